Context: an optimization exercise on an open-source flow, tuned for small area and a short achievable clock period. The choices shown serve that exercise and are no tape-out recipe. The RTL was checked by simulation tests, not by an equivalence proof against the original design. Order is by start time. A run may have started before the one above it ended, and the first run may already hold edits. Not every run is shown, and edits may drop behaviour that the tests do not exercise.

**config.mk**
```make
export PLATFORM = sky130hd
export DESIGN_NAME = single_cycle_alu_memory
export DESIGN_NICKNAME = single_cycle_alu_memory
export VERILOG_FILES = /design/flow/design.v
export SDC_FILE = /design/flow/constraint.sdc
export NUM_CORES = 4
export LEC_CHECK = 0
export CAP_MARGIN = 30
export CORE_MARGIN = 2
export CORE_UTILIZATION = 30
export SLEW_MARGIN = 30
```
**constraint.sdc**
```tcl
create_clock -name core_clock -period 35.0 [get_ports {clk}]
set_input_delay 7.0000 -clock core_clock [delete_from_list [all_inputs] [get_ports {clk}]]
set_output_delay 7.0000 -clock core_clock [all_outputs]
set_load 0.01 [all_outputs]
```
**design.v**
```verilog
module single_cycle_alu_memory (
    input clk, rst, start,
    input [1:0] op,                 
    input [1:0] mem_op,             
    input [7:0] addr,               
    input [7:0] in_a, in_b,         
    input [7:0] write_data,         
    output reg [15:0] result,       
    output reg error,               
    output reg done                 
);
    reg [7:0] memory [0:255];       
    always @(posedge clk or posedge rst) begin
        if (rst) begin
            result <= 0;
            error <= 0;
            done <= 0;
        end else if (start) begin
            done <= 0;
            error <= 0;
            if (mem_op == 2'b01) begin
                memory[addr] <= write_data;
                done <= 1;
            end else if (mem_op == 2'b10) begin
                result <= memory[addr];
                done <= 1;
            end else begin
                case (op)
                    2'b00: result <= in_a + in_b;                      
                    2'b01: result <= in_a - in_b;                      
                    2'b10: result <= in_a * in_b;                      
                    2'b11: begin
                        if (in_b != 0)
                            result <= in_a / in_b;                     
                        else begin
                            result <= 16'hFFFF;                        
                            error <= 1;
                        end
                    end
                    default: result <= 16'h0;
                endcase
                done <= 1;
            end
        end
    end
endmodule
```
**run.sh**
```bash
#!/bin/bash
# synth_recipe.tcl (not shown) runs the flow's synth.tcl, then flattens the netlist and writes it again
# the make line also repeats each setting of config.mk as NAME=value (left out here)
make -C /OpenROAD-flow-scripts/flow DESIGN_CONFIG=/design/flow/config.mk WORK_HOME=/design/flow/orfs CLKGATE_MAP_FILE= SYNTH_SCRIPT=/design/flow/synth_recipe.tcl finish
```
==> flow_metrics.env, run 1 <==
export IMPL_synth_edf_count=2048
export IMPL_io_buffers=56
export IMPL_hold_viol=0
export IMPL_synthToLayoutAreaGrowth_pct=26.5
export IMPL_min_period_ps=33060
export IMPL_start_util_pct=30.1
export IMPL_slew_violations=0
export IMPL_grt_busiest_layer="met2"
export IMPL_drc=0
export IMPL_synthAdderAreaFrac_pct=3.23
export IMPL_die_w_um=533
export IMPL_ys_ff_latch=2066
export IMPL_post_place_ws_ps=246
export IMPL_utilization_pct=38.1
export IMPL_antenna_found_initial=100
export IMPL_grt_pass1_vias=63009
export IMPL_place_congestion=1.17
export IMPL_synth_lib_cells_used_distinct=98
export IMPL_synthTopCellsByCount="2048 x edfxtp_1, 403 x nor2_1, 377 x a221oi_1"
export IMPL_ys_warnings_count=2
export IMPL_first_pass_iters=12
export IMPL_final_antenna_net_count=0
export IMPL_cts_sinks=2066
export IMPL_grt_pass1_wl_um=707000
export IMPL_hold_worst_slack_ps=476
export IMPL_dieArea_um2=284000
export IMPL_postCtsSetupRepairBufs=0
export IMPL_grt_max_degree=120
export IMPL_synth_top_family_by_area="compound AO/OA/AOI/OAI gates"
export IMPL_core_area_um2=279000
export IMPL_nNetsFinal=6627
export IMPL_max_freq_ghz=0.0302
export IMPL_clk_pin_slew_ps=70
export IMPL_grt_use_met1_pct=42.2
export IMPL_vias=74236
export IMPL_synth_top_area_share_pct=73.2
export IMPL_grt_overflow_total=0
export IMPL_end_kind="flop"
export IMPL_ys_seq_area_share_pct=73.7
export IMPL_muxShareOfSynthArea_pct=0.496
export IMPL_maxCapViolations=0
export IMPL_gr_usage_met3_pct=28.0
export IMPL_clk_insertion_delay_late_ps=950
export IMPL_cts_made_buffers=210
export IMPL_critical_path_top_delay_family="compound AO/OA/AOI/OAI gates"
export IMPL_setup_violations=0
export IMPL_status="finished clean"
export IMPL_cp_max_fo=15
export IMPL_vias_per_cell=7.13
export IMPL_finalCritPeriodShare_pct=94.5
export IMPL_pin_count=57
export IMPL_clock_skew_ps=114
export IMPL_tritoncts="yes"
export IMPL_met2_usage_pct=49.7
export IMPL_path_class="in -> reg"
export IMPL_cp_num_buf_inv=13
export IMPL_crit_required_ps=35720
export IMPL_cts_root_buffer="clkbuf_16"
export IMPL_synth_xor_area_share_pct=0.626
export IMPL_synth_compound_area_share_pct=13.4
export IMPL_drive_gt1_share_pct=26.8
export IMPL_relSlewSlack_pct=8.80
export IMPL_synth_area_um2=84000
export IMPL_rows=194
export IMPL_avgRoutedWirePerCell_um=54.9
export IMPL_synth_area_per_cell_um2=15.9
export IMPL_cp_slowest_cell="clkdlybuf4s50_1"
export IMPL_tightest_slew_ps=1360
export IMPL_wl_um=572000
export IMPL_clock_path_buffers=3
export IMPL_synth_top_flop_cell="edfxtp_1"
export IMPL_cp_data_arrival_time_ps=33790
export IMPL_synthArstFlopShare_pct=0.871
export IMPL_synthSimpleGateAreaFrac_pct=7.26
export IMPL_synth_area_leaders="edfxtp_1 73%, a221oi_1 3.9%, a22o_1 3.9%"
export IMPL_worst_path_most_repeated_cell="o21a_1"
export IMPL_die_y_um=533
export IMPL_fin_ws_ps=1940
export IMPL_yosysMostFrequentCell="edfxtp_1"
export IMPL_cp_start_kind="input pin"
export IMPL_track_usage_pct=39.0
export IMPL_synth_largest_area_cell="edfxtp_1"
export IMPL_drt_iter0_drc=17256
export IMPL_cts_max_level=4
export IMPL_place_hpwl_um=403000
export IMPL_hp_class="reg -> reg"
export IMPL_max_stage_delay_ps=490
export IMPL_synthCells=5300
[worst paths after layout]
kind	cells after the start	from	to	slack [ps]
max	132	in_b[0]	result[0]	1940
min reg2reg	1	done	done	480
max in group asynchronous	2	rst	result[0]	27830
max reg2reg	9	memory[55][2]	result[2]	30300
min in group asynchronous	2	rst	done	6580
min	1	done	done	480
[metal layers]
metal | wire length (µm) | part of all wire, %
met1 | 183000 | 32
met3 | 110000 | 19
met4 | 61400 | 11
met2 | 214000 | 37
met5 | 3940 | 0.69
[registers in the layout, indices dropped and copies added (netlist names)]
| register | count |
|---|---|
| memory | 2048 |
| error | 1 |
| done | 1 |
| result | 16 |
[repair_timing]
action | 4_1_cts | 5_1_grt
resized for setup | 0 | 16
hold endpoints to repair | 0 | 0
endpoints found under the setup margin | 0 | 1
hold buffers | 0 | 0
[layout make-up]
| type | instances | area, µm² |
|---|---|---|
| fillers | 25772 | 173000 |
| flip-flops and latches | 2066 | 61900 |
| multi-input cells | 2960 | 23900 |
| repair buffers | 1048 | 8370 |
| clock buffers | 254 | 5460 |
| well taps | 3724 | 4660 |
| clock inverters | 128 | 1240 |
| inverters | 109 | 409 |
| diodes | 123 | 308 |
[cells in the final DEF, fill, tap and decap left out, drive strengths merged, types with 16 or more instances in the layout]
cell type / netlist / routed
a22oi: 265 / 265
nor2: 407 / 407
xor2: 20 / 20
clkbuf: 120 / 260
a22o: 376 / 376
clkinv: 1 / 100
ha: 155 / 155
nand3: 65 / 65
nand2b: 25 / 25
mux2: 25 / 25
diode: 0 / 123
nand4: 163 / 163
edfxtp: 2048 / 2048
fa: 38 / 38
o21a: 37 / 37
o31ai: 17 / 17
buf: 52 / 994
nor2b: 19 / 19
nand2: 132 / 132
nor4: 51 / 51
o21ai: 91 / 91
nor3: 320 / 320
bufinv: 0 / 16
dfrtp: 18 / 18
a221oi: 378 / 378
a211oi: 16 / 16
a21oi: 116 / 116
a21o: 23 / 23
clkdlybuf4s50: 0 / 48
xnor2: 40 / 40
inv: 108 / 117
or3: 18 / 18
[stage by stage]
stage | setup TNS (ps) | std cells | cell area, µm²
6_report | 0 | 10412 | 106000
5_1_grt | -70.0 | 10316 | 106000
4_1_cts | 0 | 10258 | 105000
3_5_place_dp | 0 | 9876 | 98700
3_3_place_gp | 0 | 9803 | 97700
2_1_floorplan | 0 | 5307 | 84000
[kinds of logic (layout without fill, tap and decap cells)]
family / Yosys count / count (layout)
AO/OA/AOI/OAI: 1413 / 1413
XOR/XNOR: 60 / 60
flip-flops: 2066 / 2066
adder cells (fa/ha/maj): 194 / 194
buffers and inverters: 281 / 1539
multiplexers: 37 / 37
AND/OR/NAND/NOR: 1248 / 1248
other: 1 / 131
Power of run 1 is not shown: the default activity estimate is doubtful for this run.
==> inputs of run 2 (changes only) <==
==> design.v (replaced) <==
module single_cycle_alu_memory (
    input clk, rst, start,
    input [1:0] op,                 
    input [1:0] mem_op,             
    input [7:0] addr,               
    input [7:0] in_a, in_b,         
    input [7:0] write_data,         
    output reg [15:0] result,       
    output reg error,               
    output reg done                 
);
    reg [7:0] memory [0:255];
    wire is_wr  = (mem_op == 2'b01);
    wire is_rd  = (mem_op == 2'b10);
    wire is_alu = ~is_wr & ~is_rd;
    always @(posedge clk)
        if (start && !rst && is_wr)
            memory[addr] <= write_data;
    wire [7:0] rd_data = memory[addr];
    wire [9:0] b1 = {2'b0, in_b};
    wire [9:0] b2 = {1'b0, in_b, 1'b0};
    wire [9:0] b3 = b1 + b2;
    reg  [7:0] rem;
    reg  [7:0] quo;
    reg  [9:0] t;
    reg        c1, c2, c3;
    integer k;
    always @* begin
        rem = in_a;
        for (k = 3; k >= 0; k = k - 1) begin
            t  = {2'b0, rem} >> (2*k);
            c1 = t >= b1;
            c2 = t >= b2;
            c3 = t >= b3;
            quo[2*k+1] = c2;
            quo[2*k]   = c3 | (c1 & ~c2);
            if (c3)      rem = rem - (b3 << (2*k));
            else if (c2) rem = rem - (b2 << (2*k));
            else if (c1) rem = rem - (b1 << (2*k));
        end
    end
    wire b_zero = (in_b == 8'd0);
    reg [15:0] alu;
    always @* begin
        case (op)
            2'b00: alu = {8'd0, in_a} + {8'd0, in_b};
            2'b01: alu = {8'd0, in_a} - {8'd0, in_b};
            2'b10: alu = in_a * in_b;
            default: alu = b_zero ? 16'hFFFF : {8'd0, quo};
        endcase
    end
    always @(posedge clk or posedge rst) begin
        if (rst) begin
            result <= 16'd0;
            error  <= 1'b0;
            done   <= 1'b0;
        end else if (start) begin
            done  <= 1'b1;
            error <= is_alu & (op == 2'b11) & b_zero;
            if (is_rd)
                result <= {8'd0, rd_data};
            else if (is_alu)
                result <= alu;
        end
    end
endmodule
==> flow/run.sh (new file) <==
#!/bin/bash
set -euo pipefail
sed 's/"\${@:-finish}"/ADDER_MAP_FILE= "${@:-finish}"/' standard.sh > standard_nofa.sh
grep -q 'ADDER_MAP_FILE= ' standard_nofa.sh
for step in synth floorplan place cts route finish; do
    bash standard_nofa.sh $step > flow_$step.log 2>&1
done
==> standard.sh (new file) <==
#!/bin/bash
# synth_recipe.tcl (not shown) runs the flow's synth.tcl, then flattens the netlist and writes it again
# the make line also repeats each setting of config.mk as NAME=value (left out here)
make -C /OpenROAD-flow-scripts/flow DESIGN_CONFIG=/design/flow/config.mk WORK_HOME=/design/flow/orfs CLKGATE_MAP_FILE= SYNTH_SCRIPT=/design/flow/synth_recipe.tcl "${@:-finish}"
--- a/config.mk
+++ b/config.mk
@@ -7,5 +7,5 @@
 export LEC_CHECK = 0
 export CAP_MARGIN = 30
 export CORE_MARGIN = 2
-export CORE_UTILIZATION = 30
+export CORE_UTILIZATION = 50
 export SLEW_MARGIN = 30
removed: run.sh
==> run 2 against run 1 <==
Cell area down 11%; highest routed layer unchanged; critical path type unchanged; die area down 39%; setup slack better by 20000 ps; area after synthesis up 0.99%; core utilization up 18 points; maximum frequency rose to 2.6 times the previous value; critical path depth down 117; non-clock buffer count down 904; count of clock-buffer cells in the layout up 5.
==> flow_metrics.env, run 2 <==
export IMPL_clock_path_buffers=3
export IMPL_top_register="memory"
export IMPL_setup_tns_ps=0
export IMPL_r2r_slack_ps=30770
export IMPL_relSlewSlack_pct=33.3
export IMPL_finalCritPeriodShare_pct=36.9
export IMPL_r2r_start="memory[87][0]"
export IMPL_clk_insertion_delay_late_ps=840
export IMPL_synthArstFlopShare_pct=0.871
export IMPL_hp_class="reg -> reg"
export IMPL_cp_start_kind="input pin"
export IMPL_grt_max_degree=142
export IMPL_cts_resized=0
export IMPL_cp_data_arrival_time_ps=13640
export IMPL_layout_top_registers="memory x2048, result x16"
export IMPL_holdPathEnd="done"
export IMPL_ys_ff_latch=2066
export IMPL_core_area_um2=169000
export IMPL_max_stage_delay_ps=860
export IMPL_wl_um=217000
export IMPL_yosysMostFrequentCell="edfxtp_1"
export IMPL_fin_ws_ps=22080
export IMPL_maxCapViolations=0
export IMPL_largest_reg_flops=2048
export IMPL_rows=151
export IMPL_drive_gt1_share_pct=24.9
export IMPL_clock_skew_ps=27.5
export IMPL_worstHoldStart="done"
export IMPL_drc=0
export IMPL_stdcell_area_um2=94700
export IMPL_post_place_ws_ps=21140
export IMPL_place_hpwl_um=133000
export IMPL_cts_root_buffer="clkbuf_16"
export IMPL_status="finished clean"
export IMPL_dieArea_um2=173000
export IMPL_synth_area_um2=84800
export IMPL_final_common_cell="edfxtp_1"
export IMPL_cp_slowest_cell="a2111oi_1"
export IMPL_pin_count=57
export IMPL_end_kind="flop"
export IMPL_synthCells=4188
export IMPL_ys_warnings_count=1
export IMPL_crit_required_ps=35720
export IMPL_worst_path_most_repeated_cell="buf_4"
export IMPL_crit_start="addr[0]"
export IMPL_place_congestion=0.853
export IMPL_slew_violations=0
export IMPL_grt_pass1_wl_um=313000
export IMPL_postCtsSetupRepairBufs=0
export IMPL_start_util_pct=50.2
export IMPL_cts_max_level=4
export IMPL_path_class="in -> reg"
export IMPL_first_pass_iters=6
export IMPL_track_usage_pct=25.3
export IMPL_setup_violations=0
export IMPL_utilization_pct=56.1
export IMPL_hold_buffers=0
export IMPL_synth_lib_cells_used_distinct=91
export IMPL_io_buffers=56
export IMPL_grt_pass1_vias=42474
export IMPL_final_cell_mix="2048 x edfxtp_1, 651 x mux4_2, 331 x nor2_1, 212 x clkbuf_16, 166 x nand2_1"
export IMPL_r2r_end="result[0]"
export IMPL_die_y_um=416
export IMPL_avgRoutedWirePerCell_um=32.4
export IMPL_vias=42255
export IMPL_synth_top_area_share_pct=72.5
export IMPL_grt_overflow_total=0
export IMPL_max_freq_ghz=0.0774
export IMPL_die_w_um=416
export IMPL_r2r_cells=11
export IMPL_min_period_ps=12920
export IMPL_synth_area_per_cell_um2=20.3
export IMPL_synth_top_flop_cell="edfxtp_1"
export IMPL_tightest_slew_ps=996
export IMPL_vias_per_cell=6.32
export IMPL_final_antenna_net_count=0
export IMPL_clk_pin_slew_ps=50
export IMPL_hold_viol=0
export IMPL_cts_made_buffers=209
export IMPL_crit_chain="buf_8, buf_4, buf_4, buf_4, buf_4, mux4_2, mux4_2, mux2i_1, o22ai_1, a2111oi_1, buf_4, a31oi_1, o2111ai_1, a21oi_1, a22o_1"
export IMPL_synthTopCellsByCount="2048 x edfxtp_1, 651 x mux4_2, 340 x nor2_1"
export IMPL_cp_max_fo=40
export IMPL_ys_seq_area_share_pct=73.0
export IMPL_synth_area_leaders="edfxtp_1 72%, mux4_2 17%, nor2_1 1.5%"
export IMPL_min_path_cells=1
export IMPL_synth_edf_count=2048
export IMPL_grt_setup_unrepaired="no"
export IMPL_nNetsFinal=4332
export IMPL_cts_sinks=2066
export IMPL_placed_cell_area_um2=88000
export IMPL_tritoncts="yes"
export IMPL_drt_iter0_drc=5021
export IMPL_synth_largest_area_cell="edfxtp_1"
export IMPL_synthToLayoutAreaGrowth_pct=11.7
export IMPL_antenna_found_initial=12
run 2: cell count changes after synthesis, sizes merged, moves of 44 or more:
cell and change:
a221oi -370, ha -155, nor3 -302, xnor2 +44, nor2 -67, mux4 +651
a22oi -256, clkbuf +52, a22o -367, nand4 -152, inv -75, nand2 +46
a21oi -61
run 2: metrics by stage:
step	std cells	hold slack, ps
CTS	6682	493
global placement	6298	453
floorplan	4188	509
detailed placement	6298	480
global route	6684	502
finish	6685	479
run 2: worst max path at each step:
stage                endpoint  slack [ps]  cells after the start
floorplan           result[6]       23480                     12
global placement    result[0]       20880                     15
detailed placement  result[0]       21140                     15
CTS                 result[0]       22030                     15
global route        result[0]       21630                     15
finish              result[0]       22080                     15
run 2: critical path: cells and delay by family:
kind | cells | cell delay, ps
buffers and inverters | 6 | 3300
AO/OA/AOI/OAI | 6 | 1820
multiplexers | 3 | 1390
run 2: final cells by class:
type	instances	area (µm²)
clock buffer	259	5480
multi-input combinational	1836	21900
clock inverter	125	1180
sequential	2066	61900
inverter	36	135
tap	2218	2780
antenna	1	2.50
timing repair buffer	144	1320
fill	12748	74200
run 2: metal layers:
layer  global-route usage, %  vias up  share of wire, %
li1                        -    17602                 -
met1                    36.7    22845                42
met2                    40.3     1513                49
met3                    4.33      291               7.1
met4                    6.68        4               2.5
met5                       0        -             0.012
run 2: cell families (layout without fill, tap and decap cells):
group | after synthesis | count (layout) | synth area share [%]
AO/OA/AOI/OAI | 322 | 322 | 2.76
other | 0 | 1 | 0
flip-flops | 2066 | 2066 | 73.0
AND/OR/NAND/NOR | 676 | 676 | 3.43
buffers and inverters | 286 | 564 | 1.30
XOR/XNOR | 114 | 114 | 1.31
adder cells (fa/ha/maj) | 43 | 43 | 0.513
multiplexers | 681 | 681 | 17.7
Power of run 2 is not shown: the default activity estimate is doubtful for this run.
==> inputs of run 3 (changes only) <==
--- a/design.v
+++ b/design.v
@@ -1,3 +1,17 @@
+module mem_hold (input we, input wen, input d, input q, output y);
+    assign y = (we & d) | (wen & q);
+endmodule
+module rd_aoi3 (input s0, d0, s1, d1, s2, d2, output y);
+    assign y = ~((s0 & d0) | (s1 & d1) | (s2 & d2));
+endmodule
+module row_ctl (input hn, ln, hw, hwn, l, output sel, we, wen);
+    assign sel = ~(hn | ln);
+    assign we  = ~(hwn | ln);
+    assign wen = ~(hw & l);
+endmodule
+module rd_or (input [85:0] xn, output y);
+    assign y = ~&xn;
+endmodule
 module single_cycle_alu_memory (
     input clk, rst, start,
     input [1:0] op,                 
@@ -9,14 +23,44 @@
     output reg error,               
     output reg done                 
 );
-    reg [7:0] memory [0:255];
     wire is_wr  = (mem_op == 2'b01);
     wire is_rd  = (mem_op == 2'b10);
     wire is_alu = ~is_wr & ~is_rd;
-    always @(posedge clk)
-        if (start && !rst && is_wr)
-            memory[addr] <= write_data;
-    wire [7:0] rd_data = memory[addr];
+    wire wr_go = start & ~rst & is_wr;
+    wire [15:0] hi = 16'd1 << addr[7:4];
+    wire [15:0] lo = 16'd1 << addr[3:0];
+    wire [15:0] hiw = hi & {16{wr_go}};
+    wire [255:0] sel;
+    wire [255:0] we;
+    wire [255:0] wen;
+    wire [2047:0] bits;             
+    genvar r, b, g;
+    generate
+        for (r = 0; r < 256; r = r + 1) begin : row
+            reg [7:0] word;
+            wire [7:0] nxt;
+            row_ctl ctl (.hn(~hi[r/16]), .ln(~lo[r%16]), .hw(hiw[r/16]), .hwn(~hiw[r/16]),
+                         .l(lo[r%16]), .sel(sel[r]), .we(we[r]), .wen(wen[r]));
+            for (b = 0; b < 8; b = b + 1) begin : bt
+                mem_hold h (.we(we[r]), .wen(wen[r]), .d(write_data[b]), .q(word[b]), .y(nxt[b]));
+                assign bits[256*b + r] = word[b];
+            end
+            always @(posedge clk)
+                word <= nxt;
+        end
+    endgenerate
+    wire [7:0] rd_data;
+    generate
+        for (b = 0; b < 8; b = b + 1) begin : col
+            wire [85:0] xn;
+            for (g = 0; g < 85; g = g + 1) begin : grp
+                rd_aoi3 a (.s0(sel[3*g]), .d0(bits[256*b + 3*g]), .s1(sel[3*g+1]), .d1(bits[256*b + 3*g+1]),
+                           .s2(sel[3*g+2]), .d2(bits[256*b + 3*g+2]), .y(xn[g]));
+            end
+            assign xn[85] = ~(sel[255] & bits[256*b + 255]);
+            rd_or o (.xn(xn), .y(rd_data[b]));
+        end
+    endgenerate
     wire [9:0] b1 = {2'b0, in_b};
     wire [9:0] b2 = {1'b0, in_b, 1'b0};
     wire [9:0] b3 = b1 + b2;
--- a/config.mk
+++ b/config.mk
@@ -8,4 +8,7 @@
 export CAP_MARGIN = 30
 export CORE_MARGIN = 2
 export CORE_UTILIZATION = 50
+export CTS_BUF_LIST = sky130_fd_sc_hd__clkbuf_4 sky130_fd_sc_hd__clkbuf_8
 export SLEW_MARGIN = 30
+export SYNTH_HIERARCHICAL = 1
+export SYNTH_MINIMUM_KEEP_SIZE = 0
==> run 3 against run 2 <==
Count of clock-buffer cells in the layout is 290 higher; sequential share of layout area is 18 points lower; first-iteration DRC count is 120% higher; setup slack better by 670 ps; cell count is 42% higher; non-clock buffer count is 13 higher; cell area is 7.3% lower; core utilization is 1.7 points higher; critical path depth is 3 higher; flip-flop and latch count stayed put; area after synthesis is 9.8% lower.
==> flow_metrics.env, run 3 <==
export IMPL_ys_seq_area_share_pct=54.2
export IMPL_hold_viol=0
export IMPL_die_y_um=395
export IMPL_clk_pin_slew_ps=60
export IMPL_synthTopCellsByCount="2052 x a22o_1, 2048 x dfxtp_1, 680 x a222oi_1"
export IMPL_final_common_cell="a22o_1"
export IMPL_largest_reg_flops=2048
export IMPL_tightest_slew_ps=1100
export IMPL_ys_warnings_count=7
export IMPL_nNetsFinal=7249
export IMPL_start_util_pct=50.4
export IMPL_crit_chain="clkdlybuf4s50_1, buf_4, inv_1, a221oi_1, nor2_1, a21oi_1, a31oi_1, o311a_1, o221ai_1, o221ai_1, nand2_1, o32ai_1, or4_4, and2_4, maj3_2, or4_4, and3b_1, o41ai_2"
export IMPL_cts_max_level=5
export IMPL_place_congestion=0.974
export IMPL_post_place_ws_ps=21770
export IMPL_status="finished clean"
export IMPL_cts_resized=0
export IMPL_core_area_um2=152000
export IMPL_grt_max_degree=129
export IMPL_cts_root_buffer="clkbuf_8"
export IMPL_synth_largest_area_cell="dfxtp_1"
export IMPL_cts_sinks=2066
export IMPL_grt_setup_unrepaired="no"
export IMPL_top_register="row.word"
export IMPL_max_stage_delay_ps=610
export IMPL_clk_insertion_delay_late_ps=1050
export IMPL_clock_path_buffers=4
export IMPL_final_antenna_net_count=0
export IMPL_drt_iter0_drc=11056
export IMPL_hp_class="reg -> reg"
export IMPL_grt_pass1_wl_um=421000
export IMPL_clock_skew_ps=84.4
export IMPL_synth_top_flop_cell="dfxtp_1"
export IMPL_drive_gt1_share_pct=10.4
export IMPL_cp_start_kind="input pin"
export IMPL_track_usage_pct=35.1
export IMPL_crit_required_ps=35940
export IMPL_relSlewSlack_pct=26.4
export IMPL_tritoncts="yes"
export IMPL_max_freq_ghz=0.0816
export IMPL_io_buffers=56
export IMPL_ys_ff_latch=2066
export IMPL_wl_um=288000
export IMPL_rows=143
export IMPL_place_hpwl_um=180000
export IMPL_min_path_cells=1
export IMPL_holdPathEnd="row[91].word[4]"
export IMPL_slew_violations=0
export IMPL_grt_overflow_total=0
export IMPL_dieArea_um2=156000
export IMPL_vias_per_cell=7.12
export IMPL_vias=67583
export IMPL_path_class="in -> reg"
export IMPL_synthCells=6767
export IMPL_synthArstFlopShare_pct=0.871
export IMPL_r2r_slack_ps=31110
export IMPL_layout_top_registers="row.word x2048, result x16"
export IMPL_worstHoldStart="row[91].word[4]"
export IMPL_synth_lib_cells_used_distinct=90
export IMPL_synth_area_per_cell_um2=11.3
export IMPL_setup_violations=0
export IMPL_maxCapViolations=0
export IMPL_r2r_cells=10
export IMPL_synth_top_area_share_pct=53.6
export IMPL_setup_tns_ps=0
export IMPL_hold_buffers=0
export IMPL_cp_data_arrival_time_ps=13200
export IMPL_final_cell_mix="2052 x a22o_1, 2048 x dfxtp_1, 680 x a222oi_1, 595 x nor2_1, 460 x clkbuf_8"
export IMPL_end_kind="flop"
export IMPL_pin_count=57
export IMPL_first_pass_iters=11
export IMPL_grt_pass1_vias=63164
export IMPL_cp_slowest_cell="a21oi_1"
export IMPL_yosysMostFrequentCell="a22o_1"
export IMPL_crit_start="in_b[3]"
export IMPL_antenna_found_initial=10
export IMPL_die_w_um=395
export IMPL_r2r_start="row[210].word[0]"
export IMPL_finalCritPeriodShare_pct=35.0
export IMPL_cts_made_buffers=348
export IMPL_synth_area_um2=76500
export IMPL_cp_max_fo=32
export IMPL_fin_ws_ps=22750
export IMPL_synth_edf_count=0
export IMPL_avgRoutedWirePerCell_um=30.4
export IMPL_r2r_end="result[0]"
export IMPL_drc=0
export IMPL_synth_area_leaders="dfxtp_1 54%, a22o_1 23%, a222oi_1 8.9%"
export IMPL_synthToLayoutAreaGrowth_pct=14.7
export IMPL_min_period_ps=12250
export IMPL_postCtsSetupRepairBufs=0
run 3: changes by cell type after synthesis, moves of 14 or more:
| cell | before | now |
|---|---|---|
| nand2_1 | 178 | 428 |
| dfxtp_1 | 0 | 2048 |
| buf_1 | 64 | 9 |
| edfxtp_1 | 2048 | 0 |
| a22o_1 | 9 | 2052 |
| mux4_2 | 651 | 0 |
| nor4_1 | 7 | 40 |
| a222oi_1 | 1 | 680 |
| inv_1 | 33 | 70 |
| nand4_1 | 11 | 184 |
| nor2_1 | 340 | 595 |
| clkbuf_1 | 172 | 45 |
| or4_1 | 2 | 16 |
run 3: worst max-delay path, delay by kind of cell:
kind	cells	cell delay (ps)
AOI/OAI and AO/OA	8	2660
and+or+nand+nor	6	2060
buffers and inverters	3	1170
adders and majority gates	1	300
run 3: cells by family (layout without fill, tap and decap cells):
kind of cell	Yosys count	count (layout)	share of synthesized area, %
adders and majority gates	44	44	0.579
DFF	2066	2066	54.2
AOI/OAI and AO/OA	3005	3005	34.8
buffers and inverters	135	823	0.695
other	0	6	0
xor gates and xnor gates	123	123	1.59
and+or+nand+nor	1380	1380	7.97
muxes	14	14	0.188
run 3: metal layers:
layer | GRT usage, % | up-vias | wire length, µm
li1 | - | 29538 | -
met1 | 49.8 | 32998 | 123000
met2 | 50.6 | 4312 | 121000
met3 | 8.00 | 731 | 31400
met4 | 16.0 | 4 | 12600
met5 | 0 | - | 26
run 3: layout make-up:
class                           count  area [µm²]
Multi-Input combinational cell   4566       34700
Antenna cell                        6        15.0
Sequential cell                  2066       41400
Fill cell                       12883       64100
Tap cell                         2030        2540
Timing Repair Buffer              157        1400
Clock buffer                      549        7000
Clock inverter                     46         422
Inverter                           71         268
run 3: worst max-delay path by stage:
stage                 to  cells past startpoint  slack, ps
2_1_floorplan  result[1]                     18      23210
3_3_place_gp   result[1]                     18      21820
3_5_place_dp   result[1]                     18      21770
4_1_cts        result[1]                     18      22890
5_1_grt        result[1]                     18      22320
6_report       result[1]                     18      22750
run 3: metrics by stage:
step	hold WS (ps)	instance area [µm²]	std cells	util, %
4_1_cts	471	87700	9483	57.7
6_report	469	87800	9491	57.8
5_1_grt	477	87800	9487	57.8
3_3_place_gp	448	80300	8888	52.8
2_1_floorplan	438	76500	6767	-
3_5_place_dp	451	80300	8888	52.9
run 3: per-module statistics from Yosys (local to each module, per instance):
module / copies in the design / cells inside
mem_hold: 2048 / 1
single_cycle_alu_memory: 1 / 3039
rd_aoi3: 680 / 1
row_ctl: 256 / 3
rd_or: 8 / 29
Power of run 3 is not shown: the default activity estimate is doubtful for this run.
==> inputs of run 4 (changes only) <==
--- a/config.mk
+++ b/config.mk
@@ -8,7 +8,7 @@
 export CAP_MARGIN = 30
 export CORE_MARGIN = 2
 export CORE_UTILIZATION = 50
-export CTS_BUF_LIST = sky130_fd_sc_hd__clkbuf_4 sky130_fd_sc_hd__clkbuf_8
+export CTS_BUF_LIST = sky130_fd_sc_hd__clkbuf_8
 export SLEW_MARGIN = 30
 export SYNTH_HIERARCHICAL = 1
 export SYNTH_MINIMUM_KEEP_SIZE = 0
==> run 4 against run 3 <==
Still clean; area after synthesis unchanged; via count grew 0.34%; synthesized cell count stayed put; clock skew grew 4.6 ps; worst hold slack barely moved; routed wire length about the same; flip-flop and latch count unchanged; highest routed layer unchanged.
==> flow_metrics.env, run 4 <==
export IMPL_ys_warnings_count=7
export IMPL_pin_count=57
export IMPL_start_util_pct=50.4
export IMPL_final_antenna_net_count=0
export IMPL_drt_iter0_drc=11402
export IMPL_synth_area_per_cell_um2=11.3
export IMPL_tightest_slew_ps=1080
export IMPL_die_w_um=395
export IMPL_cts_made_buffers=348
export IMPL_wl_um=288000
export IMPL_vias=67815
export IMPL_synthCells=6767
export IMPL_ys_ff_latch=2066
export IMPL_stdcell_area_um2=87500
export IMPL_clock_skew_ps=89.0
export IMPL_drive_gt1_share_pct=9.20
export IMPL_slew_violations=0
export IMPL_cts_max_level=5
export IMPL_cp_data_arrival_time_ps=13270
export IMPL_cp_slowest_cell="a21oi_1"
export IMPL_place_hpwl_um=180000
export IMPL_drc=0
export IMPL_synthTopCellsByCount="2052 x a22o_1, 2048 x dfxtp_1, 680 x a222oi_1"
export IMPL_final_cell_mix="2052 x a22o_1, 2048 x dfxtp_1, 680 x a222oi_1, 595 x nor2_1, 460 x clkbuf_8"
export IMPL_postCtsSetupRepairBufs=0
export IMPL_nNetsFinal=7249
export IMPL_setup_violations=0
export IMPL_final_common_cell="a22o_1"
export IMPL_placed_cell_area_um2=80300
export IMPL_synthArstFlopShare_pct=0.871
export IMPL_synth_largest_area_cell="dfxtp_1"
export IMPL_first_pass_iters=12
export IMPL_synth_area_leaders="dfxtp_1 54%, a22o_1 23%, a222oi_1 8.9%"
export IMPL_status="finished clean"
export IMPL_max_stage_delay_ps=620
export IMPL_synth_top_area_share_pct=53.6
export IMPL_grt_max_degree=129
export IMPL_layout_top_registers="row.word x2048, result x16"
export IMPL_cp_num_buf_inv=3
export IMPL_cp_max_fo=32
export IMPL_track_usage_pct=35.1
export IMPL_largest_reg_flops=2048
export IMPL_synth_lib_cells_used_distinct=90
export IMPL_tritoncts="yes"
export IMPL_clk_insertion_delay_late_ps=1060
export IMPL_antenna_found_initial=11
export IMPL_avgRoutedWirePerCell_um=30.4
export IMPL_dieArea_um2=156000
export IMPL_cp_start_kind="input pin"
export IMPL_grt_overflow_total=0
export IMPL_crit_required_ps=35940
export IMPL_grt_pass1_wl_um=421000
export IMPL_place_congestion=0.974
export IMPL_max_freq_ghz=0.0811
export IMPL_synthToLayoutAreaGrowth_pct=14.3
export IMPL_cts_sinks=2066
export IMPL_critical_path_top_delay_family="compound AO/OA/AOI/OAI gates"
export IMPL_utilization_pct=57.6
export IMPL_synth_top_flop_cell="dfxtp_1"
export IMPL_vias_per_cell=7.15
export IMPL_clk_pin_slew_ps=60
export IMPL_path_class="in -> reg"
export IMPL_setup_tns_ps=0
export IMPL_ys_seq_area_share_pct=54.2
export IMPL_finalCritPeriodShare_pct=35.2
export IMPL_grt_pass1_vias=63227
export IMPL_yosysMostFrequentCell="a22o_1"
export IMPL_crit_chain="clkdlybuf4s50_1, buf_4, inv_1, a221oi_1, nor2_1, a21oi_1, a31oi_1, o311a_1, o221ai_1, o221ai_1, nand2_1, o32ai_1, or4_4, and2_4, maj3_2, or4_4, and3b_1, o41ai_2"
export IMPL_r2r_cells=10
export IMPL_synth_area_um2=76500
export IMPL_synth_edf_count=0
export IMPL_cts_root_buffer="clkbuf_8"
export IMPL_hold_viol=0
export IMPL_maxCapViolations=0
export IMPL_worst_path_stages=18
export IMPL_cts_resized=0
export IMPL_r2r_slack_ps=31110
export IMPL_core_area_um2=152000
export IMPL_hp_class="reg -> reg"
export IMPL_die_y_um=395
export IMPL_rows=143
export IMPL_min_period_ps=12330
export IMPL_top_register="row.word"
export IMPL_relSlewSlack_pct=28.2
export IMPL_grt_setup_unrepaired="no"
export IMPL_min_path_cells=1
export IMPL_clock_path_buffers=4
export IMPL_hold_buffers=0
export IMPL_io_buffers=56
export IMPL_end_kind="flop"
## run 4: cell counts after synthesis
Identical to the previous run, type by type.
## run 4: final timing paths
path,startpoint,to
max in group asynchronous,rst,result[1]
setup reg to reg,row[210].word[0],result[0]
hold / removal,row[163].word[5],row[163].word[5]
hold reg to reg,row[163].word[5],row[163].word[5]
setup / recovery,in_b[3],result[1]
min in group asynchronous,rst,result[0]
## run 4: final cells by class
class / instances / area [µm²]
fill: 12925 / 64400
sequential: 2066 / 41400
multi-input combinational: 4566 / 34700
clock buffer: 460 / 6330
tap: 2030 / 2540
timing repair buffer: 157 / 1400
clock inverter: 135 / 756
inverter: 71 / 268
antenna: 5 / 12.5
## run 4: per-stage QoR
step | worst slack [ps] | hold WS, ps | instances
5_1_grt | 22330 | 477 | 9488
3_5_place_dp | 21770 | 451 | 8888
6_report | 22670 | 469 | 9490
4_1_cts | 22890 | 471 | 9483
3_3_place_gp | 21820 | 448 | 8888
2_1_floorplan | 23210 | 438 | 6767
## run 4: worst reg2reg max path, stage by stage, from the launching register on
cell	delay [ps]
dfxtp_1	330
a222oi_1	550
nand4_1	350
nor4_2	710
nand4_1	410
or4_1	710
nand2b_1	190
a21oi_1	190
nand3_1	100
a21oi_1	170
a21oi_1	90
## run 4: layer usage
metal  wire length [µm]  vias up  track usage [%]
li1                   -    29521                -
met1             123000    33152             49.9
met2             122000     4383             50.6
met3              30900      753             7.84
met4              12600        6             16.1
met5                 41        -                0
## run 4: per-module statistics from Yosys (local to each module, per instance)
| module | flops+latches | cell area [µm²] | cells inside | times used |
|---|---|---|---|---|
| single_cycle_alu_memory | 2066 | 47500 | 3039 | 1 |
| mem_hold | 0 | 8.76 | 1 | 2048 |
| row_ctl | 0 | 11.3 | 3 | 256 |
| rd_aoi3 | 0 | 10.0 | 1 | 680 |
| rd_or | 0 | 181 | 29 | 8 |
## run 4: cell families (layout without fill, tap and decap cells)
logic type,count (synthesis),after routing,share of synthesized area (%)
simple gates,1380,1380,7.97
fa+ha+maj,44,44,0.579
compound gates,3005,3005,34.8
buf+inv,135,823,0.695
mux,14,14,0.188
xor+xnor,123,123,1.59
other cells,0,5,0
flops,2066,2066,54.2
Power of run 4 is not shown: the default activity estimate is doubtful for this run.
==> inputs of run 5 (changes only) <==
--- a/design.v
+++ b/design.v
@@ -1,13 +1,12 @@
-module mem_hold (input we, input wen, input d, input q, output y);
-    assign y = (we & d) | (wen & q);
+module mem_hold (input act, input actn, input d, input q, output y);
+    assign y = (act & d) | (actn & q);
 endmodule
 module rd_aoi3 (input s0, d0, s1, d1, s2, d2, output y);
     assign y = ~((s0 & d0) | (s1 & d1) | (s2 & d2));
 endmodule
-module row_ctl (input hn, ln, hw, hwn, l, output sel, we, wen);
-    assign sel = ~(hn | ln);
-    assign we  = ~(hwn | ln);
-    assign wen = ~(hw & l);
+module row_ctl (input hn, ln, h, l, output act, actn);
+    assign act  = ~(hn | ln);
+    assign actn = ~(h & l);
 endmodule
 module rd_or (input [85:0] xn, output y);
     assign y = ~&xn;
@@ -26,38 +25,40 @@
     wire is_wr  = (mem_op == 2'b01);
     wire is_rd  = (mem_op == 2'b10);
     wire is_alu = ~is_wr & ~is_rd;
-    wire wr_go = start & ~rst & is_wr;
+    wire go    = start & ~rst;
+    wire wr_go = go & is_wr;
+    wire rd_go = go & is_rd;
     wire [15:0] hi = 16'd1 << addr[7:4];
     wire [15:0] lo = 16'd1 << addr[3:0];
-    wire [15:0] hiw = hi & {16{wr_go}};
-    wire [255:0] sel;
-    wire [255:0] we;
-    wire [255:0] wen;
+    wire [15:0] hia = hi & {16{wr_go | rd_go}};
+    wire [255:0] act;
+    wire [255:0] actn;
+    wire [7:0] rd_data;
+    wire [7:0] col_d = wr_go ? write_data : rd_data;
     wire [2047:0] bits;             
     genvar r, b, g;
     generate
         for (r = 0; r < 256; r = r + 1) begin : row
             reg [7:0] word;
             wire [7:0] nxt;
-            row_ctl ctl (.hn(~hi[r/16]), .ln(~lo[r%16]), .hw(hiw[r/16]), .hwn(~hiw[r/16]),
-                         .l(lo[r%16]), .sel(sel[r]), .we(we[r]), .wen(wen[r]));
+            row_ctl ctl (.hn(~hia[r/16]), .ln(~lo[r%16]), .h(hia[r/16]), .l(lo[r%16]),
+                         .act(act[r]), .actn(actn[r]));
             for (b = 0; b < 8; b = b + 1) begin : bt
-                mem_hold h (.we(we[r]), .wen(wen[r]), .d(write_data[b]), .q(word[b]), .y(nxt[b]));
+                mem_hold h (.act(act[r]), .actn(actn[r]), .d(col_d[b]), .q(word[b]), .y(nxt[b]));
                 assign bits[256*b + r] = word[b];
             end
             always @(posedge clk)
                 word <= nxt;
         end
     endgenerate
-    wire [7:0] rd_data;
     generate
         for (b = 0; b < 8; b = b + 1) begin : col
             wire [85:0] xn;
             for (g = 0; g < 85; g = g + 1) begin : grp
-                rd_aoi3 a (.s0(sel[3*g]), .d0(bits[256*b + 3*g]), .s1(sel[3*g+1]), .d1(bits[256*b + 3*g+1]),
-                           .s2(sel[3*g+2]), .d2(bits[256*b + 3*g+2]), .y(xn[g]));
+                rd_aoi3 a (.s0(act[3*g]), .d0(bits[256*b + 3*g]), .s1(act[3*g+1]), .d1(bits[256*b + 3*g+1]),
+                           .s2(act[3*g+2]), .d2(bits[256*b + 3*g+2]), .y(xn[g]));
             end
-            assign xn[85] = ~(sel[255] & bits[256*b + 255]);
+            assign xn[85] = ~(act[255] & bits[256*b + 255]);
             rd_or o (.xn(xn), .y(rd_data[b]));
         end
     endgenerate
==> flow/run.sh (replaced) <==
#!/bin/bash
# The standard layout (standard.sh) with these changes, set in a copy of
# its config.mk:
#  - synthesis leaves full and half adders as plain logic for abc instead of
#    mapping them to the fa/ha cells first, so abc can optimise the
#    arithmetic for delay;
#  - if flow/abc.script exists, abc maps the logic with it instead of ORFS's
#    abc_speed.script (the rest of synthesis is unchanged);
#  - clock tree: sink clusters of up to 14 flip-flops driven by clkbuf_8 and no dummy
#    loads, instead of one clkbuf_16 per ~10 flip-flops;
#  - extra settings from flow/extra.mk, if present (here: ports buffered
#    with buf_4 instead of the delay cell buffer_ports picks by itself;
#    repair_timing asked for 26 ns of setup slack, so that it sizes and
#    buffers the worst paths although the 35 ns clock is met; with
#    TNS_END_PERCENT 0 in config.mk it works on the worst path only).
# Each make target's output goes to its own log in this folder.
set -euo pipefail
here=$(pwd)
cp config.mk flow_config.mk
cat >> flow_config.mk <<'EOC'
export ADDER_MAP_FILE =
export CTS_ARGS = -sink_clustering_enable -repair_clock_nets -dont_use_dummy_load -sink_clustering_size 14 -sink_clustering_max_diameter 55 -buf_list {sky130_fd_sc_hd__clkbuf_4 sky130_fd_sc_hd__clkbuf_8}
EOC
if [[ -f flow/extra.mk ]]; then cat flow/extra.mk >> flow_config.mk; fi
synth_script=$here/synth_recipe.tcl
if [[ -f flow/abc.script ]]; then
    sed "s#log_cmd abc {\*}\$abc_args#log_cmd abc {*}[lreplace \$abc_args 1 1 $here/flow/abc.script]#" \
        "$FLOW_HOME/scripts/synth.tcl" > synth_core.tcl
    grep -q "flow/abc.script" synth_core.tcl
    sed "s#\$::env(SCRIPTS_DIR)/synth.tcl#$here/synth_core.tcl#" synth_recipe.tcl > synth_mine.tcl
    grep -q "synth_core.tcl" synth_mine.tcl
    synth_script=$here/synth_mine.tcl
fi
sed -e "s#DESIGN_CONFIG=[^ ]*#DESIGN_CONFIG=$here/flow_config.mk#" \
    -e "s#SYNTH_SCRIPT=[^ ]*#SYNTH_SCRIPT=$synth_script#" standard.sh > standard_mine.sh
grep -q "DESIGN_CONFIG=$here/flow_config.mk" standard_mine.sh
for step in ${FLOW_STEPS:-synth floorplan place cts route finish}; do
    bash standard_mine.sh $step > flow_$step.log 2>&1
done
==> flow/abc.script (new file) <==
&get -n
&st
&dch
&nf
&st
&syn2
&if -g -K 6
&synch2
&nf
&st
&syn2
&if -g -K 6
&synch2
&nf
&st
&syn2
&if -g -K 6
&synch2
&nf
&st
&syn2
&if -g -K 6
&synch2
&nf
&st
&syn2
&if -g -K 6
&synch2
&nf
&st
&syn2
&if -g -K 6
&synch2
&nf
&st
&syn2
&if -g -K 6
&synch2
&nf
&st
&syn2
&if -g -K 6
&synch2
&nf
&st
&syn2
&if -g -K 6
&synch2
&nf
&st
&syn2
&if -g -K 6
&synch2
&nf
&st
&dch -f
&nf
&put
buffer -c
topo
stime -c
upsize -c
dnsize -c
==> flow/extra.mk (new file) <==
export BUFFER_PORTS_ARGS = -buffer_cell sky130_fd_sc_hd__buf_4
export SETUP_SLACK_MARGIN = 26
--- a/config.mk
+++ b/config.mk
@@ -8,7 +8,7 @@
 export CAP_MARGIN = 30
 export CORE_MARGIN = 2
 export CORE_UTILIZATION = 50
-export CTS_BUF_LIST = sky130_fd_sc_hd__clkbuf_8
 export SLEW_MARGIN = 30
 export SYNTH_HIERARCHICAL = 1
 export SYNTH_MINIMUM_KEEP_SIZE = 0
+export TNS_END_PERCENT = 0
==> run 5 against run 4 <==
Count of clock-buffer cells in the layout decreased by 282; sequential share of layout area increased by 0.60 points; via count down 2.5%; area after synthesis fell by 1.8%; largest cell class unchanged; first-iteration DRC count shrank 2.8%; setup slack improved by 1100 ps; maximum frequency is 10% higher; worst hold slack better by 2.1 ps; critical path type unchanged; cell area shrank 1.3%; register-to-register slack worse by 340 ps.
==> flow_metrics.env, run 5 <==
export IMPL_hold_viol=0
export IMPL_slew_violations=0
export IMPL_avgRoutedWirePerCell_um=31.9
export IMPL_clk_insertion_delay_late_ps=950
export IMPL_r2r_cells=9
export IMPL_vias_per_cell=7.21
export IMPL_grt_pass1_wl_um=411000
export IMPL_synth_area_leaders="dfxtp_1 55%, a22o_1 24%, a222oi_1 9.1%"
export IMPL_antenna_found_initial=16
export IMPL_end_kind="flop"
export IMPL_stdcell_area_um2=86400
export IMPL_synth_area_um2=75200
export IMPL_grt_pass1_vias=59318
export IMPL_grt_setup_unrepaired="yes"
export IMPL_drt_iter0_drc=11084
export IMPL_place_hpwl_um=156000
export IMPL_max_stage_delay_ps=700
export IMPL_relSlewSlack_pct=24.4
export IMPL_largest_reg_flops=2048
export IMPL_start_util_pct=50.3
export IMPL_grt_overflow_total=0
export IMPL_first_pass_iters=17
export IMPL_ys_warnings_count=7
export IMPL_nNetsFinal=7183
export IMPL_place_congestion=0.890
export IMPL_tritoncts="yes"
export IMPL_synth_edf_count=0
export IMPL_core_area_um2=150000
export IMPL_min_period_ps=11200
export IMPL_cts_made_buffers=178
export IMPL_path_class="in -> reg"
export IMPL_die_w_um=392
export IMPL_track_usage_pct=35.4
export IMPL_r2r_end="row[173].word[7]"
export IMPL_clock_skew_ps=146
export IMPL_hp_class="reg -> reg"
export IMPL_ys_ff_latch=2066
export IMPL_rows=142
export IMPL_ys_seq_area_share_pct=55.1
export IMPL_cp_start_kind="input pin"
export IMPL_drive_gt1_share_pct=12.2
export IMPL_hold_worst_slack_ps=471
export IMPL_setup_violations=0
export IMPL_r2r_start="row[93].word[7]"
export IMPL_die_y_um=392
export IMPL_setup_tns_ps=0
export IMPL_io_buffers=56
export IMPL_worstHoldStart="row[64].word[0]"
export IMPL_final_antenna_net_count=0
export IMPL_synth_area_per_cell_um2=11.6
export IMPL_cp_slowest_cell="or4_4"
export IMPL_drc=0
export IMPL_placed_cell_area_um2=80500
export IMPL_final_cell_mix="2051 x a22o_1, 2048 x dfxtp_1, 680 x a222oi_1, 397 x buf_4, 395 x nand2_1"
export IMPL_synthTopCellsByCount="2051 x a22o_1, 2048 x dfxtp_1, 680 x a222oi_1"
export IMPL_crit_required_ps=35790
export IMPL_vias=66090
export IMPL_final_common_cell="a22o_1"
export IMPL_top_register="row.word"
export IMPL_yosysMostFrequentCell="a22o_1"
export IMPL_maxCapViolations=0
export IMPL_synth_lib_cells_used_distinct=85
export IMPL_synth_top_flop_cell="dfxtp_1"
export IMPL_critical_path_top_delay_family="simple AND/OR/NAND/NOR gates"
export IMPL_synth_largest_area_cell="dfxtp_1"
export IMPL_synthCells=6488
export IMPL_synth_top_area_share_pct=54.5
export IMPL_holdPathEnd="row[64].word[0]"
export IMPL_cts_sinks=2066
export IMPL_status="finished clean"
export IMPL_cts_max_level=4
export IMPL_cts_root_buffer="clkbuf_8"
export IMPL_cp_num_buf_inv=5
export IMPL_cp_max_fo=74
export IMPL_wl_um=292000
export IMPL_r2r_slack_ps=30770
export IMPL_hold_buffers=0
export IMPL_tightest_slew_ps=1130
export IMPL_finalCritPeriodShare_pct=32.0
export IMPL_synthToLayoutAreaGrowth_pct=14.9
export IMPL_synthArstFlopShare_pct=0.871
export IMPL_layout_top_registers="row.word x2048, result x16"
export IMPL_clock_path_buffers=3
export IMPL_grt_max_degree=89
export IMPL_dieArea_um2=153000
export IMPL_min_path_cells=1
export IMPL_cp_data_arrival_time_ps=11990
export IMPL_pin_count=57
export IMPL_max_freq_ghz=0.0893
export IMPL_crit_chain="buf_8, xnor2_4, or2_4, nor2_1, and2_4, nand2_4, buf_12, nor2_4, buf_6, buf_4, a222oi_1, nand4_1, nor4_4, nand4_1, or4_4, mux2_8, buf_12, a22o_1"
export IMPL_clk_pin_slew_ps=80
## run 5: cell types whose count changed in the layout (fill, tap and decap cells not counted), sizes merged, moves of 35 or more
cell / previous run / this run
buf: 110 / 487
clkbuf: 460 / 184
clkdlybuf4s50: 47 / 0
clkinv: 41 / 6
inv: 153 / 47
mux2: 3 / 41
nor2: 596 / 366
## run 5: through the flow
stage               cells  utilization, %  setup WS, ps
floorplan            6488               -         23960
global placement     8806            53.7         20480
detailed placement   8806            53.8         20620
CTS                  9085            56.9         23970
global route         9159            57.7         23900
finish               9162            57.7         23800
## run 5: worst max path at each step
stage | from | to | slack, ps | cells after the start
finish | mem_op[1] | row[183].word[4] | 23800 | 18
global route | mem_op[1] | row[188].word[4] | 23900 | 18
CTS | mem_op[0] | row[217].word[6] | 23970 | 18
detailed placement | rst | row[225].word[0] | 20620 | 19
global placement | rst | row[118].word[0] | 20480 | 16
floorplan | in_b[7] | result[0] | 23960 | 19
## run 5: what timing repair did
| item | in CTS | in global routing |
|---|---|---|
| endpoints found under the setup margin | 2064 | 2064 |
| buffers inserted | 60 | 53 |
| resized for setup | 175 | 100 |
| pin swaps | 88 | 118 |
| cloned | 41 | 20 |
## run 5: worst reg2reg max path, delay by kind of cell (launching register included)
family	cells	cell delay [ps]
and+or+nand+nor	4	2190
DFF	1	320
buffers and inverters	2	380
muxes	1	420
AOI/OAI and AO/OA	2	820
## run 5: logic make-up (layout without fill, tap and decap cells)
kind of cell | Yosys count | in the layout | share of synthesized area (%)
compound gates | 3025 | 3025 | 35.5
xor+xnor | 98 | 98 | 1.34
fa+ha+maj | 15 | 15 | 0.201
buf+inv | 112 | 730 | 0.594
flops | 2066 | 2066 | 55.1
mux | 10 | 42 | 0.148
other cells | 0 | 4 | 0
simple gates | 1162 | 1166 | 7.08
## run 5: Yosys stat by module, one instance, submodules excluded
| module | cell area [µm²] | cells | flip-flops and latches |
|---|---|---|---|
| rd_aoi3 | 10.0 | 1 | 0 |
| row_ctl | 7.51 | 2 | 0 |
| single_cycle_alu_memory | 47100 | 3016 | 2066 |
| rd_or | 181 | 29 | 0 |
| mem_hold | 8.76 | 1 | 0 |
## run 5: cell type report
type | instances | area (µm²)
antenna | 4 | 10.0
inverter | 55 | 234
fill | 12741 | 63200
sequential | 2066 | 41400
timing repair buffer | 497 | 4820
clock buffer | 178 | 2450
multi-input combinational | 4346 | 34900
tap | 2016 | 2520
## run 5: metal layers
metal  wire (µm)  part of all wire, %  up-vias  global-route usage [%]
met2      125000                   43     3947                    51.9
li1            -                    -    28808                       -
met3       30700                   11      559                    7.33
met5          63                0.022        -                       0
met1      123000                   42    32766                    50.5
met4       13100                  4.5       10                    14.9
Power of run 5 is not shown: the default activity estimate is doubtful for this run.
==> inputs of run 6 (changes only) <==
==> design.v: back to that of run 3 <==
==> run 6 against run 5 <==
Still clean on timing, DRC and antenna; maximum frequency grew 6.8%; routed wire length about the same; cell area decreased by 2.7%; die area increased by 1.5%; flip-flop and latch count stayed put; setup slack better by 720 ps; global-route usage grew 0.12 points; area after synthesis increased by 1.5%; first-iteration DRC count increased by 1.5%; via count increased by 2.0%; register-to-register slack gained 720 ps; sequential share of layout area up 1.3 points; largest cell class unchanged.
==> flow_metrics.env, run 6 <==
export IMPL_post_place_ws_ps=22800
export IMPL_top_register="row.word"
export IMPL_synthCells=6764
export IMPL_drt_iter0_drc=11245
export IMPL_cp_data_arrival_time_ps=11310
export IMPL_synthArstFlopShare_pct=0.871
export IMPL_critical_path_top_delay_family="simple AND/OR/NAND/NOR gates"
export IMPL_cp_slowest_cell="nor4_1"
export IMPL_r2r_end="result[2]"
export IMPL_hp_class="reg -> reg"
export IMPL_dieArea_um2=156000
export IMPL_tritoncts="yes"
export IMPL_start_util_pct=50.3
export IMPL_ys_ff_latch=2066
export IMPL_cp_start_kind="input pin"
export IMPL_met2_usage_pct=51.8
export IMPL_io_buffers=56
export IMPL_synth_area_um2=76300
export IMPL_setup_violations=0
export IMPL_avgRoutedWirePerCell_um=32.0
export IMPL_synth_top_flop_cell="dfxtp_1"
export IMPL_ys_warnings_count=7
export IMPL_die_y_um=395
export IMPL_critPathCapture="result[2]"
export IMPL_tightest_slew_ps=1060
export IMPL_clk_pin_slew_ps=80
export IMPL_grt_pass1_vias=62891
export IMPL_crit_chain="buf_4, nor2b_1, nand2_2, buf_6, nor2_1, a222oi_1, nand4_1, nor4_1, nand4_1, or4_1, o22ai_1, a21oi_1"
export IMPL_core_area_um2=152000
export IMPL_wl_um=292000
export IMPL_grt_pass1_wl_um=424000
export IMPL_worst_path_stages=12
export IMPL_fin_ws_ps=24520
export IMPL_r2r_cells=7
export IMPL_synthToLayoutAreaGrowth_pct=10.1
export IMPL_utilization_pct=55.4
export IMPL_max_freq_ghz=0.0954
export IMPL_worst_path_most_repeated_cell="nand4_1"
export IMPL_final_cell_mix="2050 x a22o_1, 2048 x dfxtp_1, 680 x a222oi_1, 604 x nor2_1, 412 x nand2_1"
export IMPL_first_pass_iters=13
export IMPL_grt_use_met1_pct=50.3
export IMPL_stdcell_area_um2=84000
export IMPL_place_hpwl_um=181000
export IMPL_rows=143
export IMPL_hold_buffers=0
export IMPL_synth_area_leaders="dfxtp_1 54%, a22o_1 24%, a222oi_1 8.9%"
export IMPL_cts_root_buffer="clkbuf_8"
export IMPL_vias=67380
export IMPL_drive_gt1_share_pct=7.55
export IMPL_drc=0
export IMPL_largest_reg_flops=2048
export IMPL_crit_start="addr[3]"
export IMPL_final_common_cell="a22o_1"
export IMPL_crit_required_ps=35830
export IMPL_clock_skew_ps=98.5
export IMPL_synth_edf_count=0
export IMPL_grt_setup_unrepaired="yes"
export IMPL_synthTopCellsByCount="2050 x a22o_1, 2048 x dfxtp_1, 680 x a222oi_1"
export IMPL_layout_top_registers="row.word x2048, result x16"
export IMPL_ys_seq_area_share_pct=54.3
export IMPL_setup_tns_ps=0
export IMPL_die_w_um=395
export IMPL_cts_max_level=4
export IMPL_synth_area_per_cell_um2=11.3
export IMPL_cts_made_buffers=179
export IMPL_synth_top_area_share_pct=53.7
export IMPL_cp_max_fo=20
export IMPL_r2r_slack_ps=31490
export IMPL_pin_count=57
export IMPL_grt_overflow_total=0
export IMPL_clk_insertion_delay_late_ps=950
export IMPL_grt_busiest_layer="met2"
export IMPL_status="finished clean"
export IMPL_end_kind="flop"
export IMPL_vias_per_cell=7.38
export IMPL_path_class="in -> reg"
export IMPL_clock_path_buffers=3
export IMPL_min_period_ps=10480
export IMPL_final_antenna_net_count=0
export IMPL_grt_max_degree=137
export IMPL_gr_usage_met3_pct=7.54
export IMPL_synth_lib_cells_used_distinct=91
export IMPL_antenna_found_initial=20
export IMPL_place_congestion=0.972
export IMPL_maxCapViolations=0
export IMPL_finalCritPeriodShare_pct=30.0
export IMPL_placed_cell_area_um2=79800
export IMPL_synth_largest_area_cell="dfxtp_1"
export IMPL_max_stage_delay_ps=930
export IMPL_hold_viol=0
export IMPL_slew_violations=0
export IMPL_yosysMostFrequentCell="a22o_1"
export IMPL_nNetsFinal=7124
export IMPL_cp_num_buf_inv=2
export IMPL_track_usage_pct=35.6
export IMPL_cts_sinks=2066
export IMPL_r2r_start="row[201].word[2]"
export IMPL_relSlewSlack_pct=29.6
run 6: routing by layer:
metal	share of wire (%)	wire [µm]	vias to the layer above
met1	42	124000	33278
met5	0.041	120	-
li1	-	-	29029
met2	42	122000	4244
met3	11	31700	809
met4	4.8	14200	20
run 6: how the worst min path moves through the flow:
stage / slack (ps) / from / cells past startpoint / end
6_report: 460 / done / 1 / done
5_1_grt: 480 / row[31].word[5] / 1 / row[31].word[5]
4_1_cts: 470 / done / 1 / done
3_5_place_dp: 450 / row[42].word[2] / 1 / row[42].word[2]
3_3_place_gp: 450 / row[165].word[7] / 1 / row[165].word[7]
2_1_floorplan: 440 / row[0].word[0] / 1 / row[0].word[0]
run 6: per-module statistics from Yosys (local to each module, per instance):
module / copies in the design / flops+latches
mem_hold: 2048 / 0
rd_aoi3: 680 / 0
rd_or: 8 / 0
row_ctl: 256 / 0
single_cycle_alu_memory: 1 / 2066
run 6: cell type report:
type                    instances  area (µm²)
inverters                      51         235
fillers                     13267       67700
clock buffers                 179        2460
flip-flops and latches       2066       41400
diodes                         13        32.5
repair buffers                204        2170
multi-input cells            4583       35100
well taps                    2030        2540
run 6: timing repair:
item | in CTS | in global routing
setup buffers | 58 | 17
gates resized for setup | 120 | 61
gates cloned | 4 | 2
pin swaps | 26 | 30
setup endpoints to repair | 1574 | 1725
run 6: logic make-up (layout without fill, tap and decap cells):
kind of cell	count (synthesis)	count (layout)	synth area share [%]
AND/OR/NAND/NOR	1453	1454	8.46
adder cells (fa/ha/maj)	21	21	0.277
AO/OA/AOI/OAI	3007	3007	35.0
flip-flops	2066	2066	54.3
other	0	13	0
multiplexers	7	7	0.0918
XOR/XNOR	94	94	1.25
buffers and inverters	116	434	0.607
run 6: per-stage QoR:
stage,std cells,hold slack (ps)
2_1_floorplan,6764,438
3_3_place_gp,8851,451
3_5_place_dp,8853,452
4_1_cts,9094,467
5_1_grt,9118,482
6_report,9126,464
Power of run 6 is not shown: the default activity estimate is doubtful for this run.
==> inputs of run 7 (changes only) <==
--- a/flow/run.sh
+++ b/flow/run.sh
@@ -12,7 +12,8 @@
 #    with buf_4 instead of the delay cell buffer_ports picks by itself;
 #    repair_timing asked for 26 ns of setup slack, so that it sizes and
 #    buffers the worst paths although the 35 ns clock is met; with
-#    TNS_END_PERCENT 0 in config.mk it works on the worst path only).
+#    TNS_END_PERCENT 0 in config.mk it works on the worst path only;
+#    the slow or4 cells are not used).
 # Each make target's output goes to its own log in this folder.
 set -euo pipefail
 here=$(pwd)
==> flow/extra.mk (replaced) <==
export BUFFER_PORTS_ARGS = -buffer_cell sky130_fd_sc_hd__buf_4
export SETUP_SLACK_MARGIN = 26
export DONT_USE_CELLS += sky130_fd_sc_hd__or4_1 sky130_fd_sc_hd__or4_2 sky130_fd_sc_hd__or4_4 sky130_fd_sc_hd__or4b_1 sky130_fd_sc_hd__or4b_2 sky130_fd_sc_hd__or4b_4 sky130_fd_sc_hd__or4bb_1 sky130_fd_sc_hd__or4bb_2 sky130_fd_sc_hd__or4bb_4
==> run 7 against run 6 <==
Still clean; cell area rose by 0.52%; setup slack improved by 400 ps; register-to-register slack improved by 240 ps; critical path type unchanged.
==> flow_metrics.env, run 7 <==
export IMPL_worst_path_stages=12
export IMPL_synth_top_area_share_pct=53.7
export IMPL_drc=0
export IMPL_track_usage_pct=35.2
export IMPL_synth_largest_area_cell="dfxtp_1"
export IMPL_io_buffers=56
export IMPL_clock_path_buffers=3
export IMPL_final_common_cell="a22o_1"
export IMPL_cp_max_fo=17
export IMPL_synthToLayoutAreaGrowth_pct=10.7
export IMPL_grt_overflow_total=0
export IMPL_drive_gt1_share_pct=8.15
export IMPL_first_pass_iters=13
export IMPL_cts_sinks=2066
export IMPL_status="finished clean"
export IMPL_relSlewSlack_pct=23.3
export IMPL_synthCells=6757
export IMPL_place_hpwl_um=182000
export IMPL_final_fill_count=13163
export IMPL_r2r_cells=10
export IMPL_finalCritPeriodShare_pct=28.8
export IMPL_synth_area_per_cell_um2=11.3
export IMPL_layout_top_registers="row.word x2048, result x16"
export IMPL_cts_max_level=4
export IMPL_synth_lib_cells_used_distinct=96
export IMPL_synth_area_um2=76300
export IMPL_largest_reg_flops=2048
export IMPL_avgRoutedWirePerCell_um=32.0
export IMPL_wl_um=292000
export IMPL_tightest_slew_ps=1150
export IMPL_max_freq_ghz=0.0991
export IMPL_min_period_ps=10090
export IMPL_synth_area_leaders="dfxtp_1 54%, a22o_1 24%, a222oi_1 8.9%"
export IMPL_max_stage_delay_ps=960
export IMPL_slew_violations=0
export IMPL_min_path_cells=1
export IMPL_end_kind="flop"
export IMPL_crit_chain="buf_4, nor2b_2, nand3_4, buf_6, nor2_1, a222oi_1, nand4_1, nor4_1, and4_1, nand3_1, o22ai_1, a21oi_1"
export IMPL_final_antenna_net_count=0
export IMPL_crit_required_ps=35780
export IMPL_rows=143
export IMPL_cp_data_arrival_time_ps=10870
export IMPL_synthArstFlopShare_pct=0.871
export IMPL_yosysMostFrequentCell="a22o_1"
export IMPL_maxCapViolations=0
export IMPL_ys_seq_area_share_pct=54.3
export IMPL_clk_insertion_delay_late_ps=930
export IMPL_setup_tns_ps=0
export IMPL_dieArea_um2=156000
export IMPL_die_y_um=395
export IMPL_ys_ff_latch=2066
export IMPL_setup_violations=0
export IMPL_grt_setup_unrepaired="yes"
export IMPL_cp_slowest_cell="nor4_1"
export IMPL_vias_per_cell=7.37
export IMPL_critical_path_top_delay_family="simple AND/OR/NAND/NOR gates"
export IMPL_cp_start_kind="input pin"
export IMPL_place_congestion=0.995
export IMPL_cts_root_buffer="clkbuf_8"
export IMPL_grt_max_degree=120
export IMPL_cts_made_buffers=180
export IMPL_synth_edf_count=0
export IMPL_start_util_pct=50.3
export IMPL_ys_warnings_count=7
export IMPL_nNetsFinal=7120
export IMPL_grt_pass1_vias=62597
export IMPL_tritoncts="yes"
export IMPL_path_class="in -> reg"
export IMPL_cp_num_buf_inv=2
export IMPL_grt_pass1_wl_um=421000
export IMPL_antenna_found_initial=9
export IMPL_synth_top_flop_cell="dfxtp_1"
export IMPL_synthTopCellsByCount="2049 x a22o_1, 2048 x dfxtp_1, 680 x a222oi_1"
export IMPL_pin_count=57
export IMPL_clk_pin_slew_ps=70
export IMPL_hp_class="reg -> reg"
export IMPL_top_register="row.word"
export IMPL_drt_iter0_drc=11403
export IMPL_clock_skew_ps=108
export IMPL_multi_input_area_um2=35300
export IMPL_hold_viol=0
export IMPL_vias=67208
export IMPL_seq_area_um2=41400
export IMPL_final_cell_mix="2049 x a22o_1, 2048 x dfxtp_1, 680 x a222oi_1, 612 x nor2_1, 405 x nand2_1"
export IMPL_core_area_um2=152000
export IMPL_die_w_um=395
==> run 7: cell types whose count changed after synthesis, sizes merged, moves of 8 or more <==
cell	delta
clkbuf	-8
and4	+8
nand4	-8
nor4	+8
or4	-18
==> run 7: worst paths after layout <==
kind	startpoint	endpoint	slack (ps)
max in group asynchronous	rst	result[13]	28100
worst max-delay path	addr[2]	result[3]	24910
worst max register to register	row[144].word[0]	result[0]	31730
worst min register to register	row[64].word[5]	row[64].word[5]	470
worst min-delay path	row[64].word[5]	row[64].word[5]	470
min in group asynchronous	rst	result[0]	6250
==> run 7: cell families (layout without fill, tap and decap cells) <==
family,Yosys count,count (layout),share of synthesized area [%]
muxes,8,8,0.105
adders and majority gates,19,19,0.251
AOI/OAI and AO/OA,3010,3010,35.1
xor gates and xnor gates,93,93,1.24
buffers and inverters,117,439,0.625
other,0,5,0
and+or+nand+nor,1444,1444,8.36
DFF,2066,2066,54.3
==> run 7: routing by layer <==
layer | GRT usage, % | vias to the layer above | routed length, µm
li1 | - | 28989 | -
met1 | 49.9 | 33197 | 124000
met2 | 51.9 | 4282 | 124000
met3 | 7.34 | 724 | 30900
met4 | 15.0 | 16 | 13200
met5 | 0 | - | 125
==> run 7: modules after synthesis (local to each module, per instance) <==
module	cell area, µm²	flops+latches	copies in the design
rd_aoi3	10.0	0	680
row_ctl	11.3	0	256
single_cycle_alu_memory	47200	2066	1
mem_hold	8.76	0	2048
rd_or	184	0	8
==> run 7: what timing repair did <==
item | in CTS | in global routing
hold buffers | 0 | 0
gates resized for setup | 178 | 68
cloned | 9 | 2
pin swaps | 58 | 46
endpoints found under the setup margin | 1572 | 1902
setup buffers | 51 | 20
==> run 7: worst register-to-register path, cell delays in order (launching register included) <==
cell      delay, ps
dfxtp_1         330
a222oi_1        520
nand4_1         460
nor4_4          430
buf_4           200
and4_4          250
nand3_1         160
a211oi_2        340
o211a_1         220
o211a_1         160
a211oi_2         60
==> run 7: final cells by class <==
class | instances | area share (%)
Antenna cell | 5 | 0.0148
Clock buffer | 180 | 2.93
Inverter | 54 | 0.281
Multi-Input combinational cell | 4574 | 41.9
Sequential cell | 2066 | 49.1
Tap cell | 2030 | 3.01
Timing Repair Buffer | 205 | 2.83
==> run 7: stage by stage <==
step / instances / utilization [%] / area [µm²] / hold WS (ps) / setup WS [ps]
4_1_cts: 9087 / 55.3 / 83900 / 473 / 25120
3_5_place_dp: 8847 / 52.6 / 79900 / 451 / 22950
6_report: 9114 / 55.7 / 84500 / 471 / 24910
5_1_grt: 9110 / 55.7 / 84400 / 483 / 24890
2_1_floorplan: 6757 / - / 76300 / 438 / 24460
3_3_place_gp: 8842 / 52.5 / 79600 / 451 / 23100
Power of run 7 is not shown: the default activity estimate is doubtful for this run.
==> inputs of run 8 (changes only) <==
--- a/config.mk
+++ b/config.mk
@@ -7,7 +7,7 @@
 export LEC_CHECK = 0
 export CAP_MARGIN = 30
 export CORE_MARGIN = 2
-export CORE_UTILIZATION = 50
+export CORE_UTILIZATION = 62
 export SLEW_MARGIN = 30
 export SYNTH_HIERARCHICAL = 1
 export SYNTH_MINIMUM_KEEP_SIZE = 0
==> run 8 against run 7 <==
First-iteration DRC count grew 22%; non-clock buffer count grew 13; synthesized cell count is the same; cell count shrank 4.4%; core utilization grew 13 points; count of clock-buffer cells in the layout shrank 5; setup slack lost 100 ps; die area shrank 19%; register-to-register slack gained 20 ps; area after synthesis is the same; routed wire length shrank 4.1%; via count grew 1.5%.
==> flow_metrics.env, run 8 <==
export IMPL_status="finished clean"
export IMPL_cts_made_buffers=175
export IMPL_drive_gt1_share_pct=7.67
export IMPL_slew_violations=0
export IMPL_path_class="in -> reg"
export IMPL_min_path_cells=1
export IMPL_tritoncts="yes"
export IMPL_finalCritPeriodShare_pct=29.1
export IMPL_rows=128
export IMPL_fin_cells=8717
export IMPL_ys_seq_area_share_pct=54.3
export IMPL_cts_max_level=4
export IMPL_largest_reg_flops=2048
export IMPL_antenna_found_initial=10
export IMPL_grt_pass1_vias=63427
export IMPL_top_register="row.word"
export IMPL_crit_required_ps=35730
export IMPL_clk_insertion_delay_late_ps=950
export IMPL_avgRoutedWirePerCell_um=32.1
export IMPL_cp_data_arrival_time_ps=10920
export IMPL_worstHoldStart="done"
export IMPL_min_period_ps=10190
export IMPL_maxCapViolations=0
export IMPL_utilization_pct=68.6
export IMPL_clock_skew_ps=93.6
export IMPL_start_util_pct=62.6
export IMPL_hp_class="reg -> reg"
export IMPL_synthTopCellsByCount="2049 x a22o_1, 2048 x dfxtp_1, 680 x a222oi_1"
export IMPL_place_hpwl_um=171000
export IMPL_synth_lib_cells_used_distinct=96
export IMPL_clock_path_buffers=3
export IMPL_first_pass_iters=12
export IMPL_synth_edf_count=0
export IMPL_synth_top_area_share_pct=53.7
export IMPL_synth_largest_area_cell="dfxtp_1"
export IMPL_gr_usage_met3_pct=11.4
export IMPL_tightest_slew_ps=1190
export IMPL_setup_tns_ps=0
export IMPL_core_area_um2=122000
export IMPL_pin_count=57
export IMPL_grt_overflow_total=0
export IMPL_hold_buffers=0
export IMPL_clk_pin_slew_ps=80
export IMPL_grt_max_degree=152
export IMPL_grt_use_met1_pct=57.5
export IMPL_cts_root_buffer="clkbuf_8"
export IMPL_layout_top_registers="row.word x2048, result x16"
export IMPL_cts_sinks=2066
export IMPL_grt_busiest_layer="met2"
export IMPL_end_kind="flop"
export IMPL_track_usage_pct=42.2
export IMPL_synthArstFlopShare_pct=0.871
export IMPL_ys_ff_latch=2066
export IMPL_io_buffers=56
export IMPL_synthCells=6757
export IMPL_final_fill_count=9172
export IMPL_final_antenna_net_count=0
export IMPL_vias=68239
export IMPL_place_congestion=1.02
export IMPL_dieArea_um2=126000
export IMPL_hold_viol=0
export IMPL_nNetsFinal=7130
export IMPL_ys_warnings_count=7
export IMPL_synth_area_per_cell_um2=11.3
export IMPL_final_cell_mix="2049 x a22o_1, 2048 x dfxtp_1, 680 x a222oi_1, 614 x nor2_1, 411 x nand2_1"
export IMPL_synth_area_um2=76300
export IMPL_met2_usage_pct=60.7
export IMPL_die_y_um=355
export IMPL_cp_max_fo=33
export IMPL_drc=0
export IMPL_die_w_um=355
export IMPL_grt_setup_unrepaired="yes"
export IMPL_r2r_start="row[201].word[0]"
export IMPL_synth_top_flop_cell="dfxtp_1"
export IMPL_r2r_end="result[0]"
export IMPL_max_freq_ghz=0.0981
export IMPL_holdPathEnd="done"
export IMPL_yosysMostFrequentCell="a22o_1"
export IMPL_vias_per_cell=7.83
export IMPL_grt_pass1_wl_um=408000
export IMPL_setup_violations=0
export IMPL_final_common_cell="a22o_1"
export IMPL_synthToLayoutAreaGrowth_pct=9.61
export IMPL_synth_area_leaders="dfxtp_1 54%, a22o_1 24%, a222oi_1 8.9%"
export IMPL_wl_um=280000
export IMPL_r2r_cells=9
export IMPL_r2r_slack_ps=31750
export IMPL_relSlewSlack_pct=20.3
export IMPL_place_inst=8458
export IMPL_drt_iter0_drc=13926
export IMPL_cp_start_kind="input pin"
[run 8: cell count changes in the layout (fill, tap and decap cells not counted), sizes merged]
cell,previous run,this run
buf,194,208
bufbuf,9,7
clkbuf,182,178
clkinv,3,10
clkinvlp,4,3
diode,5,3
inv,47,41
nand2,431,432
nand3,55,56
[run 8: how the worst max path moves through the flow]
| stage | end | depth (start not counted) | from |
|---|---|---|---|
| floorplan | result[0] | 16 | in_b[5] |
| global route | result[0] | 17 | in_a[6] |
| finish | result[5] | 12 | addr[2] |
| CTS | result[0] | 16 | in_b[1] |
| global placement | result[0] | 14 | addr[3] |
| detailed placement | result[0] | 14 | addr[3] |
[run 8: timing repair]
item | 4_1_cts | 5_1_grt
gates resized for setup | 148 | 43
buffers inserted | 43 | 23
pin swaps | 55 | 38
endpoints found under the setup margin | 1161 | 1858
gates cloned | 10 | 3
hold endpoints to repair | 0 | 0
[run 8: stage by stage]
| stage | setup WS [ps] | hold slack [ps] | area, µm² |
|---|---|---|---|
| after floorplan | 24460 | 438 | 76300 |
| after global placement | 22690 | 450 | 79200 |
| after detailed placement | 23070 | 452 | 79400 |
| after CTS | 25160 | 473 | 83100 |
| after global routing | 24870 | 483 | 83600 |
| final | 24810 | 473 | 83600 |
[run 8: cells by family (layout without fill, tap and decap cells)]
logic type | count (synthesis) | after routing | share of synthesized area, %
AO/OA/AOI/OAI | 3010 | 3010 | 35.1
multiplexers | 8 | 8 | 0.105
other | 0 | 3 | 0
buffers and inverters | 117 | 447 | 0.625
adder cells (fa/ha/maj) | 19 | 19 | 0.251
flip-flops | 2066 | 2066 | 54.3
AND/OR/NAND/NOR | 1444 | 1446 | 8.36
XOR/XNOR | 93 | 93 | 1.24
[run 8: worst max-delay path, stage by stage]
cell	delay [ps]
buf_4	200
nor2_1	180
nand2_2	110
buf_8	420
nor2_1	290
a222oi_1	480
nand4_1	390
nor4_2	990
and4_1	430
nand3_1	120
a21oi_1	190
a21oi_1	100
[run 8: final cells by class]
class	instances	area, µm²	share of cell area (%)
multi-input cells	4576	35100	42.0
flip-flops and latches	2066	41400	49.6
repair buffers	218	2380	2.85
diodes	3	7.51	0.00898
clock buffers	175	2410	2.88
well taps	1625	2030	2.43
inverters	54	225	0.269
[run 8: metal layers]
metal	share of wire [%]	vias up	routed length [µm]
met2	42	5272	116000
met4	6.0	18	16900
met1	39	32920	108000
li1	-	29036	-
met5	0.050	-	141
met3	14	993	38200
[run 8: per-module statistics from Yosys (local to each module, per instance)]
module | times used | area (µm²) | flip-flops and latches
mem_hold | 2048 | 8.76 | 0
rd_aoi3 | 680 | 10.0 | 0
rd_or | 8 | 184 | 0
row_ctl | 256 | 11.3 | 0
single_cycle_alu_memory | 1 | 47200 | 2066
Power of run 8 is not shown: the default activity estimate is doubtful for this run.
==> inputs of run 9 (changes only) <==
--- a/flow/run.sh
+++ b/flow/run.sh
@@ -6,21 +6,21 @@
 #    arithmetic for delay;
 #  - if flow/abc.script exists, abc maps the logic with it instead of ORFS's
 #    abc_speed.script (the rest of synthesis is unchanged);
-#  - clock tree: sink clusters of up to 14 flip-flops driven by clkbuf_8 and no dummy
+#  - clock tree: sink clusters of up to 16 flip-flops driven by clkbuf_8 and no dummy
 #    loads, instead of one clkbuf_16 per ~10 flip-flops;
 #  - extra settings from flow/extra.mk, if present (here: ports buffered
 #    with buf_4 instead of the delay cell buffer_ports picks by itself;
 #    repair_timing asked for 26 ns of setup slack, so that it sizes and
 #    buffers the worst paths although the 35 ns clock is met; with
 #    TNS_END_PERCENT 0 in config.mk it works on the worst path only;
-#    the slow or4 cells are not used).
+#    the slow or4 and nor4 cells are not used).
 # Each make target's output goes to its own log in this folder.
 set -euo pipefail
 here=$(pwd)
 cp config.mk flow_config.mk
 cat >> flow_config.mk <<'EOC'
 export ADDER_MAP_FILE =
-export CTS_ARGS = -sink_clustering_enable -repair_clock_nets -dont_use_dummy_load -sink_clustering_size 14 -sink_clustering_max_diameter 55 -buf_list {sky130_fd_sc_hd__clkbuf_4 sky130_fd_sc_hd__clkbuf_8}
+export CTS_ARGS = -sink_clustering_enable -repair_clock_nets -dont_use_dummy_load -sink_clustering_size 16 -sink_clustering_max_diameter 60 -buf_list {sky130_fd_sc_hd__clkbuf_4 sky130_fd_sc_hd__clkbuf_8}
 EOC
 if [[ -f flow/extra.mk ]]; then cat flow/extra.mk >> flow_config.mk; fi
 synth_script=$here/synth_recipe.tcl
==> flow/extra.mk (replaced) <==
export BUFFER_PORTS_ARGS = -buffer_cell sky130_fd_sc_hd__buf_4
export SETUP_SLACK_MARGIN = 26
export DONT_USE_CELLS += sky130_fd_sc_hd__or4_1 sky130_fd_sc_hd__or4_2 sky130_fd_sc_hd__or4_4 sky130_fd_sc_hd__or4b_1 sky130_fd_sc_hd__or4b_2 sky130_fd_sc_hd__or4b_4 sky130_fd_sc_hd__or4bb_1 sky130_fd_sc_hd__or4bb_2 sky130_fd_sc_hd__or4bb_4 sky130_fd_sc_hd__nor4_1 sky130_fd_sc_hd__nor4_2 sky130_fd_sc_hd__nor4_4 sky130_fd_sc_hd__nor4b_1 sky130_fd_sc_hd__nor4b_2 sky130_fd_sc_hd__nor4b_4 sky130_fd_sc_hd__nor4bb_1 sky130_fd_sc_hd__nor4bb_2 sky130_fd_sc_hd__nor4bb_4
--- a/config.mk
+++ b/config.mk
@@ -7,7 +7,7 @@
 export LEC_CHECK = 0
 export CAP_MARGIN = 30
 export CORE_MARGIN = 2
-export CORE_UTILIZATION = 62
+export CORE_UTILIZATION = 50
 export SLEW_MARGIN = 30
 export SYNTH_HIERARCHICAL = 1
 export SYNTH_MINIMUM_KEEP_SIZE = 0
==> run 9 against run 8 <==
Critical path depth rose by 2; setup slack got worse by 450 ps; register-to-register slack got worse by 120 ps; global-route usage fell by 7.4 points; core utilization fell by 14 points; cell count rose by 4.2%; flip-flop and latch count did not move; worst hold slack improved by 2.7 ps; highest routed layer unchanged.
==> flow_metrics.env, run 9 <==
export IMPL_grt_setup_unrepaired="yes"
export IMPL_critical_path_top_delay_family="simple AND/OR/NAND/NOR gates"
export IMPL_synth_area_um2=76200
export IMPL_place_hpwl_um=176000
export IMPL_clk_insertion_delay_late_ps=910
export IMPL_grt_use_met1_pct=48.9
export IMPL_first_pass_iters=13
export IMPL_worstHoldStart="row[99].word[5]"
export IMPL_synth_compound_area_share_pct=34.8
export IMPL_placed_cell_area_um2=79700
export IMPL_seq_area_um2=41400
export IMPL_grt_busiest_layer="met2"
export IMPL_pin_count=57
export IMPL_synth_largest_area_cell="dfxtp_1"
export IMPL_core_area_um2=152000
export IMPL_synth_xor_area_share_pct=1.33
export IMPL_antenna_found_initial=22
export IMPL_synth_area_leaders="dfxtp_1 54%, a22o_1 24%, a222oi_1 8.9%"
export IMPL_yosysMostFrequentCell="a22o_1"
export IMPL_final_antenna_net_count=0
export IMPL_ys_seq_area_share_pct=54.4
export IMPL_wl_um=286000
export IMPL_die_w_um=394
export IMPL_path_class="in -> reg"
export IMPL_muxShareOfSynthArea_pct=0.0804
export IMPL_tightest_slew_ps=1190
export IMPL_synth_top_flop_cell="dfxtp_1"
export IMPL_cts_made_buffers=158
export IMPL_final_cell_mix="2049 x a22o_1, 2048 x dfxtp_1, 680 x a222oi_1, 679 x nor2_1, 424 x nand2_1"
export IMPL_avgRoutedWirePerCell_um=31.5
export IMPL_r2r_start="row[132].word[0]"
export IMPL_grt_max_degree=136
export IMPL_max_freq_ghz=0.0940
export IMPL_drive_gt1_share_pct=5.78
export IMPL_relSlewSlack_pct=20.5
export IMPL_synth_top_family_by_area="compound AO/OA/AOI/OAI gates"
export IMPL_vias=66491
export IMPL_largest_reg_flops=2048
export IMPL_vias_per_cell=7.32
export IMPL_crit_required_ps=35790
export IMPL_synth_edf_count=0
export IMPL_synthArstFlopShare_pct=0.871
export IMPL_cp_max_fo=16
export IMPL_cts_max_level=4
export IMPL_met2_usage_pct=50.5
export IMPL_grt_pass1_vias=61489
export IMPL_fin_ws_ps=24360
export IMPL_slew_violations=0
export IMPL_hold_viol=0
export IMPL_io_buffers=56
export IMPL_cts_sinks=2066
export IMPL_crit_chain="buf_4, nor2b_1, buf_4, nand3_1, nor2_1, a222oi_1, nand4_1, nor2_2, nand4_1, or3_4, a211oi_1, nand3_1, nor3_2, a221oi_2"
export IMPL_place_congestion=0.958
export IMPL_maxCapViolations=0
export IMPL_gr_usage_met3_pct=7.69
export IMPL_ys_warnings_count=7
export IMPL_synth_top_area_share_pct=53.8
export IMPL_hold_worst_slack_ps=476
export IMPL_ys_ff_latch=2066
export IMPL_setup_tns_ps=0
export IMPL_max_stage_delay_ps=680
export IMPL_synthToLayoutAreaGrowth_pct=8.16
export IMPL_finalCritPeriodShare_pct=30.4
export IMPL_synth_lib_cells_used_distinct=84
export IMPL_nNetsFinal=7082
export IMPL_rows=143
export IMPL_synthAdderAreaFrac_pct=0.289
export IMPL_layout_top_registers="row.word x2048, result x16"
export IMPL_final_fill_count=13406
export IMPL_status="finished clean"
export IMPL_post_place_ws_ps=23110
export IMPL_stdcell_area_um2=82400
export IMPL_dieArea_um2=156000
export IMPL_track_usage_pct=34.8
export IMPL_die_y_um=394
export IMPL_grt_overflow_total=0
export IMPL_hold_buffers=0
export IMPL_cp_data_arrival_time_ps=11430
export IMPL_top_register="row.word"
export IMPL_clock_skew_ps=105
export IMPL_cp_start_kind="input pin"
export IMPL_synth_area_per_cell_um2=11.2
export IMPL_hp_class="reg -> reg"
export IMPL_tritoncts="yes"
export IMPL_synthCells=6802
export IMPL_cp_slowest_cell="nand3_1"
export IMPL_clock_path_buffers=3
export IMPL_synthSimpleGateAreaFrac_pct=8.53
export IMPL_multi_input_area_um2=34700
export IMPL_cts_root_buffer="clkbuf_8"
export IMPL_setup_violations=0
export IMPL_min_period_ps=10640
export IMPL_drc=0
export IMPL_clk_pin_slew_ps=90
export IMPL_start_util_pct=50.2
export IMPL_end_kind="flop"
export IMPL_cp_num_buf_inv=2
export IMPL_synthTopCellsByCount="2049 x a22o_1, 2048 x dfxtp_1, 682 x nor2_1"
export IMPL_final_common_cell="a22o_1"
export IMPL_crit_start="addr[4]"
export IMPL_grt_pass1_wl_um=416000
export IMPL_drt_iter0_drc=11663
[run 9: cell types whose count changed after synthesis, sizes merged, moves of 12 or more]
| cell | delta |
|---|---|
| nand4 | +16 |
| or3 | +12 |
| nor4 | -42 |
| nor2 | +73 |
| buf | -12 |
| clkbuf | +14 |
[run 9: per-module statistics from Yosys, one instance, submodules excluded]
module | area, µm² | flops+latches | cells | copies in the design
single_cycle_alu_memory | 47000 | 2066 | 3010 | 1
rd_or | 203 | 0 | 37 | 8
row_ctl | 11.3 | 0 | 3 | 256
rd_aoi3 | 10.0 | 0 | 1 | 680
mem_hold | 8.76 | 0 | 1 | 2048
[run 9: cells by family after synthesis]
family | Yosys count
buffers and inverters | 118
adder cells (fa/ha/maj) | 22
AO/OA/AOI/OAI | 2992
flip-flops | 2066
AND/OR/NAND/NOR | 1495
XOR/XNOR | 103
multiplexers | 6
[run 9: final cells by class]
type / instances / area share [%]
flip-flops and latches: 2066 / 50.3
multi-input cells: 4619 / 42.1
well taps: 2030 / 3.08
clock buffers: 158 / 2.64
repair buffers: 145 / 1.62
inverters: 53 / 0.269
diodes: 11 / 0.0334
[run 9: final timing paths]
check / to / slack (ps) / depth (start not counted)
hold / removal: row[99].word[5] / 480 / 1
hold reg to reg: row[99].word[5] / 480 / 1
setup reg to reg: result[0] / 31630 / 9
max in group asynchronous: result[8] / 28500 / 3
min in group asynchronous: error / 6150 / 3
setup / recovery: result[0] / 24360 / 14
[run 9: what timing repair did]
item,CTS,global route
resized for setup,48,25
gates cloned,0,1
setup buffers,18,9
setup endpoints to repair,1219,1372
pin swaps,14,7
[run 9: through the flow]
stage,utilization (%),instances
6_report,54.3,9082
5_1_grt,54.3,9076
4_1_cts,54.2,9060
3_5_place_dp,52.5,8884
3_3_place_gp,52.5,8883
2_1_floorplan,-,6802
[run 9: routing by layer]
metal  vias up  share of wire [%]
met5         -              0.044
li1      28859                  -
met2      4131                 42
met3       688                 11
met4        18                5.0
met1     32795                 42
Power of run 9 is not shown: the default activity estimate is doubtful for this run.
==> inputs of run 10 (changes only) <==
--- a/config.mk
+++ b/config.mk
@@ -5,10 +5,10 @@
 export SDC_FILE = /design/flow/constraint.sdc
 export NUM_CORES = 4
 export LEC_CHECK = 0
-export CAP_MARGIN = 30
+export CAP_MARGIN = 15
 export CORE_MARGIN = 2
 export CORE_UTILIZATION = 50
-export SLEW_MARGIN = 30
+export SLEW_MARGIN = 15
 export SYNTH_HIERARCHICAL = 1
 export SYNTH_MINIMUM_KEEP_SIZE = 0
 export TNS_END_PERCENT = 0
==> run 10 against run 9 <==
First-iteration DRC count decreased by 2.1%; worst hold slack got worse by 3.4 ps; area after synthesis unchanged; cell count about the same; critical path depth unchanged; routed wire length about the same; global-route usage increased by 0.11 points; non-clock buffer count decreased by 7; sequential share of layout area increased by 0.084 points; via count decreased by 0.58%; setup slack got worse by 99 ps; core utilization decreased by 0.091 points; critical path type unchanged.
==> flow_metrics.env, run 10 <==
export IMPL_status="finished clean"
export IMPL_final_common_cell="a22o_1"
export IMPL_setup_tns_ps=0
export IMPL_tritoncts="yes"
export IMPL_r2r_cells=9
export IMPL_synth_largest_area_cell="dfxtp_1"
export IMPL_track_usage_pct=34.9
export IMPL_place_congestion=0.958
export IMPL_die_y_um=394
export IMPL_io_buffers=56
export IMPL_cp_slowest_cell="or3_4"
export IMPL_r2r_start="row[132].word[0]"
export IMPL_layout_top_registers="row.word x2048, result x16"
export IMPL_worstHoldStart="row[253].word[4]"
export IMPL_avgRoutedWirePerCell_um=31.5
export IMPL_ys_ff_latch=2066
export IMPL_drt_iter0_drc=11422
export IMPL_vias=66107
export IMPL_cts_max_level=4
export IMPL_cts_root_buffer="clkbuf_8"
export IMPL_grt_pass1_wl_um=417000
export IMPL_top_register="row.word"
export IMPL_grt_max_degree=136
export IMPL_drc=0
export IMPL_nNetsFinal=7075
export IMPL_place_hpwl_um=176000
export IMPL_synth_compound_area_share_pct=34.8
export IMPL_synth_lib_cells_used_distinct=84
export IMPL_start_util_pct=50.2
export IMPL_multi_input_area_um2=34700
export IMPL_finalCritPeriodShare_pct=30.7
export IMPL_synthSimpleGateAreaFrac_pct=8.53
export IMPL_synth_area_um2=76200
export IMPL_ys_seq_area_share_pct=54.4
export IMPL_core_area_um2=152000
export IMPL_synthArstFlopShare_pct=0.871
export IMPL_final_cell_mix="2049 x a22o_1, 2048 x dfxtp_1, 680 x a222oi_1, 679 x nor2_1, 423 x nand2_1"
export IMPL_max_stage_delay_ps=600
export IMPL_relSlewSlack_pct=15.2
export IMPL_path_class="in -> reg"
export IMPL_rows=143
export IMPL_synth_edf_count=0
export IMPL_antenna_found_initial=18
export IMPL_min_period_ps=10740
export IMPL_hp_class="reg -> reg"
export IMPL_crit_chain="buf_4, nor2b_1, nand2_4, buf_6, nor2_1, a222oi_1, nand4_1, nor2_1, nand4_1, or3_4, a211oi_1, nand3_1, nor3_2, a221oi_2"
export IMPL_final_antenna_net_count=0
export IMPL_dieArea_um2=156000
export IMPL_wl_um=286000
export IMPL_grt_pass1_vias=61778
export IMPL_cp_max_fo=19
export IMPL_min_path_cells=1
export IMPL_clk_insertion_delay_late_ps=940
export IMPL_cp_start_kind="input pin"
export IMPL_synth_area_leaders="dfxtp_1 54%, a22o_1 24%, a222oi_1 8.9%"
export IMPL_synthTopCellsByCount="2049 x a22o_1, 2048 x dfxtp_1, 682 x nor2_1"
export IMPL_synth_top_area_share_pct=53.8
export IMPL_seq_area_um2=41400
export IMPL_final_fill_count=13383
export IMPL_first_pass_iters=10
export IMPL_max_freq_ghz=0.0931
export IMPL_vias_per_cell=7.28
export IMPL_die_w_um=394
export IMPL_cts_made_buffers=158
export IMPL_hold_viol=0
export IMPL_slew_violations=0
export IMPL_grt_overflow_total=0
export IMPL_synthAdderAreaFrac_pct=0.289
export IMPL_muxShareOfSynthArea_pct=0.0804
export IMPL_end_kind="flop"
export IMPL_synth_top_family_by_area="compound AO/OA/AOI/OAI gates"
export IMPL_synth_top_flop_cell="dfxtp_1"
export IMPL_maxCapViolations=0
export IMPL_synthToLayoutAreaGrowth_pct=7.98
export IMPL_clk_pin_slew_ps=80
export IMPL_cp_data_arrival_time_ps=11410
export IMPL_synthCells=6802
export IMPL_synth_area_per_cell_um2=11.2
export IMPL_crit_start="addr[2]"
export IMPL_synth_xor_area_share_pct=1.33
export IMPL_largest_reg_flops=2048
export IMPL_drive_gt1_share_pct=5.62
export IMPL_crit_required_ps=35670
export IMPL_ys_warnings_count=7
export IMPL_setup_violations=0
export IMPL_hold_buffers=0
export IMPL_yosysMostFrequentCell="a22o_1"
export IMPL_grt_setup_unrepaired="yes"
export IMPL_cts_sinks=2066
export IMPL_clock_skew_ps=142
export IMPL_tightest_slew_ps=1270
export IMPL_pin_count=57
export IMPL_clock_path_buffers=3
==> run 10: final cells by class <==
type	instances	share of cell area [%]
Antenna cell	11	0.0334
Clock buffer	158	2.64
Inverter	53	0.243
Multi-Input combinational cell	4619	42.1
Sequential cell	2066	50.4
Tap cell	2030	3.09
Timing Repair Buffer	138	1.52
==> run 10: through the flow <==
stage	area (µm²)	std cells	hold slack (ps)	utilization (%)	worst slack (ps)
2_1_floorplan	76300	6802	438	-	23930
3_3_place_gp	79600	8883	450	52.5	23150
3_5_place_dp	79600	8883	451	52.5	23090
4_1_cts	82200	9060	474	54.2	24460
5_1_grt	82300	9069	487	54.2	24320
6_report	82300	9075	473	54.2	24260
==> run 10: critical path, delay by kind of cell <==
| kind | cells | cell delay (ps) |
|---|---|---|
| and+or+nand+nor | 9 | 2950 |
| AOI/OAI and AO/OA | 3 | 900 |
| buffers and inverters | 2 | 510 |
==> run 10: logic make-up after synthesis <==
family / count (synthesis)
AOI/OAI and AO/OA: 2992
xor gates and xnor gates: 103
buffers and inverters: 118
muxes: 6
and+or+nand+nor: 1495
adders and majority gates: 22
DFF: 2066
==> run 10: final timing paths <==
path / endpoint / slack, ps
setup / recovery: result[0] / 24260
hold / removal: row[253].word[4] / 470
setup reg to reg: result[0] / 31470
hold reg to reg: row[253].word[4] / 470
max in group asynchronous: result[8] / 28490
min in group asynchronous: error / 6160
==> run 10: layer usage <==
layer	track usage (%)	up-vias	share of wire, %	routed length, µm
met5	0	-	0.030	85
met2	50.7	4073	42	119000
met1	49.1	32494	42	121000
met3	7.78	705	11	30100
met4	16.6	12	5.2	14700
li1	-	28823	-	-
==> run 10: timing repair <==
action                                  in CTS  in global routing
gates cloned                                 1                  0
hold endpoints to repair                     0                  0
pin swaps                                   14                  6
buffers inserted                            18                  4
endpoints found under the setup margin    1580               1949
resized for setup                           54                 16
==> run 10: per-module statistics from Yosys, one instance, submodules excluded <==
module                   flip-flops and latches  times used  area, µm²  cells
row_ctl                                       0         256       11.3      3
mem_hold                                      0        2048       8.76      1
rd_or                                         0           8        203     37
rd_aoi3                                       0         680       10.0      1
single_cycle_alu_memory                    2066           1      47000   3010
Power of run 10 is not shown: the default activity estimate is doubtful for this run.
==> inputs of run 11 (changes only) <==
--- a/flow/run.sh
+++ b/flow/run.sh
@@ -6,21 +6,21 @@
 #    arithmetic for delay;
 #  - if flow/abc.script exists, abc maps the logic with it instead of ORFS's
 #    abc_speed.script (the rest of synthesis is unchanged);
-#  - clock tree: sink clusters of up to 16 flip-flops driven by clkbuf_8 and no dummy
+#  - clock tree: sink clusters of up to 14 flip-flops driven by clkbuf_8 and no dummy
 #    loads, instead of one clkbuf_16 per ~10 flip-flops;
 #  - extra settings from flow/extra.mk, if present (here: ports buffered
 #    with buf_4 instead of the delay cell buffer_ports picks by itself;
-#    repair_timing asked for 26 ns of setup slack, so that it sizes and
-#    buffers the worst paths although the 35 ns clock is met; with
-#    TNS_END_PERCENT 0 in config.mk it works on the worst path only;
-#    the slow or4 and nor4 cells are not used).
+#    repair_timing asked for 25.5 ns of setup slack, so that it sizes and
+#    buffers the critical paths although the 35 ns clock is met; it
+#    works on every endpoint with less slack than that;
+#    the slow or4 cells are not used).
 # Each make target's output goes to its own log in this folder.
 set -euo pipefail
 here=$(pwd)
 cp config.mk flow_config.mk
 cat >> flow_config.mk <<'EOC'
 export ADDER_MAP_FILE =
-export CTS_ARGS = -sink_clustering_enable -repair_clock_nets -dont_use_dummy_load -sink_clustering_size 16 -sink_clustering_max_diameter 60 -buf_list {sky130_fd_sc_hd__clkbuf_4 sky130_fd_sc_hd__clkbuf_8}
+export CTS_ARGS = -sink_clustering_enable -repair_clock_nets -dont_use_dummy_load -sink_clustering_size 14 -sink_clustering_max_diameter 55 -buf_list {sky130_fd_sc_hd__clkbuf_4 sky130_fd_sc_hd__clkbuf_8}
 EOC
 if [[ -f flow/extra.mk ]]; then cat flow/extra.mk >> flow_config.mk; fi
 synth_script=$here/synth_recipe.tcl
==> flow/extra.mk (replaced) <==
export BUFFER_PORTS_ARGS = -buffer_cell sky130_fd_sc_hd__buf_4
export SETUP_SLACK_MARGIN = 25.5
export DONT_USE_CELLS += sky130_fd_sc_hd__or4_1 sky130_fd_sc_hd__or4_2 sky130_fd_sc_hd__or4_4 sky130_fd_sc_hd__or4b_1 sky130_fd_sc_hd__or4b_2 sky130_fd_sc_hd__or4b_4 sky130_fd_sc_hd__or4bb_1 sky130_fd_sc_hd__or4bb_2 sky130_fd_sc_hd__or4bb_4
--- a/config.mk
+++ b/config.mk
@@ -5,10 +5,10 @@
 export SDC_FILE = /design/flow/constraint.sdc
 export NUM_CORES = 4
 export LEC_CHECK = 0
-export CAP_MARGIN = 15
+export CAP_MARGIN = 30
 export CORE_MARGIN = 2
 export CORE_UTILIZATION = 50
-export SLEW_MARGIN = 15
+export SLEW_MARGIN = 30
 export SYNTH_HIERARCHICAL = 1
 export SYNTH_MINIMUM_KEEP_SIZE = 0
-export TNS_END_PERCENT = 0
+export TNS_END_PERCENT = 100
==> run 11 against run 10 <==
Still clean; synthesized cell count down 0.66%; core utilization grew 1.8 points; maximum frequency increased by 6.1%; critical path type unchanged; critical endpoint unchanged.
==> flow_metrics.env, run 11 <==
export IMPL_status="finished clean"
export IMPL_r2r_cells=9
export IMPL_io_buffers=56
export IMPL_drt_iter0_drc=11181
export IMPL_hp_class="reg -> reg"
export IMPL_synth_top_area_share_pct=53.7
export IMPL_holdPathEnd="row[53].word[5]"
export IMPL_drc=0
export IMPL_synth_compound_area_share_pct=35.1
export IMPL_synth_xor_area_share_pct=1.24
export IMPL_grt_max_degree=121
export IMPL_final_cell_mix="2049 x a22o_1, 2048 x dfxtp_1, 680 x a222oi_1, 607 x nor2_1, 406 x nand2_1"
export IMPL_synth_top_flop_cell="dfxtp_1"
export IMPL_worstHoldStart="row[53].word[5]"
export IMPL_yosysMostFrequentCell="a22o_1"
export IMPL_clock_path_buffers=3
export IMPL_final_fill_count=13170
export IMPL_r2r_start="row[183].word[0]"
export IMPL_synthSimpleGateAreaFrac_pct=8.36
export IMPL_cp_start_kind="input pin"
export IMPL_synthCells=6757
export IMPL_synth_area_leaders="dfxtp_1 54%, a22o_1 24%, a222oi_1 8.9%"
export IMPL_grt_setup_unrepaired="yes"
export IMPL_first_pass_iters=13
export IMPL_dieArea_um2=156000
export IMPL_top_register="row.word"
export IMPL_muxShareOfSynthArea_pct=0.105
export IMPL_nNetsFinal=7142
export IMPL_end_kind="flop"
export IMPL_place_hpwl_um=178000
export IMPL_synth_area_um2=76300
export IMPL_setup_tns_ps=0
export IMPL_pin_count=57
export IMPL_synth_edf_count=0
export IMPL_cp_data_arrival_time_ps=10890
export IMPL_final_antenna_net_count=0
export IMPL_clock_skew_ps=75.7
export IMPL_cp_num_buf_inv=2
export IMPL_path_class="in -> reg"
export IMPL_vias_per_cell=7.42
export IMPL_synth_area_per_cell_um2=11.3
export IMPL_relSlewSlack_pct=24.2
export IMPL_synthAdderAreaFrac_pct=0.251
export IMPL_synth_top_family_by_area="compound AO/OA/AOI/OAI gates"
export IMPL_cts_sinks=2066
export IMPL_antenna_found_initial=13
export IMPL_finalCritPeriodShare_pct=28.9
export IMPL_cts_root_buffer="clkbuf_8"
export IMPL_synthArstFlopShare_pct=0.871
export IMPL_cts_made_buffers=177
export IMPL_cp_slowest_cell="a222oi_1"
export IMPL_critical_path_top_delay_family="simple AND/OR/NAND/NOR gates"
export IMPL_min_path_cells=1
export IMPL_slew_violations=0
export IMPL_ys_warnings_count=7
export IMPL_rows=143
export IMPL_grt_overflow_total=0
export IMPL_setup_violations=0
export IMPL_avgRoutedWirePerCell_um=32.3
export IMPL_die_w_um=395
export IMPL_min_period_ps=10120
export IMPL_vias=67781
export IMPL_synthTopCellsByCount="2049 x a22o_1, 2048 x dfxtp_1, 680 x a222oi_1"
export IMPL_max_freq_ghz=0.0988
export IMPL_wl_um=295000
export IMPL_crit_chain="buf_4, nor2b_1, nand3_4, buf_12, nor2_1, a222oi_1, nand4_1, nor4_4, and4_4, nand3_2, a211oi_2, o211a_1, o211a_1, a211oi_2"
export IMPL_ys_ff_latch=2066
export IMPL_final_common_cell="a22o_1"
export IMPL_drive_gt1_share_pct=9.00
export IMPL_ys_seq_area_share_pct=54.3
export IMPL_crit_required_ps=35770
export IMPL_start_util_pct=50.3
export IMPL_cp_max_fo=21
export IMPL_r2r_end="result[0]"
export IMPL_grt_pass1_wl_um=423000
export IMPL_maxCapViolations=0
export IMPL_core_area_um2=152000
export IMPL_synthToLayoutAreaGrowth_pct=11.5
export IMPL_synth_lib_cells_used_distinct=96
export IMPL_clk_insertion_delay_late_ps=900
export IMPL_synth_largest_area_cell="dfxtp_1"
export IMPL_place_congestion=0.979
export IMPL_clk_pin_slew_ps=80
export IMPL_max_stage_delay_ps=660
export IMPL_die_y_um=395
export IMPL_cts_max_level=4
export IMPL_layout_top_registers="row.word x2048, result x16"
export IMPL_hold_buffers=0
export IMPL_track_usage_pct=35.4
export IMPL_r2r_slack_ps=31730
export IMPL_grt_pass1_vias=63258
export IMPL_tritoncts="yes"
export IMPL_hold_viol=0
export IMPL_tightest_slew_ps=1130
export IMPL_largest_reg_flops=2048
[run 11: logic make-up (layout without fill, tap and decap cells)]
kind of cell / count (synthesis) / in the layout
adders and majority gates: 19 / 19
AOI/OAI and AO/OA: 3010 / 3010
DFF: 2066 / 2066
xor gates and xnor gates: 93 / 93
other: 0 / 5
muxes: 8 / 8
buffers and inverters: 117 / 460
and+or+nand+nor: 1444 / 1445
[run 11: how the worst max path moves through the flow]
stage / startpoint / end / depth (start not counted)
2_1_floorplan: in_b[5] / result[0] / 16
3_3_place_gp: addr[2] / result[0] / 14
3_5_place_dp: addr[3] / result[0] / 14
4_1_cts: in_b[7] / result[0] / 17
5_1_grt: in_b[7] / result[0] / 17
6_report: addr[1] / result[0] / 14
[run 11: final cells by class]
cell class	instances	area, µm²	area share [%]
antenna	5	12.5	0.0147
clock buffer	177	2440	2.86
inverter	54	246	0.290
multi-input combinational	4575	35600	41.8
sequential	2066	41400	48.7
tap	2030	2540	2.99
timing repair buffer	229	2810	3.31
[run 11: routing by layer]
| layer | wire length (µm) | GRT usage, % | up-vias |
|---|---|---|---|
| li1 | - | - | 29056 |
| met1 | 124000 | 50.2 | 33608 |
| met2 | 125000 | 52.1 | 4389 |
| met3 | 32800 | 7.31 | 718 |
| met4 | 13500 | 15.1 | 10 |
| met5 | 59 | 0 | - |
[run 11: metrics by stage]
stage / utilization, % / worst slack (ps) / cell area [µm²] / hold slack [ps] / instances
after floorplan: - / 24460 / 76500 / 438 / 6757
after global placement: 52.6 / 22990 / 79800 / 451 / 8847
after detailed placement: 52.7 / 22920 / 80000 / 452 / 8849
after CTS: 55.5 / 25140 / 84300 / 473 / 9094
after global routing: 56.1 / 24890 / 85000 / 483 / 9133
final: 56.1 / 24880 / 85100 / 472 / 9136
[run 11: per-module statistics from Yosys (local to each module, per instance)]
module,area (µm²),cells
single_cycle_alu_memory,47200,3021
rd_or,184,30
mem_hold,8.76,1
rd_aoi3,10.0,1
row_ctl,11.3,3
[run 11: timing repair]
item,in CTS,in global routing
setup endpoints to repair,320,63
gates resized for setup,209,73
pin swaps,80,81
buffers inserted,53,32
gates cloned,15,4
[run 11: worst register-to-register path, cell delays in order, from the launching register on]
cell and delay (ps):
dfxtp_1 330, a222oi_1 630, nand4_1 370, nor4_4 520, and4_4 330, nand3_2 140, a211oi_2 360, o211a_1 230
o211a_1 160, a211oi_2 60
Power of run 11 is not shown: the default activity estimate is doubtful for this run.
==> inputs of run 12 (changes only) <==
--- a/design.v
+++ b/design.v
@@ -9,8 +9,33 @@
     assign we  = ~(hwn | ln);
     assign wen = ~(hw & l);
 endmodule
-module rd_or (input [85:0] xn, output y);
-    assign y = ~&xn;
+module rd_nand4 (input a, b, c, d, output y);
+    assign y = ~(a & b & c & d);
+endmodule
+module rd_nor2 (input a, b, output y);
+    assign y = ~(a | b);
+endmodule
+module rd_nor3 (input a, b, c, output y);
+    assign y = ~(a | b | c);
+endmodule
+module rd_or (input [85:0] xn, output yn);
+    wire [87:0] x = {2'b11, xn};
+    wire [21:0] l1;
+    wire [10:0] l2;
+    wire [2:0]  l3;
+    genvar i;
+    generate
+        for (i = 0; i < 22; i = i + 1) begin : g1
+            rd_nand4 n (.a(x[4*i]), .b(x[4*i+1]), .c(x[4*i+2]), .d(x[4*i+3]), .y(l1[i]));
+        end
+        for (i = 0; i < 11; i = i + 1) begin : g2
+            rd_nor2 n (.a(l1[2*i]), .b(l1[2*i+1]), .y(l2[i]));
+        end
+    endgenerate
+    rd_nand4 n30 (.a(l2[0]), .b(l2[1]), .c(l2[2]),  .d(l2[3]), .y(l3[0]));
+    rd_nand4 n31 (.a(l2[4]), .b(l2[5]), .c(l2[6]),  .d(l2[7]), .y(l3[1]));
+    rd_nand4 n32 (.a(l2[8]), .b(l2[9]), .c(l2[10]), .d(1'b1),  .y(l3[2]));
+    rd_nor3 n4 (.a(l3[0]), .b(l3[1]), .c(l3[2]), .y(yn));
 endmodule
 module single_cycle_alu_memory (
     input clk, rst, start,
@@ -49,7 +74,8 @@
                 word <= nxt;
         end
     endgenerate
-    wire [7:0] rd_data;
+    wire [7:0] rd_data_n;
+    wire [7:0] rd_data = ~rd_data_n;
     generate
         for (b = 0; b < 8; b = b + 1) begin : col
             wire [85:0] xn;
@@ -58,7 +84,7 @@
                            .s2(sel[3*g+2]), .d2(bits[256*b + 3*g+2]), .y(xn[g]));
             end
             assign xn[85] = ~(sel[255] & bits[256*b + 255]);
-            rd_or o (.xn(xn), .y(rd_data[b]));
+            rd_or o (.xn(xn), .yn(rd_data_n[b]));
         end
     endgenerate
     wire [9:0] b1 = {2'b0, in_b};
--- a/flow/run.sh
+++ b/flow/run.sh
@@ -6,13 +6,13 @@
 #    arithmetic for delay;
 #  - if flow/abc.script exists, abc maps the logic with it instead of ORFS's
 #    abc_speed.script (the rest of synthesis is unchanged);
-#  - clock tree: sink clusters of up to 14 flip-flops driven by clkbuf_8 and no dummy
+#  - clock tree: sink clusters of up to 16 flip-flops driven by clkbuf_8 and no dummy
 #    loads, instead of one clkbuf_16 per ~10 flip-flops;
 #  - extra settings from flow/extra.mk, if present (here: ports buffered
 #    with buf_4 instead of the delay cell buffer_ports picks by itself;
-#    repair_timing asked for 25.5 ns of setup slack, so that it sizes and
-#    buffers the critical paths although the 35 ns clock is met; it
-#    works on every endpoint with less slack than that;
+#    repair_timing asked for 26 ns of setup slack, so that it sizes and
+#    buffers the worst paths although the 35 ns clock is met; with
+#    TNS_END_PERCENT 0 in config.mk it works on the worst path only;
 #    the slow or4 cells are not used).
 # Each make target's output goes to its own log in this folder.
 set -euo pipefail
@@ -20,7 +20,7 @@
 cp config.mk flow_config.mk
 cat >> flow_config.mk <<'EOC'
 export ADDER_MAP_FILE =
-export CTS_ARGS = -sink_clustering_enable -repair_clock_nets -dont_use_dummy_load -sink_clustering_size 14 -sink_clustering_max_diameter 55 -buf_list {sky130_fd_sc_hd__clkbuf_4 sky130_fd_sc_hd__clkbuf_8}
+export CTS_ARGS = -sink_clustering_enable -repair_clock_nets -dont_use_dummy_load -sink_clustering_size 16 -sink_clustering_max_diameter 60 -buf_list {sky130_fd_sc_hd__clkbuf_4 sky130_fd_sc_hd__clkbuf_8}
 EOC
 if [[ -f flow/extra.mk ]]; then cat flow/extra.mk >> flow_config.mk; fi
 synth_script=$here/synth_recipe.tcl
==> flow/extra.mk (replaced) <==
export BUFFER_PORTS_ARGS = -buffer_cell sky130_fd_sc_hd__buf_4
export SETUP_SLACK_MARGIN = 26
export DONT_USE_CELLS += sky130_fd_sc_hd__or4_1 sky130_fd_sc_hd__or4_2 sky130_fd_sc_hd__or4_4 sky130_fd_sc_hd__or4b_1 sky130_fd_sc_hd__or4b_2 sky130_fd_sc_hd__or4b_4 sky130_fd_sc_hd__or4bb_1 sky130_fd_sc_hd__or4bb_2 sky130_fd_sc_hd__or4bb_4
--- a/config.mk
+++ b/config.mk
@@ -11,4 +11,4 @@
 export SLEW_MARGIN = 30
 export SYNTH_HIERARCHICAL = 1
 export SYNTH_MINIMUM_KEEP_SIZE = 0
-export TNS_END_PERCENT = 100
+export TNS_END_PERCENT = 0
==> run 12 against run 11 <==
Register-to-register slack got worse by 170 ps; routed wire length increased by 1.9%; cell count increased by 0.77%; critical endpoint unchanged; sequential share of layout area increased by 0.16 points; still clean on timing, DRC and antenna; setup slack got worse by 92 ps; synthesized cell count increased by 0.87%; area after synthesis increased by 0.29%; cell area decreased by 0.32%; clock skew decreased by 7.4 ps.
==> flow_metrics.env, run 12 <==
export IMPL_hold_buffers=0
export IMPL_core_area_um2=152000
export IMPL_final_cell_mix="2051 x a22o_1, 2048 x dfxtp_1, 680 x a222oi_1, 667 x nor2_1, 402 x nand2_1"
export IMPL_track_usage_pct=36.1
export IMPL_io_buffers=56
export IMPL_max_freq_ghz=0.0979
export IMPL_final_fill_count=13001
export IMPL_place_congestion=0.955
export IMPL_end_kind="flop"
export IMPL_synth_lib_cells_used_distinct=94
export IMPL_tritoncts="yes"
export IMPL_synthCells=6816
export IMPL_synthArstFlopShare_pct=0.871
export IMPL_cp_max_fo=12
export IMPL_first_pass_iters=11
export IMPL_grt_max_degree=140
export IMPL_synth_top_flop_cell="dfxtp_1"
export IMPL_path_class="in -> reg"
export IMPL_vias=67691
export IMPL_grt_pass1_wl_um=429000
export IMPL_grt_pass1_vias=62717
export IMPL_relSlewSlack_pct=25.4
export IMPL_vias_per_cell=7.35
export IMPL_r2r_cells=11
export IMPL_avgRoutedWirePerCell_um=32.7
export IMPL_final_common_cell="a22o_1"
export IMPL_layout_top_registers="row.word x2048, result x16"
export IMPL_cts_made_buffers=159
export IMPL_clock_skew_ps=68.3
export IMPL_synthToLayoutAreaGrowth_pct=10.8
export IMPL_top_register="row.word"
export IMPL_cts_sinks=2066
export IMPL_dieArea_um2=156000
export IMPL_synth_area_leaders="dfxtp_1 54%, a22o_1 23%, a222oi_1 8.9%"
export IMPL_drive_gt1_share_pct=8.08
export IMPL_final_antenna_net_count=0
export IMPL_start_util_pct=50.4
export IMPL_synth_area_um2=76500
export IMPL_setup_tns_ps=0
export IMPL_r2r_slack_ps=31560
export IMPL_slew_violations=0
export IMPL_yosysMostFrequentCell="a22o_1"
export IMPL_cts_root_buffer="clkbuf_8"
export IMPL_largest_reg_flops=2048
export IMPL_r2r_start="row[180].word[0]"
export IMPL_status="finished clean"
export IMPL_die_w_um=395
export IMPL_synth_area_per_cell_um2=11.2
export IMPL_drt_iter0_drc=11534
export IMPL_tightest_slew_ps=1120
export IMPL_min_period_ps=10210
export IMPL_ys_warnings_count=7
export IMPL_cts_max_level=4
export IMPL_r2r_end="result[0]"
export IMPL_pin_count=57
export IMPL_grt_overflow_total=0
export IMPL_antenna_found_initial=25
export IMPL_grt_setup_unrepaired="yes"
export IMPL_clk_pin_slew_ps=90
export IMPL_critPathCapture="result[0]"
export IMPL_synth_top_area_share_pct=53.6
export IMPL_synth_largest_area_cell="dfxtp_1"
export IMPL_hold_viol=0
export IMPL_rows=143
export IMPL_maxCapViolations=0
export IMPL_crit_required_ps=35760
export IMPL_cp_start_kind="input pin"
export IMPL_die_y_um=395
export IMPL_setup_violations=0
export IMPL_synth_edf_count=0
export IMPL_hp_class="reg -> reg"
export IMPL_finalCritPeriodShare_pct=29.2
export IMPL_crit_start="addr[0]"
export IMPL_ys_ff_latch=2066
export IMPL_drc=0
export IMPL_synthTopCellsByCount="2051 x a22o_1, 2048 x dfxtp_1, 680 x a222oi_1, 680 x nor2_1, 425 x nand2_1"
export IMPL_place_hpwl_um=178000
export IMPL_cp_data_arrival_time_ps=10980
export IMPL_clock_path_buffers=3
export IMPL_nNetsFinal=7209
export IMPL_wl_um=301000
export IMPL_ys_seq_area_share_pct=54.2
export IMPL_clk_insertion_delay_late_ps=900
-- run 12: per-stage QoR --
step	cells	instance area [µm²]	setup slack (ps)	util (%)	hold WS, ps
2_1_floorplan	6832	76600	24420	-	438
3_3_place_gp	8919	80000	23040	52.6	450
3_5_place_dp	8919	80000	23080	52.7	451
4_1_cts	9149	83800	25040	55.1	473
5_1_grt	9199	84800	24870	55.8	488
6_report	9206	84800	24790	55.8	471
-- run 12: how the worst min path moves through the flow --
| stage | start | end | cells after the start |
|---|---|---|---|
| finish | done | done | 1 |
| floorplan | row[0].word[0] | row[0].word[0] | 1 |
| detailed placement | done | done | 1 |
| global route | row[160].word[1] | row[160].word[1] | 1 |
| CTS | row[150].word[2] | row[150].word[2] | 1 |
| global placement | row[153].word[0] | row[153].word[0] | 1 |
-- run 12: area by class of cell --
| cell class | count | area [µm²] | share of cell area (%) |
|---|---|---|---|
| inverters | 48 | 205 | 0.242 |
| diodes | 8 | 20.0 | 0.0236 |
| flip-flops and latches | 2066 | 41400 | 48.9 |
| clock buffers | 159 | 2190 | 2.58 |
| well taps | 2030 | 2540 | 3.00 |
| repair buffers | 236 | 2840 | 3.35 |
| multi-input cells | 4659 | 35500 | 41.9 |
-- run 12: kinds of logic after synthesis --
group                      count (synthesis)  synth area share, %
AOI/OAI and AO/OA                       3016                 35.0
and+or+nand+nor                         1492                 8.57
buffers and inverters                    110                0.567
DFF                                     2066                 54.2
xor gates and xnor gates                  99                 1.32
adders and majority gates                 20                0.263
other                                      8               0.0393
muxes                                      5               0.0654
-- run 12: worst max-delay path, cell delays in order --
cell	delay (ps)
buf_4	170
nor2b_4	220
nand2_4	180
buf_12	180
buf_12	190
nor2_1	160
a222oi_1	410
nand4_1	270
nor2_1	260
nand4_1	460
nor3_4	430
o21ai_1	160
a21oi_2	210
o211ai_1	140
a21oi_1	190
nand2_1	70
o211a_1	220
-- run 12: modules after synthesis, one instance, submodules excluded --
module                   flops+latches  cells
single_cycle_alu_memory           2066   3016
row_ctl                              0      3
rd_aoi3                              0      1
rd_nor3                              0      1
mem_hold                             0      1
rd_nand4                             0      1
rd_nor2                              0      1
rd_or                                0      1
-- run 12: per-layer routing --
metal  vias to the layer above  global-route usage (%)  wire (µm)
met5                         -                       0        172
met1                     33280                    49.6     123000
met2                      4394                    52.6     126000
li1                      29178                       -          -
met3                       813                    8.55      33800
met4                        26                    18.8      17500
-- run 12: repair_timing --
action | CTS | global route
hold endpoints to repair | 0 | 0
buffers inserted | 60 | 37
resized for setup | 171 | 78
pin swaps | 50 | 54
endpoints found under the setup margin | 1296 | 1249
cloned | 11 | 11
Power of run 12 is not shown: the default activity estimate is doubtful for this run.
==> inputs of run 13 (changes only) <==
--- a/flow/run.sh
+++ b/flow/run.sh
@@ -6,7 +6,7 @@
 #    arithmetic for delay;
 #  - if flow/abc.script exists, abc maps the logic with it instead of ORFS's
 #    abc_speed.script (the rest of synthesis is unchanged);
-#  - clock tree: sink clusters of up to 16 flip-flops driven by clkbuf_8 and no dummy
+#  - clock tree: sink clusters of up to 14 flip-flops driven by clkbuf_8 and no dummy
 #    loads, instead of one clkbuf_16 per ~10 flip-flops;
 #  - extra settings from flow/extra.mk, if present (here: ports buffered
 #    with buf_4 instead of the delay cell buffer_ports picks by itself;
@@ -20,7 +20,7 @@
 cp config.mk flow_config.mk
 cat >> flow_config.mk <<'EOC'
 export ADDER_MAP_FILE =
-export CTS_ARGS = -sink_clustering_enable -repair_clock_nets -dont_use_dummy_load -sink_clustering_size 16 -sink_clustering_max_diameter 60 -buf_list {sky130_fd_sc_hd__clkbuf_4 sky130_fd_sc_hd__clkbuf_8}
+export CTS_ARGS = -sink_clustering_enable -repair_clock_nets -dont_use_dummy_load -sink_clustering_size 14 -sink_clustering_max_diameter 55 -buf_list {sky130_fd_sc_hd__clkbuf_4 sky130_fd_sc_hd__clkbuf_8}
 EOC
 if [[ -f flow/extra.mk ]]; then cat flow/extra.mk >> flow_config.mk; fi
 synth_script=$here/synth_recipe.tcl
==> run 13 against run 12 <==
Cell count hardly changed; flip-flop and latch count stayed put; non-clock buffer count is 15 lower; critical endpoint unchanged.
==> flow_metrics.env, run 13 <==
export IMPL_synth_xor_area_share_pct=1.32
export IMPL_avgRoutedWirePerCell_um=32.4
export IMPL_stdcell_area_um2=84700
export IMPL_min_period_ps=10170
export IMPL_synth_largest_area_cell="dfxtp_1"
export IMPL_cts_max_level=4
export IMPL_vias=67391
export IMPL_cts_sinks=2066
export IMPL_clk_pin_slew_ps=80
export IMPL_min_path_cells=1
export IMPL_final_cell_mix="2051 x a22o_1, 2048 x dfxtp_1, 680 x a222oi_1, 666 x nor2_1, 400 x nand2_1"
export IMPL_synth_top_flop_cell="dfxtp_1"
export IMPL_holdPathEnd="done"
export IMPL_core_area_um2=152000
export IMPL_status="finished clean"
export IMPL_synth_lib_cells_used_distinct=94
export IMPL_synth_top_family_by_area="compound AO/OA/AOI/OAI gates"
export IMPL_synth_compound_area_share_pct=35.0
export IMPL_cp_data_arrival_time_ps=10950
export IMPL_grt_overflow_total=0
export IMPL_ys_warnings_count=7
export IMPL_grt_max_degree=140
export IMPL_r2r_start="row[180].word[0]"
export IMPL_drt_iter0_drc=11172
export IMPL_synth_area_leaders="dfxtp_1 54%, a22o_1 23%, a222oi_1 8.9%"
export IMPL_rows=143
export IMPL_wl_um=298000
export IMPL_pin_count=57
export IMPL_synth_edf_count=0
export IMPL_grt_setup_unrepaired="yes"
export IMPL_cts_made_buffers=178
export IMPL_maxCapViolations=0
export IMPL_top_register="row.word"
export IMPL_grt_pass1_wl_um=430000
export IMPL_ys_ff_latch=2066
export IMPL_hp_class="reg -> reg"
export IMPL_antenna_found_initial=15
export IMPL_synthSimpleGateAreaFrac_pct=8.57
export IMPL_cp_slowest_cell="a222oi_1"
export IMPL_clock_path_buffers=3
export IMPL_path_class="in -> reg"
export IMPL_drc=0
export IMPL_dieArea_um2=156000
export IMPL_first_pass_iters=14
export IMPL_grt_pass1_vias=62964
export IMPL_largest_reg_flops=2048
export IMPL_ys_seq_area_share_pct=54.2
export IMPL_post_place_ws_ps=23080
export IMPL_nNetsFinal=7214
export IMPL_synthAdderAreaFrac_pct=0.263
export IMPL_track_usage_pct=36.2
export IMPL_finalCritPeriodShare_pct=29.1
export IMPL_yosysMostFrequentCell="a22o_1"
export IMPL_end_kind="flop"
export IMPL_die_w_um=395
export IMPL_synthArstFlopShare_pct=0.871
export IMPL_place_congestion=0.955
export IMPL_r2r_slack_ps=31640
export IMPL_r2r_end="result[0]"
export IMPL_muxShareOfSynthArea_pct=0.0654
export IMPL_final_common_cell="a22o_1"
export IMPL_clk_insertion_delay_late_ps=980
export IMPL_place_hpwl_um=178000
export IMPL_cts_root_buffer="clkbuf_8"
export IMPL_synthToLayoutAreaGrowth_pct=10.7
export IMPL_die_y_um=395
export IMPL_worstHoldStart="done"
export IMPL_setup_violations=0
export IMPL_crit_chain="buf_4, nor2b_2, nand2_4, buf_12, buf_4, nor2_1, a222oi_1, nand4_1, nor2_1, nand4_1, nor3_4, o21ai_1, a21oi_2, o211ai_1, a21oi_1, nand2_1, o211a_1"
export IMPL_clock_skew_ps=107
export IMPL_hold_viol=0
export IMPL_layout_top_registers="row.word x2048, result x16"
export IMPL_max_freq_ghz=0.0983
export IMPL_drive_gt1_share_pct=8.04
export IMPL_tightest_slew_ps=1110
export IMPL_vias_per_cell=7.32
export IMPL_synth_area_per_cell_um2=11.2
export IMPL_max_stage_delay_ps=580
export IMPL_fin_ws_ps=24830
export IMPL_start_util_pct=50.4
export IMPL_setup_tns_ps=0
export IMPL_crit_required_ps=35780
export IMPL_synthCells=6816
export IMPL_cp_start_kind="input pin"
export IMPL_placed_cell_area_um2=80000
export IMPL_cp_max_fo=8
export IMPL_slew_violations=0
export IMPL_io_buffers=56
export IMPL_relSlewSlack_pct=25.6
export IMPL_synth_top_area_share_pct=53.6
export IMPL_r2r_cells=11
export IMPL_synth_area_um2=76500
export IMPL_final_antenna_net_count=0
export IMPL_synthTopCellsByCount="2051 x a22o_1, 2048 x dfxtp_1, 680 x a222oi_1, 680 x nor2_1, 425 x nand2_1"
export IMPL_tritoncts="yes"
## run 13: worst max path at each step
stage,from,endpoint,slack [ps],depth (start not counted)
after floorplan,in_b[4],result[1],24420,16
after detailed placement,addr[2],result[0],23080,16
after global placement,addr[1],result[0],23040,15
final,addr[3],result[0],24830,17
after global routing,in_a[4],result[0],24890,18
after CTS,in_b[7],result[1],25040,17
## run 13: logic make-up (layout without fill, tap and decap cells)
| group | after synthesis | count (layout) |
|---|---|---|
| AND/OR/NAND/NOR | 1492 | 1495 |
| buffers and inverters | 110 | 447 |
| multiplexers | 5 | 5 |
| adder cells (fa/ha/maj) | 20 | 20 |
| AO/OA/AOI/OAI | 3016 | 3017 |
| other | 8 | 25 |
| flip-flops | 2066 | 2066 |
| XOR/XNOR | 99 | 99 |
## run 13: modules after synthesis, one instance, submodules excluded
module                   times used  cell area, µm²  cells  flip-flops and latches
single_cycle_alu_memory           1           47200   3016                    2066
rd_or                             8            3.75      1                       0
rd_nor2                          88            3.75      1                       0
mem_hold                       2048            8.76      1                       0
rd_nor3                           8            10.0      1                       0
rd_nand4                        200            6.26      1                       0
rd_aoi3                         680            10.0      1                       0
row_ctl                         256            11.3      3                       0
## run 13: per-layer routing
metal	wire (µm)	share of wire (%)	up-vias	track usage, %
met5	291	0.098	-	0
met4	17800	6.0	26	19.2
met3	33000	11	812	8.43
met2	125000	42	4255	52.7
met1	122000	41	33110	49.7
li1	-	-	29188	-
## run 13: layout make-up
type                    instances  area [µm²]
diodes                          1        2.50
clock buffers                 178        2450
fillers                     13000       67200
inverters                      48         198
multi-input cells            4660       35500
flip-flops and latches       2066       41400
well taps                    2030        2540
repair buffers                221        2580
## run 13: timing repair
item,in CTS,in global routing
setup endpoints to repair,1191,1133
gates cloned,11,6
hold buffers,0,0
pin swaps,51,44
setup buffers,67,21
gates resized for setup,169,69
## run 13: worst max-delay path, delay by kind of cell
family,cells,cell delay [ps]
compound gates,6,1480
buf+inv,3,520
simple gates,8,1900
## run 13: per-stage QoR
step                      utilization [%]  std cells  hold WS (ps)
after floorplan                         -       6832           438
after global placement               52.6       8919           450
after detailed placement             52.7       8919           451
after CTS                            55.3       9175           471
after global routing                 55.8       9204           482
final                                55.8       9204           467
Power of run 13 is not shown: the default activity estimate is doubtful for this run.

## separate check: timing with driven ports
The flow's constraints put no driver on any port. The routed layouts listed below were extracted and timed again, unchanged, in two steps.
Step 1, drivers: a clkbuf_16 drives clk and a buf_2 each remaining input, both assumed.
Step 2 times the ports against the registers' clock, not the clock port: input delays grow and output delays shrink by t, the midpoint of the rising clock arrivals with the driver on.
Slacks: no drivers / after step 1 / after step 2; pairs: no drivers / after step 1.
run	shift t [ns]	setup WS [ns]	worst hold slack (ns)	slew at the worst register clock pin (ns)
run 1	1.008	1.935 / 2.009 / 1.001	0.476 / 0.476 / 0.476	0.08 / 0.08
run 2	0.923	22.077 / 22.118 / 21.195	0.479 / 0.479 / 0.479	0.06 / 0.06
run 3	1.107	22.748 / 22.802 / 21.695	0.469 / 0.469 / 0.469	0.07 / 0.07
run 4	1.094	22.672 / 22.716 / 21.622	0.469 / 0.469 / 0.469	0.07 / 0.07
run 5	0.953	23.799 / 23.816 / 22.863	0.471 / 0.471 / 0.471	0.10 / 0.10
run 6	0.984	24.515 / 24.566 / 23.581	0.464 / 0.464 / 0.464	0.10 / 0.10
run 7	0.970	24.911 / 24.923 / 23.953	0.471 / 0.471 / 0.471	0.10 / 0.10
run 8	0.983	24.807 / 24.741 / 23.758	0.473 / 0.473 / 0.473	0.10 / 0.10
run 9	0.971	24.360 / 24.294 / 23.323	0.476 / 0.476 / 0.476	0.11 / 0.11
run 10	0.945	24.261 / 24.195 / 23.250	0.473 / 0.473 / 0.473	0.11 / 0.11
run 11	0.970	24.880 / 24.894 / 23.924	0.472 / 0.472 / 0.472	0.10 / 0.10
run 12	0.964	24.788 / 24.803 / 23.840	0.471 / 0.471 / 0.471	0.11 / 0.11
run 13	0.996	24.829 / 24.863 / 23.866	0.467 / 0.467 / 0.467	0.10 / 0.10
After both steps setup and hold are still met in every run listed. For run 3, which loses most, drivers alone change the setup slack by +0.054 ns; drivers and shift together by -1.053 ns.
